From an optimization exercise on the open Yosys and OpenROAD flow, aimed at a short achievable clock period and few clock cycles; shortcuts taken in it are not production practice. Function was checked by simulation only, so behaviour that the tests miss may differ from the original. Runs are listed by start time; runs that overlapped did not see each other's results, and the first one shown may already differ from the original design. Some runs may be left out. An edit can pass the tests and still lose a function that they never use. Power is estimated from default activity; no workload was simulated.

`design/flow/config.mk`:
```
export PLATFORM = sky130hd
export DESIGN_NAME = mips
export DESIGN_NICKNAME = mips
export VERILOG_FILES = /design/flow/design.v
export SDC_FILE = /design/flow/constraint.sdc
export NUM_CORES = 4
export LEC_CHECK = 0
export CAP_MARGIN = 20
export CORE_MARGIN = 2
export CORE_UTILIZATION = 40
export SLEW_MARGIN = 20
```
`design/flow/constraint.sdc`:
```
create_clock -name core_clock -period 11.0 [get_ports {clock}]
set_input_delay 2.2000 -clock core_clock [delete_from_list [all_inputs] [get_ports {clock}]]
set_output_delay 2.2000 -clock core_clock [all_outputs]
set_load 0.01 [all_outputs]
```
`design/flow/design.v`:
```
module and_3b(output wire res,input wire a, input wire b, input wire c );
    wire ab;  
    and (ab, a, b);  
    and (res, ab, c);  
endmodule
module and_4b(output wire res,input wire a, input wire b, input wire c, input wire d );
    wire ab, cd;  
    and (ab, a, b);  
    and (cd, c, d);  
    and (res, ab, cd);  
endmodule
module and_5b(output wire res,input wire a, input wire b, input wire c, input wire d, input wire e);
	and_4b and1(t1, a,b,c,d);
	and and2(res, t1,e);
endmodule
module and_6b (
    output wire out,
    input wire in1,
    input wire in2,
    input wire in3,
    input wire in4,
    input wire in5,
    input wire in6
);
    wire temp; 
    and_5b and_5b_0 (temp, in1, in2, in3, in4, in5);
    and and_0 (out, temp, in6);
endmodule
module or_3b( output wire res, input wire a, input wire b, input wire c);
    wire ab;  
    or (ab, a, b);  
    or (res, ab, c);  
endmodule
module or_4b( output wire res, input wire a, input wire b, input wire c, input wire d);
    wire ab, cd;  
    or (ab, a, b);  
    or (cd, c, d);  
    or (res, ab, cd);  
endmodule
module or_5b( output wire res, input wire a, input wire b, input wire c, input wire d, input wire e);
    wire ab, cd, abc;  
    or (ab, a, b);  
    or (cd, c, d);  
    or (abc, ab, cd);  
    or (res, abc, e);  
endmodule
module xor_3b( output wire y,input wire a, input wire b, input wire c);
    wire ab;  
    xor (ab, a, b);  
    xor (y, ab, c);  
endmodule
module buf_4b( output  [3:0] y, input  [3:0] a);
    buf buf0 ( y[0],a[0]);
    buf buf1 ( y[1],a[1]);
    buf buf2 ( y[2],a[2]);
    buf buf3 ( y[3],a[3]);
endmodule
module mux_2x1_1b (
    output wire out,
    input wire in1,
    input wire in2,
    input wire sel
);
    wire nsel;
    wire a, b;
    not (nsel, sel);  
    and (a, in1, nsel);  
    and (b, in2, sel);  
    or (out, a, b);  
endmodule
module mux_2x1_5b (
    output wire [4:0] out,
    input wire [4:0] in1,
    input wire [4:0] in2,
    input wire sel
);
    genvar i;
    generate
        for (i = 0; i < 5; i = i + 1) begin : mux_gen
            mux_2x1_1b mux_i (.out(out[i]), .in1(in1[i]), .in2(in2[i]), .sel(sel));
        end
    endgenerate
endmodule
module mux_2x1_32b (
    output wire [31:0] out,
    input wire [31:0] in1,
    input wire [31:0] in2,
    input wire sel
);
    genvar i;
    generate
        for (i = 0; i < 32; i = i + 1) begin : mux_gen
            mux_2x1_1b mux_i (.out(out[i]), .in1(in1[i]), .in2(in2[i]), .sel(sel));
        end
    endgenerate
endmodule
module mux8x1_1b(
    input [2:0] sel,
    output wire res,
    input in0, in1, in2, in3, in4, in5, in6, in7
);
    wire and_out0, and_out1, and_out2, and_out3, and_out4, and_out5, and_out6, and_out7;
    wire or_out0, or_out1, or_out2, or_out3;
	 wire sel0,sel1,sel2,sel3,sel4,sel5,sel6,sel7;
    and_3b and1(sel0,!sel[2],!sel[1],!sel[0] );
	 and_3b and2(sel1,!sel[2],!sel[1],sel[0] );
	 and_3b and3(sel2,!sel[2],sel[1],!sel[0] );
	 and_3b and4(sel3,!sel[2],sel[1],sel[0] );
	 and_3b and5(sel4,sel[2],!sel[1],!sel[0] );
	 and_3b and6(sel5,sel[2],!sel[1],sel[0] );
	 and_3b and7(sel6,sel[2],sel[1],!sel[0] );
	 and_3b and8(sel7,sel[2],sel[1],sel[0] );
    and(and_out0, sel0, in0);
    and(and_out1, sel1, in1);
    and(and_out2, sel2, in2);
    and(and_out3, sel3, in3);
    and(and_out4, sel4, in4);
    and(and_out5, sel5, in5);
    and(and_out6, sel6, in6);
    and(and_out7, sel7, in7);
    or(or_out0, and_out0, and_out1);
    or(or_out1, and_out2, and_out3);
    or(or_out2, and_out4, and_out5);
    or(or_out3, and_out6, and_out7);
    or_4b or1(res, or_out0, or_out1, or_out2, or_out3);
endmodule
module mux8x1_32b(
    input [2:0] sel,
    output [31:0] res,
    input [31:0] in0, in1, in2, in3, in4, in5, in6, in7
);
    mux8x1_1b u0 (.sel(sel), .res(res[0]), .in0(in0[0]), .in1(in1[0]), .in2(in2[0]), .in3(in3[0]), .in4(in4[0]), .in5(in5[0]), .in6(in6[0]), .in7(in7[0]));
    mux8x1_1b u1 (.sel(sel), .res(res[1]), .in0(in0[1]), .in1(in1[1]), .in2(in2[1]), .in3(in3[1]), .in4(in4[1]), .in5(in5[1]), .in6(in6[1]), .in7(in7[1]));
    mux8x1_1b u2 (.sel(sel), .res(res[2]), .in0(in0[2]), .in1(in1[2]), .in2(in2[2]), .in3(in3[2]), .in4(in4[2]), .in5(in5[2]), .in6(in6[2]), .in7(in7[2]));
    mux8x1_1b u3 (.sel(sel), .res(res[3]), .in0(in0[3]), .in1(in1[3]), .in2(in2[3]), .in3(in3[3]), .in4(in4[3]), .in5(in5[3]), .in6(in6[3]), .in7(in7[3]));
    mux8x1_1b u4 (.sel(sel), .res(res[4]), .in0(in0[4]), .in1(in1[4]), .in2(in2[4]), .in3(in3[4]), .in4(in4[4]), .in5(in5[4]), .in6(in6[4]), .in7(in7[4]));
    mux8x1_1b u5 (.sel(sel), .res(res[5]), .in0(in0[5]), .in1(in1[5]), .in2(in2[5]), .in3(in3[5]), .in4(in4[5]), .in5(in5[5]), .in6(in6[5]), .in7(in7[5]));
    mux8x1_1b u6 (.sel(sel), .res(res[6]), .in0(in0[6]), .in1(in1[6]), .in2(in2[6]), .in3(in3[6]), .in4(in4[6]), .in5(in5[6]), .in6(in6[6]), .in7(in7[6]));
    mux8x1_1b u7 (.sel(sel), .res(res[7]), .in0(in0[7]), .in1(in1[7]), .in2(in2[7]), .in3(in3[7]), .in4(in4[7]), .in5(in5[7]), .in6(in6[7]), .in7(in7[7]));
    mux8x1_1b u8 (.sel(sel), .res(res[8]), .in0(in0[8]), .in1(in1[8]), .in2(in2[8]), .in3(in3[8]), .in4(in4[8]), .in5(in5[8]), .in6(in6[8]), .in7(in7[8]));
    mux8x1_1b u9 (.sel(sel), .res(res[9]), .in0(in0[9]), .in1(in1[9]), .in2(in2[9]), .in3(in3[9]), .in4(in4[9]), .in5(in5[9]), .in6(in6[9]), .in7(in7[9]));
    mux8x1_1b u10 (.sel(sel), .res(res[10]), .in0(in0[10]), .in1(in1[10]), .in2(in2[10]), .in3(in3[10]), .in4(in4[10]), .in5(in5[10]), .in6(in6[10]), .in7(in7[10]));
    mux8x1_1b u11 (.sel(sel), .res(res[11]), .in0(in0[11]), .in1(in1[11]), .in2(in2[11]), .in3(in3[11]), .in4(in4[11]), .in5(in5[11]), .in6(in6[11]), .in7(in7[11]));
    mux8x1_1b u12 (.sel(sel), .res(res[12]), .in0(in0[12]), .in1(in1[12]), .in2(in2[12]), .in3(in3[12]), .in4(in4[12]), .in5(in5[12]), .in6(in6[12]), .in7(in7[12]));
    mux8x1_1b u13 (.sel(sel), .res(res[13]), .in0(in0[13]), .in1(in1[13]), .in2(in2[13]), .in3(in3[13]), .in4(in4[13]), .in5(in5[13]), .in6(in6[13]), .in7(in7[13]));
    mux8x1_1b u14 (.sel(sel), .res(res[14]), .in0(in0[14]), .in1(in1[14]), .in2(in2[14]), .in3(in3[14]), .in4(in4[14]), .in5(in5[14]), .in6(in6[14]), .in7(in7[14]));
    mux8x1_1b u15 (.sel(sel), .res(res[15]), .in0(in0[15]), .in1(in1[15]), .in2(in2[15]), .in3(in3[15]), .in4(in4[15]), .in5(in5[15]), .in6(in6[15]), .in7(in7[15]));
    mux8x1_1b u16 (.sel(sel), .res(res[16]), .in0(in0[16]), .in1(in1[16]), .in2(in2[16]), .in3(in3[16]), .in4(in4[16]), .in5(in5[16]), .in6(in6[16]), .in7(in7[16]));
    mux8x1_1b u17 (.sel(sel), .res(res[17]), .in0(in0[17]), .in1(in1[17]), .in2(in2[17]), .in3(in3[17]), .in4(in4[17]), .in5(in5[17]), .in6(in6[17]), .in7(in7[17]));
    mux8x1_1b u18 (.sel(sel), .res(res[18]), .in0(in0[18]), .in1(in1[18]), .in2(in2[18]), .in3(in3[18]), .in4(in4[18]), .in5(in5[18]), .in6(in6[18]), .in7(in7[18]));
    mux8x1_1b u19 (.sel(sel), .res(res[19]), .in0(in0[19]), .in1(in1[19]), .in2(in2[19]), .in3(in3[19]), .in4(in4[19]), .in5(in5[19]), .in6(in6[19]), .in7(in7[19]));
    mux8x1_1b u20 (.sel(sel), .res(res[20]), .in0(in0[20]), .in1(in1[20]), .in2(in2[20]), .in3(in3[20]), .in4(in4[20]), .in5(in5[20]), .in6(in6[20]), .in7(in7[20]));
    mux8x1_1b u21 (.sel(sel), .res(res[21]), .in0(in0[21]), .in1(in1[21]), .in2(in2[21]), .in3(in3[21]), .in4(in4[21]), .in5(in5[21]), .in6(in6[21]), .in7(in7[21]));
    mux8x1_1b u22 (.sel(sel), .res(res[22]), .in0(in0[22]), .in1(in1[22]), .in2(in2[22]), .in3(in3[22]), .in4(in4[22]), .in5(in5[22]), .in6(in6[22]), .in7(in7[22]));
    mux8x1_1b u23 (.sel(sel), .res(res[23]), .in0(in0[23]), .in1(in1[23]), .in2(in2[23]), .in3(in3[23]), .in4(in4[23]), .in5(in5[23]), .in6(in6[23]), .in7(in7[23]));
    mux8x1_1b u24 (.sel(sel), .res(res[24]), .in0(in0[24]), .in1(in1[24]), .in2(in2[24]), .in3(in3[24]), .in4(in4[24]), .in5(in5[24]), .in6(in6[24]), .in7(in7[24]));
    mux8x1_1b u25 (.sel(sel), .res(res[25]), .in0(in0[25]), .in1(in1[25]), .in2(in2[25]), .in3(in3[25]), .in4(in4[25]), .in5(in5[25]), .in6(in6[25]), .in7(in7[25]));
    mux8x1_1b u26 (.sel(sel), .res(res[26]), .in0(in0[26]), .in1(in1[26]), .in2(in2[26]), .in3(in3[26]), .in4(in4[26]), .in5(in5[26]), .in6(in6[26]), .in7(in7[26]));
    mux8x1_1b u27 (.sel(sel), .res(res[27]), .in0(in0[27]), .in1(in1[27]), .in2(in2[27]), .in3(in3[27]), .in4(in4[27]), .in5(in5[27]), .in6(in6[27]), .in7(in7[27]));
    mux8x1_1b u28 (.sel(sel), .res(res[28]), .in0(in0[28]), .in1(in1[28]), .in2(in2[28]), .in3(in3[28]), .in4(in4[28]), .in5(in5[28]), .in6(in6[28]), .in7(in7[28]));
    mux8x1_1b u29 (.sel(sel), .res(res[29]), .in0(in0[29]), .in1(in1[29]), .in2(in2[29]), .in3(in3[29]), .in4(in4[29]), .in5(in5[29]), .in6(in6[29]), .in7(in7[29]));
    mux8x1_1b u30 (.sel(sel), .res(res[30]), .in0(in0[30]), .in1(in1[30]), .in2(in2[30]), .in3(in3[30]), .in4(in4[30]), .in5(in5[30]), .in6(in6[30]), .in7(in7[30]));
    mux8x1_1b u31 (.sel(sel), .res(res[31]), .in0(in0[31]), .in1(in1[31]), .in2(in2[31]), .in3(in3[31]), .in4(in4[31]), .in5(in5[31]), .in6(in6[31]), .in7(in7[31]));
endmodule
module and_32b(
    output [31:0] res,
    input [31:0] a,
    input [31:0] b
);
    and u0 (res[0], a[0], b[0]);
    and u1 (res[1], a[1], b[1]);
    and u2 (res[2], a[2], b[2]);
    and u3 (res[3], a[3], b[3]);
    and u4 (res[4], a[4], b[4]);
    and u5 (res[5], a[5], b[5]);
    and u6 (res[6], a[6], b[6]);
    and u7 (res[7], a[7], b[7]);
    and u8 (res[8], a[8], b[8]);
    and u9 (res[9], a[9], b[9]);
    and u10 (res[10], a[10], b[10]);
    and u11 (res[11], a[11], b[11]);
    and u12 (res[12], a[12], b[12]);
    and u13 (res[13], a[13], b[13]);
    and u14 (res[14], a[14], b[14]);
    and u15 (res[15], a[15], b[15]);
    and u16 (res[16], a[16], b[16]);
    and u17 (res[17], a[17], b[17]);
    and u18 (res[18], a[18], b[18]);
    and u19 (res[19], a[19], b[19]);
    and u20 (res[20], a[20], b[20]);
    and u21 (res[21], a[21], b[21]);
    and u22 (res[22], a[22], b[22]);
    and u23 (res[23], a[23], b[23]);
    and u24 (res[24], a[24], b[24]);
    and u25 (res[25], a[25], b[25]);
    and u26 (res[26], a[26], b[26]);
    and u27 (res[27], a[27], b[27]);
    and u28 (res[28], a[28], b[28]);
    and u29 (res[29], a[29], b[29]);
    and u30 (res[30], a[30], b[30]);
    and u31 (res[31], a[31], b[31]);
endmodule
module or_32b(
    output [31:0] res,
    input [31:0] a,
    input [31:0] b
);
    or u0 (res[0], a[0], b[0]);
    or u1 (res[1], a[1], b[1]);
    or u2 (res[2], a[2], b[2]);
    or u3 (res[3], a[3], b[3]);
    or u4 (res[4], a[4], b[4]);
    or u5 (res[5], a[5], b[5]);
    or u6 (res[6], a[6], b[6]);
    or u7 (res[7], a[7], b[7]);
    or u8 (res[8], a[8], b[8]);
    or u9 (res[9], a[9], b[9]);
    or u10 (res[10], a[10], b[10]);
    or u11 (res[11], a[11], b[11]);
    or u12 (res[12], a[12], b[12]);
    or u13 (res[13], a[13], b[13]);
    or u14 (res[14], a[14], b[14]);
    or u15 (res[15], a[15], b[15]);
    or u16 (res[16], a[16], b[16]);
    or u17 (res[17], a[17], b[17]);
    or u18 (res[18], a[18], b[18]);
    or u19 (res[19], a[19], b[19]);
    or u20 (res[20], a[20], b[20]);
    or u21 (res[21], a[21], b[21]);
    or u22 (res[22], a[22], b[22]);
    or u23 (res[23], a[23], b[23]);
    or u24 (res[24], a[24], b[24]);
    or u25 (res[25], a[25], b[25]);
    or u26 (res[26], a[26], b[26]);
    or u27 (res[27], a[27], b[27]);
    or u28 (res[28], a[28], b[28]);
    or u29 (res[29], a[29], b[29]);
    or u30 (res[30], a[30], b[30]);
    or u31 (res[31], a[31], b[31]);
endmodule
module xor_32b(
    output [31:0] res,
    input [31:0] a,
    input [31:0] b
);
    xor u0 (res[0], a[0], b[0]);
    xor u1 (res[1], a[1], b[1]);
    xor u2 (res[2], a[2], b[2]);
    xor u3 (res[3], a[3], b[3]);
    xor u4 (res[4], a[4], b[4]);
    xor u5 (res[5], a[5], b[5]);
    xor u6 (res[6], a[6], b[6]);
    xor u7 (res[7], a[7], b[7]);
    xor u8 (res[8], a[8], b[8]);
    xor u9 (res[9], a[9], b[9]);
    xor u10 (res[10], a[10], b[10]);
    xor u11 (res[11], a[11], b[11]);
    xor u12 (res[12], a[12], b[12]);
    xor u13 (res[13], a[13], b[13]);
    xor u14 (res[14], a[14], b[14]);
    xor u15 (res[15], a[15], b[15]);
    xor u16 (res[16], a[16], b[16]);
    xor u17 (res[17], a[17], b[17]);
    xor u18 (res[18], a[18], b[18]);
    xor u19 (res[19], a[19], b[19]);
    xor u20 (res[20], a[20], b[20]);
    xor u21 (res[21], a[21], b[21]);
    xor u22 (res[22], a[22], b[22]);
    xor u23 (res[23], a[23], b[23]);
    xor u24 (res[24], a[24], b[24]);
    xor u25 (res[25], a[25], b[25]);
    xor u26 (res[26], a[26], b[26]);
    xor u27 (res[27], a[27], b[27]);
    xor u28 (res[28], a[28], b[28]);
    xor u29 (res[29], a[29], b[29]);
    xor u30 (res[30], a[30], b[30]);
    xor u31 (res[31], a[31], b[31]);
endmodule
module nor_32b(
    output [31:0] res,
    input [31:0] a,
    input [31:0] b
);
    nor u0 (res[0], a[0], b[0]);
    nor u1 (res[1], a[1], b[1]);
    nor u2 (res[2], a[2], b[2]);
    nor u3 (res[3], a[3], b[3]);
    nor u4 (res[4], a[4], b[4]);
    nor u5 (res[5], a[5], b[5]);
    nor u6 (res[6], a[6], b[6]);
    nor u7 (res[7], a[7], b[7]);
    nor u8 (res[8], a[8], b[8]);
    nor u9 (res[9], a[9], b[9]);
    nor u10 (res[10], a[10], b[10]);
    nor u11 (res[11], a[11], b[11]);
    nor u12 (res[12], a[12], b[12]);
    nor u13 (res[13], a[13], b[13]);
    nor u14 (res[14], a[14], b[14]);
    nor u15 (res[15], a[15], b[15]);
    nor u16 (res[16], a[16], b[16]);
    nor u17 (res[17], a[17], b[17]);
    nor u18 (res[18], a[18], b[18]);
    nor u19 (res[19], a[19], b[19]);
    nor u20 (res[20], a[20], b[20]);
    nor u21 (res[21], a[21], b[21]);
    nor u22 (res[22], a[22], b[22]);
    nor u23 (res[23], a[23], b[23]);
    nor u24 (res[24], a[24], b[24]);
    nor u25 (res[25], a[25], b[25]);
    nor u26 (res[26], a[26], b[26]);
    nor u27 (res[27], a[27], b[27]);
    nor u28 (res[28], a[28], b[28]);
    nor u29 (res[29], a[29], b[29]);
    nor u30 (res[30], a[30], b[30]);
    nor u31 (res[31], a[31], b[31]);
endmodule
module cla_4b(input [3:0] a, b, input c_in, output [3:0] S  
, output G,P );
	wire g[3:0];
	wire p[3:0];
	and and1(g[0],a[0], b[0]);
	and and2(g[1],a[1], b[1]);
	and and3(g[2],a[2], b[2]);
	and and4(g[3],a[3], b[3]);
	or or1 (p[0],a[0], b[0]);
	or or2 (p[1],a[1], b[1]);
	or or3 (p[2],a[2], b[2]);
	or or4 (p[3],a[3], b[3]);
	wire c1;
	and and5(t1,p[0], c_in);
	or or5 (c1, g[0], t1);
	wire c2;
	and and6(t2, p[1],g[0]);
	and_3b and7(t3, p[1],p[0],c_in);
	or_3b or6(c2, g[1], t2, t3);
	wire c3;
	and and8(t4, p[2],g[1]);
	and_3b and9(t5, p[2],p[1],g[0]);
	and_4b and10(t6, p[2],p[1],p[0],c_in);
	or_4b or7(c3, g[2], t4, t5, t6);
	wire c4;
	and and11(t7, p[3],g[2]);
	and_3b and12(t8, p[3],p[2],g[1]);
	and_4b and13(t9, p[3],p[2],p[1],g[0]);
	and_5b and14(t10, p[3],p[2],p[1],p[0],c_in);
	or_5b or8(c4, g[3], t7, t8,t9,t10);
	xor_3b xor1(S[0], a[0],b[0],c_in);
	xor_3b xor2(S[1], a[1],b[1],c1);
	xor_3b xor3(S[2], a[2],b[2],c2);
	xor_3b xor4(S[3], a[3],b[3],c3);
	and_4b and15(P,p[3],p[2],p[1],p[0]);
	and and16(t11,p[3],g[2]);
	and_3b and17(t12, p[3],p[2],g[1]);
	and_4b and18(t13, p[3],p[2],p[1],g[0]);
	or_4b or9(G,g[3],t11,t12,t13);
endmodule
module cla_16b(input [15:0] a, b, input c_in, output [15:0] S, output c_out);
		wire [31:0] g;
		wire [31:0] p;
		wire c4,c8,c12;
		cla_4b cla_1 (a[3:0],b[3:0], c_in, S[3:0],g[0],p[0]); 
		and and1(t1, p[0],c_in);
		or or1 (c4, g[0], t1);
		cla_4b cla_2 (a[7:4],b[7:4], c4, S[7:4],g[1],p[1]); 
		and and6(t2, p[1],g[0]);
		and_3b and7(t3, p[1],p[0],c_in);
		or_3b or6(c8, g[1], t2, t3);
		cla_4b cla_3 (a[11:8],b[11:8], c8, S[11:8],g[2],p[2]);
		and and8(t4, p[2],g[1]);
		and_3b and9(t5, p[2],p[1],g[0]);
		and_4b and10(t6, p[2],p[1],p[0],c_in);
		or_4b or7(c12, g[2], t4, t5, t6);
		cla_4b cla_4 (a[15:12],b[15:12], c12, S[15:12],g[3],p[3]);
		and and11(t7, p[3],g[2]);
		and_3b and12(t8, p[3],p[2],g[1]);
		and_4b and13(t9, p[3],p[2],p[1],g[0]);
		and_5b and14(t10, p[3],p[2],p[1],p[0],c_in);
		or_5b or8(c_out, g[3], t7, t8,t9,t10);
endmodule
module cla_32b(input [31:0] a, b, input c_in, output [31:0] S, output c_out);
		wire wc;
		cla_16b cla1(a[15:0], b[15:0], c_in, S[15:0], wc);
		cla_16b cla2(a[31:16], b[31:16], wc, S[31:16], c_out);
endmodule 
module adder(input [31:0] a, b, input c_in, output [31:0] S, output c_out);
	cla_32b cla1(a,b,c_in,S,c_out);
endmodule
module flip_bit(
    input wire in_bit,
    output wire out_bit
);
    not(out_bit, in_bit);
endmodule
module flip_32b(
    input [31:0] in_number,
    output [31:0] out_number
);
    flip_bit u0 (.in_bit(in_number[0]), .out_bit(out_number[0]));
    flip_bit u1 (.in_bit(in_number[1]), .out_bit(out_number[1]));
    flip_bit u2 (.in_bit(in_number[2]), .out_bit(out_number[2]));
    flip_bit u3 (.in_bit(in_number[3]), .out_bit(out_number[3]));
    flip_bit u4 (.in_bit(in_number[4]), .out_bit(out_number[4]));
    flip_bit u5 (.in_bit(in_number[5]), .out_bit(out_number[5]));
    flip_bit u6 (.in_bit(in_number[6]), .out_bit(out_number[6]));
    flip_bit u7 (.in_bit(in_number[7]), .out_bit(out_number[7]));
    flip_bit u8 (.in_bit(in_number[8]), .out_bit(out_number[8]));
    flip_bit u9 (.in_bit(in_number[9]), .out_bit(out_number[9]));
    flip_bit u10 (.in_bit(in_number[10]), .out_bit(out_number[10]));
    flip_bit u11 (.in_bit(in_number[11]), .out_bit(out_number[11]));
    flip_bit u12 (.in_bit(in_number[12]), .out_bit(out_number[12]));
    flip_bit u13 (.in_bit(in_number[13]), .out_bit(out_number[13]));
    flip_bit u14 (.in_bit(in_number[14]), .out_bit(out_number[14]));
    flip_bit u15 (.in_bit(in_number[15]), .out_bit(out_number[15]));
    flip_bit u16 (.in_bit(in_number[16]), .out_bit(out_number[16]));
    flip_bit u17 (.in_bit(in_number[17]), .out_bit(out_number[17]));
    flip_bit u18 (.in_bit(in_number[18]), .out_bit(out_number[18]));
    flip_bit u19 (.in_bit(in_number[19]), .out_bit(out_number[19]));
    flip_bit u20 (.in_bit(in_number[20]), .out_bit(out_number[20]));
    flip_bit u21 (.in_bit(in_number[21]), .out_bit(out_number[21]));
    flip_bit u22 (.in_bit(in_number[22]), .out_bit(out_number[22]));
    flip_bit u23 (.in_bit(in_number[23]), .out_bit(out_number[23]));
    flip_bit u24 (.in_bit(in_number[24]), .out_bit(out_number[24]));
    flip_bit u25 (.in_bit(in_number[25]), .out_bit(out_number[25]));
    flip_bit u26 (.in_bit(in_number[26]), .out_bit(out_number[26]));
    flip_bit u27 (.in_bit(in_number[27]), .out_bit(out_number[27]));
    flip_bit u28 (.in_bit(in_number[28]), .out_bit(out_number[28]));
    flip_bit u29 (.in_bit(in_number[29]), .out_bit(out_number[29]));
    flip_bit u30 (.in_bit(in_number[30]), .out_bit(out_number[30]));
    flip_bit u31 (.in_bit(in_number[31]), .out_bit(out_number[31]));
endmodule
module sub_32b(input [31:0] a, b, output [31:0] res, output borrow);
    wire [31:0] b_complement;
    flip_32b flp(.in_number(b), .out_number(b_complement));
    cla_32b adder(a, b_complement, 1'b1, res, borrow);
endmodule
module lt_32b(input [31:0] a, b, output[31:0] res);
    wire borrow;
		wire[31:0] result;
    sub_32b sub(a, b, result, borrow);
	wire zero = 1'b0;	
not not0 (res[0 ],borrow);
and andt1 (res[1 ],zero);
and andt2 (res[2 ],zero);
and andt3 (res[3 ],zero);
and andt4 (res[4 ],zero);
and andt5 (res[5 ],zero);
and andt6 (res[6 ],zero);
and andt7 (res[7 ],zero);
and andt8 (res[8 ],zero);
and andt9 (res[9 ],zero);
and andt10(res[10],zero);
and andt11(res[11],zero);
and andt12(res[12],zero);
and andt13(res[13],zero);
and andt14(res[14],zero);
and andt15(res[15],zero);
and andt16(res[16],zero);
and andt17(res[17],zero);
and andt18(res[18],zero);
and andt19(res[19],zero);
and andt20(res[20],zero);
and andt21(res[21],zero);
and andt22(res[22],zero);
and andt23(res[23],zero);
and andt24(res[24],zero);
and andt25(res[25],zero);
and andt26(res[26],zero);
and andt27(res[27],zero);
and andt28(res[28],zero);
and andt29(res[29],zero);
and andt30(res[30],zero);
and andt31(res[31],zero);
endmodule
module zero_bit (
    input [31:0] data,
    output wire all_zero
);
    wire [31:0] not_data_in;
    not not_gate_0 (not_data_in[0], data[0]);
    not not_gate_1 (not_data_in[1], data[1]);
    not not_gate_2 (not_data_in[2], data[2]);
    not not_gate_3 (not_data_in[3], data[3]);
    not not_gate_4 (not_data_in[4], data[4]);
    not not_gate_5 (not_data_in[5], data[5]);
    not not_gate_6 (not_data_in[6], data[6]);
    not not_gate_7 (not_data_in[7], data[7]);
    not not_gate_8 (not_data_in[8], data[8]);
    not not_gate_9 (not_data_in[9], data[9]);
    not not_gate_10 (not_data_in[10], data[10]);
    not not_gate_11 (not_data_in[11], data[11]);
    not not_gate_12 (not_data_in[12], data[12]);
    not not_gate_13 (not_data_in[13], data[13]);
    not not_gate_14 (not_data_in[14], data[14]);
    not not_gate_15 (not_data_in[15], data[15]);
    not not_gate_16 (not_data_in[16], data[16]);
    not not_gate_17 (not_data_in[17], data[17]);
    not not_gate_18 (not_data_in[18], data[18]);
    not not_gate_19 (not_data_in[19], data[19]);
    not not_gate_20 (not_data_in[20], data[20]);
    not not_gate_21 (not_data_in[21], data[21]);
    not not_gate_22 (not_data_in[22], data[22]);
    not not_gate_23 (not_data_in[23], data[23]);
    not not_gate_24 (not_data_in[24], data[24]);
    not not_gate_25 (not_data_in[25], data[25]);
    not not_gate_26 (not_data_in[26], data[26]);
    not not_gate_27 (not_data_in[27], data[27]);
    not not_gate_28 (not_data_in[28], data[28]);
    not not_gate_29 (not_data_in[29], data[29]);
    not not_gate_30 (not_data_in[30], data[30]);
    not not_gate_31 (not_data_in[31], data[31]);
    wire [30:0] inter_wire;
    and and_gate_0 (inter_wire[0],   not_data_in[0], not_data_in[1]);
    and and_gate_1 (inter_wire[1],   inter_wire[0],    not_data_in[2]);
    and and_gate_2 (inter_wire[2],   inter_wire[1],    not_data_in[3]);
    and and_gate_3 (inter_wire[3],   inter_wire[2],    not_data_in[4]);
    and and_gate_4 (inter_wire[4],   inter_wire[3],    not_data_in[5]);
    and and_gate_5 (inter_wire[5],   inter_wire[4],    not_data_in[6]);
    and and_gate_6 (inter_wire[6],   inter_wire[5],    not_data_in[7]);
    and and_gate_7 (inter_wire[7],   inter_wire[6],    not_data_in[8]);
    and and_gate_8 (inter_wire[8],   inter_wire[7],    not_data_in[9]);
    and and_gate_9 (inter_wire[9],   inter_wire[8],    not_data_in[10]);
    and and_gate_10 (inter_wire[10], inter_wire[9],    not_data_in[11]);
    and and_gate_11 (inter_wire[11], inter_wire[10],   not_data_in[12]);
    and and_gate_12 (inter_wire[12], inter_wire[11],   not_data_in[13]);
    and and_gate_13 (inter_wire[13], inter_wire[12],   not_data_in[14]);
    and and_gate_14 (inter_wire[14], inter_wire[13],   not_data_in[15]);
    and and_gate_15 (inter_wire[15], inter_wire[14],   not_data_in[16]);
    and and_gate_16 (inter_wire[16], inter_wire[15],   not_data_in[17]);
    and and_gate_17 (inter_wire[17], inter_wire[16],   not_data_in[18]);
    and and_gate_18 (inter_wire[18], inter_wire[17],   not_data_in[19]);
    and and_gate_19 (inter_wire[19], inter_wire[18],   not_data_in[20]);
    and and_gate_20 (inter_wire[20], inter_wire[19],   not_data_in[21]);
    and and_gate_21 (inter_wire[21], inter_wire[20],   not_data_in[22]);
    and and_gate_22 (inter_wire[22], inter_wire[21],   not_data_in[23]);
    and and_gate_23 (inter_wire[23], inter_wire[22],   not_data_in[24]);
    and and_gate_24 (inter_wire[24], inter_wire[23],   not_data_in[25]);
    and and_gate_25 (inter_wire[25], inter_wire[24],   not_data_in[26]);
    and and_gate_26 (inter_wire[26], inter_wire[25],   not_data_in[27]);
    and and_gate_27 (inter_wire[27], inter_wire[26],   not_data_in[28]);
    and and_gate_28 (inter_wire[28], inter_wire[27],   not_data_in[29]);
    and and_gate_29 (inter_wire[29], inter_wire[28],   not_data_in[30]);
    and and_gate_30 (inter_wire[30], inter_wire[29],   not_data_in[31]);
    and and_gate_31 (all_zero, inter_wire[30], inter_wire[29]);
endmodule
module alu(
    output [31:0] res,
    output zero,
    input [31:0] a,
    input [31:0] b,
    input [2:0] sel
);
	wire borrow;
	wire c_in = 1'b0;
	wire x;
	wire [31:0] res_and,res_or,res_xor,res_nor,res_add,res_lt,res_sub,res_mod;
	and_32b u1(res_and,a,b);						 
	or_32b u2(res_or,a,b);							 
	xor_32b u4(res_xor,a,b);						 
	nor_32b u3(res_nor,a,b);						 
	adder u5(a, b, c_in, res_add, x);			 
	lt_32b lt1(a, b,res_lt);						 
	sub_32b sub1(a, b, res_sub, borrow);		 
	mux8x1_32b mux(sel, res, res_and,res_or,res_xor,res_nor,res_lt,res_add,res_sub, res_sub);
	zero_bit zero1(res, zero);
endmodule 
 module alu_control(
output  [2:0] C,
input [5:0] F,
input [2:0] P);
    wire rtype;
    wire not_rtype;
    wire N0, N1, N2;
    wire H0, H1, H2;
    wire R0, R1;
	 wire Mq;
    and_3b and1(rtype, P[0], P[1], P[2]);
    not not1(not_rtype, rtype);
    xor xor1(R0, F[1], F[0]);
    not not2(M1, F[2]);
    and_3b and_3b_1(R1, M1,F[1], F[0]);
    and and3(N0, P[0], not_rtype);
    and and4(N1, P[1], not_rtype);
    and and5(N2, P[2], not_rtype);
    and and6(H0, R0, rtype);
    and and7(H1, R1, rtype);
    and and8(H2, F[1], rtype);
    or or1(C[0], H0, N0);
    or or2(C[1], H1, N1);
    or or3(C[2], H2, N2);
endmodule
module control_unit (
output regDst, 
output branch, 
output memRead,
output memWrite,
output [2:0] ALUop,
output ALUsrc,
output regWrite,
output jump,
output byteOperations,
output move,  
input [5:0] opcode);
    not not_0 (not_p0, opcode[0]);
    not not_1 (not_p1, opcode[1]);
    not not_2 (not_p2, opcode[2]);
    not not_3 (not_p3, opcode[3]);
    not not_4 (not_p4, opcode[4]);
    not not_5 (not_p5, opcode[5]);
    and_6b and_6b_0 (move, opcode[5], not_p4, not_p3, not_p2, not_p1, not_p0);
    and_3b and_3b_0 (branch, opcode[5], opcode[1], opcode[0]);  
    and_6b and_6b_1 ( regDst, not_p5, not_p4, not_p3, not_p2, not_p1, not_p0);
    and_6b and_6b_5 ( temp4, not_p5, opcode[4], not_p3, not_p2, not_p1, opcode[0]);
    and_6b and_6b_3 ( temp2, not_p5, opcode[4], not_p3, not_p2, not_p1, not_p0);
    or or_0 ( memWrite, temp4, temp2);
    and_6b and_6b_4 ( temp3, not_p5, not_p4, opcode[3], not_p2, not_p1, opcode[0]);
    and_6b and_6b_2 ( temp1, not_p5, not_p4, opcode[3], not_p2, not_p1, not_p0);
    or or_1 (  memRead, temp3, temp1);
    and_3b and_3b_1 ( temp5, opcode[5], opcode[4], opcode[3]);
    not not_6 ( not_regDst, regDst);
    not not_7(temp6, temp5);
    and_3b and_3b_7 ( temp11, opcode[5], opcode[1], opcode[0]);
    not not_9 ( not_temp11, temp11);
    and_3b and_3b_6 ( ALUsrc, temp6, not_regDst, not_temp11);
    and_3b and_3b_3 ( jump, opcode[5], opcode[4], opcode[3]);
    or or_2 ( byteOperations, temp3, temp4 );
    or_3b or_3b_0 (temp10, memWrite, jump , branch );
    not not_8 ( regWrite, temp10);
	     xor xor_0 ( xor_1_0, opcode[0], opcode[1]); 
    or or_3 ( or_3_4, opcode[3], opcode[4]);
    or or_4 ( temp7 , or_3_4, xor_1_0);
    or or_5(ALUop[0], temp7, regDst);
    and_3b and_3b_5 ( temp8, not_p2, opcode[1], opcode[0]);
    or or_6 ( temp9, opcode[5], temp8);
    or or_7 ( ALUop[1], temp9, regDst);
    nand nand_0 ( ALUop[2] , opcode[2], not_p1);
endmodule
module sign_extend (
    output wire [31:0] sign_ext_imm,
    input wire [15:0] imm
); 
    wire zero = 1'b0;
    buf_4b buf_4b0 ( sign_ext_imm[3:0],imm[3:0]);
    buf_4b buf_4b1 ( sign_ext_imm[7:4],imm[7:4]);
    buf_4b buf_4b2 ( sign_ext_imm[11:8],imm[11:8]);
    buf_4b buf_4b3 ( sign_ext_imm[15:12],imm[15:12]);
    buf buf_0 ( sign_ext_imm[16],imm[15]);
    buf buf_1 ( sign_ext_imm[17],imm[15]);
    buf buf_2 ( sign_ext_imm[18],imm[15]);
    buf buf_3 ( sign_ext_imm[19],imm[15]);
    buf buf_4 ( sign_ext_imm[20],imm[15]);
    buf buf_5 ( sign_ext_imm[21],imm[15]);
    buf buf_6 ( sign_ext_imm[22],imm[15]);
    buf buf_7 ( sign_ext_imm[23],imm[15]);
    buf buf_8 ( sign_ext_imm[24],imm[15]);
    buf buf_9 ( sign_ext_imm[25],imm[15]);
    buf buf_10 ( sign_ext_imm[26],imm[15]);
    buf buf_11 ( sign_ext_imm[27],imm[15]);
    buf buf_12 ( sign_ext_imm[28],imm[15]);
    buf buf_13 ( sign_ext_imm[29],imm[15]);
    buf buf_14 ( sign_ext_imm[30],imm[15]);
    buf buf_15 ( sign_ext_imm[31],imm[15]);
endmodule
module shift_left_2 (
output [31:0] shifted_address,
input [31:0] address);
wire [1:0] zero = 2'b00;
buf_4b buf_4b0 ( shifted_address[5:2],address[3:0]);
buf_4b buf_4b1 ( shifted_address[9:6],address[7:4]);
buf_4b buf_4b2 ( shifted_address[13:10],address[11:8]);
buf_4b buf_4b3 ( shifted_address[17:14],address[15:12]);
buf_4b buf_4b4 ( shifted_address[21:18],address[19:16]);
buf_4b buf_4b5 ( shifted_address[25:22],address[23:20]);
buf_4b buf_4b6 ( shifted_address[29:26],address[27:24]);
buf buf_0 ( shifted_address[30],address[28]);
buf buf_1 ( shifted_address[31],address[29]);
buf buf_2 ( shifted_address[0],zero[0]);
buf buf_3 ( shifted_address[1],zero[1]);
endmodule
module register_block (
    input clock,
    output [31:0] read_data1,
    output [31:0] read_data2,
    input [31:0] write_data,
    input [4:0] read_reg1,
    input [4:0] read_reg2,
    input[4:0] write_reg,
    input regWrite
);
    reg [31:0] registers [31:0];
    always @ (posedge clock) begin
        if (regWrite) begin
            registers[write_reg] <= write_data;
        end
    end
    assign read_data1 = registers[read_reg1];
    assign read_data2 = registers[read_reg2];
endmodule
module mips (
    input clock,
    input reset,
    output [31:0] imem_addr,
    input  [31:0] imem_data,
    output [7:0]  dmem_addr,
    output [31:0] dmem_wdata,
    output        dmem_we,
    output        dmem_byte,
    input  [31:0] dmem_rdata
);
    wire [31:0]  instruction, read_data1, read_data2, sign_ext_imm, shifted_address, alu_result, mem_data;
    wire regDst, branch, memRead, memWrite, ALUsrc, regWrite, jump, byteOperations, move;
    wire [2:0] ALUop;
    wire [4:0] write_reg;
    wire zero;
    wire [31:0] alu_in, write_data;
    wire [2:0] alu_sel;
    wire [31:0] add_con = 32'h00000004;
    wire [31:0] temp1, temp2;
    wire temp3;
    reg [31:0] pc;
    wire [31:0] pc_in;
    wire [31:0] write_move_or_not;
    wire [31:0] jumpadress;
    wire [31:0] pc_in_1;
    always @(posedge clock) begin
        if (reset)
            pc <= 32'd0;
        else
            pc <= pc_in;
    end
    assign imem_addr = pc;
    assign instruction = imem_data;
    control_unit control_unit (
        .regDst(regDst),
        .branch(branch),
        .memRead(memRead),
        .memWrite(memWrite),
        .ALUop(ALUop),
        .ALUsrc(ALUsrc),
        .regWrite(regWrite),
        .jump(jump),
        .byteOperations(byteOperations),
        .move(move),
        .opcode(instruction[31:26])
    );
    mux_2x1_5b mux_2x1_5b (
        .out(write_reg),
        .in1(instruction[20:16]),
        .in2(instruction[15:11]),
        .sel(regDst)
    );
    mux_2x1_32b mux_2x1_32b_1 (
        .out(write_move_or_not),
        .in1(write_data),
        .in2(read_data1),
        .sel(move)
    );
    register_block register_block (
        .clock(clock),
        .read_data1(read_data1),
        .read_data2(read_data2),
        .write_data(write_move_or_not),
        .read_reg1(instruction[25:21]),
        .read_reg2(instruction[20:16]),
        .write_reg(write_reg),
        .regWrite(regWrite & ~reset)
    );
    sign_extend sign_extend (
        .sign_ext_imm(sign_ext_imm),
        .imm(instruction[15:0])
    );
    shift_left_2 shift_left_2 (
        .shifted_address(shifted_address),
        .address(sign_ext_imm)
    );
    mux_2x1_32b mux_2x1_32b_4 (
        .out(alu_in),
        .in1(read_data2),
        .in2(sign_ext_imm),
        .sel(ALUsrc)
    );
    alu_control alu_control (
        .C(alu_sel),
        .F(instruction[5:0]),
        .P(ALUop)
    );
    alu alu (
        .res(alu_result),
        .zero(zero),
        .a(read_data1),
        .b(alu_in),
        .sel(alu_sel)
    );
    assign dmem_addr  = alu_result[7:0];
    assign dmem_wdata = read_data2;
    assign dmem_we    = memWrite & ~reset;
    assign dmem_byte  = byteOperations;
    assign mem_data   = byteOperations ? {24'b0, dmem_rdata[7:0]} : dmem_rdata;
    mux_2x1_32b mux_2x1_32b_2 (
        .out(write_data),
        .in1(alu_result),
        .in2(mem_data),
        .sel(memRead)
    );
    wire c_out;
    adder adder_1 (
        .S(temp1),
        .a(pc),
        .b(add_con),
        .c_in(1'b0),
        .c_out(c_out)
    );
    wire c_out2;
    adder adder_2 (
        .S(temp2),
        .a(temp1),
        .b(shifted_address),
        .c_in(1'b0),
        .c_out(c_out2)
    );
    and and1 (temp3, branch, zero);
    mux_2x1_32b mux_2x1_32b_3 (
       .out(pc_in_1),
       .in1(temp1),
       .in2(temp2),
       .sel(temp3)
    );
    assign jumpadress = {6'b000000, instruction[25:0]};
    mux_2x1_32b mux_2x1_32b_5 (
       .out(pc_in),
       .in1(pc_in_1),
       .in2(jumpadress),
       .sel(jump)
    );
endmodule
```
`design/flow/run.sh`:
```
#!/bin/bash
# synth_recipe.tcl (not shown) runs the flow's synth.tcl, then flattens the netlist and writes it again
# the make line also repeats each setting of config.mk as NAME=value (left out here)
make -C /OpenROAD-flow-scripts/flow DESIGN_CONFIG=/design/flow/config.mk WORK_HOME=/design/flow/orfs CLKGATE_MAP_FILE= SYNTH_SCRIPT=/design/flow/synth_recipe.tcl finish
```
==> impl_metrics.ini, run 1 <==
[logic_synthesis]
synth_top_area_share_pct = 53.36
syn_nets = 3747
synthArstFlopShare_pct = 0
seq_area_frac_synth_pct = 54.47
synth.largest_area_cell = edfxtp_1
netlist_instances = 3460
yosys_warnings = 49
synthTopCellsByArea = edfxtp_1 (53%), mux4_2 (25%), ha_1 (4.3%), a21oi_1 (1.2%), nor2_1 (1.1%)
avgSynthCellArea_sq_um = 16.66
ys_types = 88
synth_ff_type = edfxtp_1
synth_area_sq_um = 57630
ys_ff_latch = 1056
synth_edf_count = 1024

[clocking]
cts_sinks = 1056
hold_buffers = 0
clock_path_buffers = 3
cts_made_buffers = 110
cts_tree = yes
clockRootBuffer = clkbuf_16
clk_latency_ps = 770
cts_resized = 0
h-tree-depth = 3
clk_pin_slew_ps = 50
post_cts_buffers = 0

[grt]
grt_pass1_vias = 34810
antenna_found_initial = 5
grt.total_usage_pct = 25.40
grt_overflow = 0
grt_first_pass_wirelength_um = 263600
grt_max_degree = 78

[final_layout]
antenna_cells = 0
fillers = 12350
fin_nets = 3858
syn2layout_area_growth_pct = 13.36
drive_above_1_share_pct = 30.29

[floorplan]
initial_core_util_pct = 40.22
die_w_um = 383.6
die_y_um = 383.6
rows = 139
core_area_sq_um = 143300
die-area_sq_um = 147100
ioPinCount = 140

[setup_path]
cp.required_ps = 8800
cp_common_cell = mux4_2
cp.arrival_ps = 7950
end_kind = output port
path_max_fanout = 48
start_kind = primary input
worst-r2r-cell-count = 25
critPathLaunch = imem_data[16]
r2r_end = pc[23]
slowest_delay_ps = 590
worstSetupPathType = primary input to output port
slowest_stage = buf_4
r2r_setup_slack_ps = 3390
cp_cell_sequence = buf_8 > buf_4 > mux4_2 > mux4_2 > mux2_2 > o21ai_0 > inv_1 > ha_1 > or4_1 > a31oi_1 > o211ai_1 > a211oi_1 > and2_1 > o41ai_1 > clkdlybuf4s50_1
r2r-start = register_block.registers[16][4]

[route]
drt_first_pass_iters = 5
drt_iter0_drc = 4594
vias_per_cell = 6.409
post_drt_wl_per_cell_um = 33.77
postRouteAntennaNets = 0
wl_um = 187700
drc = 0
vias = 35620

[sta]
hold_viol_final = 0
fin_crit_ps = 10150
post-route-period-util_pct = 92.23
tightest_slew_ps = 1170
setup_viol = 0
drv_slew = 0
rsz0062_at_grt = no
skew_ps = 51.06
fmax_ghz = 0.09857
fin_hold_ws_ps = 459.5
slew_headroom_pct = 21.79
tns_ps = 0

[placed_design]
gp_congestion = 0.9528
io_buffers = 139
dp_hpwl_um = 115700

[power_and_ir_drop]
p_comb_share_pct = 19.7
p_switching_w = 0.002971
pwr-share-clk_pct = 34.5
ir_drop_mv = 0.1344
powerDensity_nw_per_um2 = 162.9
p_leak_nw = 21.33
p_seq_share_pct = 45.8
p_int_w = 0.007670
swShare_pct = 27.92

[hold_path]
hold_class = flip-flop to flip-flop
min_delay_path_depth = 2

[status]
run_status = no timing/DRC/antenna violations

[flow_run]
maxCapViolations = 0
-- final cells by class --
| type | instances | area, sq um | area share, % |
|---|---|---|---|
| clock inverters | 61 | 608.1 | 0.9307 |
| repair buffers | 293 | 2795 | 4.278 |
| flip-flops and latches | 1056 | 31390 | 48.05 |
| multi-input cells | 1942 | 24660 | 37.75 |
| inverters | 168 | 630.6 | 0.9652 |
| well taps | 1903 | 2381 | 3.644 |
| clock buffers | 135 | 2868 | 4.389 |
-- power by group through the flow --
stage               Combinational, W  Clock (W)  Sequential [W]
floorplan                    0.00127          0         0.00497
global placement             0.00205          0         0.00496
detailed placement           0.00207          0         0.00496
CTS                          0.00207    0.00373         0.00488
global route                 0.00224    0.00387         0.00488
finish                       0.00209    0.00367         0.00488
-- worst max-delay path: cells and delay by family --
family | cells | cell delay [ps]
and+or+nand+nor | 2 | 670
adders and majority gates | 1 | 240
AOI/OAI and AO/OA | 5 | 1600
muxes | 3 | 1450
buffers and inverters | 4 | 1690
-- routing by layer --
layer,part of all wire (%),track usage [%],wire length (um),vias to the layer above
met4,4.8,11.38,9025,2
met3,9.6,4.271,18000,344
met5,0.0075,0,14,-
li1,-,-,-,14320
met1,40,35.97,74960,18910
met2,46,38.66,85720,2052
-- Yosys cell counts (16+ instances only) --
master	instances
ha_1	198
mux2_2	57
edfxtp_1	1024
nand3_1	57
nand2b_1	21
dfxtp_1	32
o211ai_1	16
fa_1	23
nor2_1	175
clkbuf_1	131
inv_1	167
nand2_1	111
buf_4	74
nor3_1	29
mux2i_1	36
a21oi_1	138
buf_1	70
o21ai_0	54
xnor2_1	54
mux4_2	640
a211oi_1	20
-- state kept, by name, indices dropped and copies added (netlist names), named ones only --
name / flops
register_block.registers: 1024
pc: 30
-- cells by family after synthesis --
logic type                 after synthesis  synth area share [%]
xor gates and xnor gates                66                 1.003
muxes                                  733                 26.75
buffers and inverters                  462                 3.604
and+or+nand+nor                        497                 4.088
adders and majority gates              221                 5.098
DFF                                   1056                 54.47
AOI/OAI and AO/OA                      425                 4.991
-- cell usage in the layout (no fill, tap or decap), types with 33 or more instances in the layout --
cell             instances
xnor2_1                 54
clkbuf_16              111
edfxtp_1              1024
nand2_1                110
a21oi_1                115
buf_4                  138
nand3_1                 57
ha_1                   198
mux4_2                 640
nor2_1                 141
inv_1                  167
mux2i_1                 36
o21ai_0                 51
mux2_2                  57
nor2_4                  33
clkdlybuf4s50_1        129
-- worst max path at each step --
stage	depth (start not counted)	slack [ps]	end
floorplan	29	1640	pc[19]
global placement	15	900	dmem_addr[0]
detailed placement	24	830	pc[23]
CTS	15	840	dmem_addr[0]
global route	15	560	dmem_addr[0]
finish	15	850	dmem_addr[0]
-- metrics by stage --
stage	util [%]	instance area, sq um	total power [W]	cells	setup slack (ps)
6_report	45.59	65330	0.01064	5558	855.0
5_1_grt	45.59	65330	0.01099	5558	565.0
4_1_cts	45.57	65310	0.01068	5558	840.2
3_5_place_dp	43.15	61830	0.007031	5362	830.0
3_3_place_gp	43.11	61780	0.007008	5362	903.7
2_1_floorplan	-	57630	0.006238	3460	1641
Testbench counts, summed over its fixed seeds: cycles 36,750.
==> inputs of run 2 (changes only) <==
==> design/flow/design.v (replaced) <==
module mips (
    input clock,
    input reset,
    output [31:0] imem_addr,
    input  [31:0] imem_data,
    output [7:0]  dmem_addr,
    output [31:0] dmem_wdata,
    output        dmem_we,
    output        dmem_byte,
    input  [31:0] dmem_rdata
);
    reg [31:0] pc;
    reg        d_valid;
    reg [31:0] d_ir;
    reg [31:0] d_pc4;
    reg        e_valid_wr;    
    reg        e_load;
    reg        e_store;
    reg        e_byte;
    reg        e_branch;      
    reg [4:0]  e_rd;
    reg [2:0]  e_sel;         
    reg [31:0] e_a;
    reg [31:0] e_b;
    reg [31:0] e_sd;          
    reg        e_fwd_a, e_fwd_b, e_fwd_sd;
    reg [31:0] e_target;
    reg        m_wr;
    reg        m_load;
    reg        m_store;
    reg        m_byte;
    reg [4:0]  m_rd;
    reg [31:0] m_res;
    reg [31:0] m_sd;
    reg        w_wr;
    reg [4:0]  w_rd;
    reg [31:0] w_data;
    reg [31:0] registers [0:31];
    assign imem_addr = pc;
    wire [31:0] pc_plus4 = pc + 32'd4;
    wire        f_jump = &imem_data[31:29];
    wire [31:0] f_jtarget = {6'b000000, imem_data[25:0]};
    wire [5:0] op = d_ir[31:26];
    wire [4:0] rs = d_ir[25:21];
    wire [4:0] rt = d_ir[20:16];
    wire [4:0] rd = d_ir[15:11];
    wire [31:0] simm = {{16{d_ir[15]}}, d_ir[15:0]};
    wire dc_rtype  = (op == 6'b000000);
    wire dc_jump   = op[5] & op[4] & op[3];
    wire dc_branch = op[5] & op[1] & op[0] & ~dc_jump;
    wire dc_move   = (op == 6'b100000);
    wire dc_store  = (op[5:1] == 5'b01000);
    wire dc_load   = (op[5:1] == 5'b00100);
    wire dc_byte   = (op == 6'b001001) | (op == 6'b010001);
    wire dc_regwr  = ~(dc_store | dc_jump | (op[5] & op[1] & op[0]));
    wire dc_useimm = ~dc_rtype & ~(op[5] & op[1] & op[0]);
    wire [2:0] P;
    assign P[0] = op[3] | op[4] | (op[0] ^ op[1]) | dc_rtype;
    assign P[1] = op[5] | (~op[2] & op[1] & op[0]) | dc_rtype;
    assign P[2] = ~op[2] | op[1];
    wire       fn_sel = &P;
    wire [2:0] C = fn_sel ? {d_ir[1], ~d_ir[2] & d_ir[1] & d_ir[0], d_ir[1] ^ d_ir[0]} : P;
    wire d_static_taken = d_valid & dc_branch & (rs == rt) & C[2] & ~(~C[1] & C[0]);
    wire [31:0] d_target = d_pc4 + {simm[29:0], 2'b00};
    wire [4:0] dst = dc_rtype ? rd : rt;
    wire uses_rs = ~d_static_taken;
    wire uses_rt = dc_rtype | dc_branch | dc_store;
    wire        e_wr_now = e_valid_wr;
    wire a_hit_e = e_wr_now & (e_rd == rs);
    wire a_hit_m = m_wr & (m_rd == rs);
    wire a_hit_w = w_wr & (w_rd == rs);
    wire b_hit_e = e_wr_now & (e_rd == rt);
    wire b_hit_m = m_wr & (m_rd == rt);
    wire b_hit_w = w_wr & (w_rd == rt);
    wire [31:0] rf_a = registers[rs];
    wire [31:0] rf_b = registers[rt];
    wire [31:0] va = a_hit_m ? m_res : a_hit_w ? w_data : rf_a;
    wire [31:0] vb = b_hit_m ? m_res : b_hit_w ? w_data : rf_b;
    wire a_wait = a_hit_e ? e_load : (a_hit_m & m_load);
    wire b_wait = b_hit_e ? e_load : (b_hit_m & m_load);
    wire stall = d_valid & ((uses_rs & a_wait) | (uses_rt & b_wait));
    wire [31:0] a  = e_fwd_a  ? m_res : e_a;
    wire [31:0] b  = e_fwd_b  ? m_res : e_b;
    wire [31:0] sd = e_fwd_sd ? m_res : e_sd;
    wire [31:0] sum  = a + b;
    wire [31:0] diff = a - b;
    wire        ltu  = a < b;
    reg  [31:0] alu;
    always @(*) begin
        case (e_sel)
            3'b000: alu = a & b;
            3'b001: alu = a | b;
            3'b010: alu = a ^ b;
            3'b011: alu = ~(a | b);
            3'b100: alu = {31'd0, ltu};
            3'b101: alu = sum;
            default: alu = diff;
        endcase
    end
    wire z_and = ~|(a & sd);
    wire z_or  = ~|(a | sd);
    wire z_add = ~|((a ^ sd) ^ {(a[30:0] | sd[30:0]), 1'b0});
    wire z_sub = (a == sd);
    wire z_lt  = ~(a < sd);
    reg  cond;
    always @(*) begin
        case (e_sel)
            3'b000: cond = z_and;
            3'b001: cond = z_or;
            3'b100: cond = z_lt;
            3'b101: cond = z_add;
            default: cond = z_sub;
        endcase
    end
    wire e_redirect = e_branch & cond;
    assign dmem_addr  = m_res[7:0];
    assign dmem_wdata = m_sd;
    assign dmem_we    = m_store;
    assign dmem_byte  = m_byte;
    wire [31:0] mem_data = m_byte ? {24'b0, dmem_rdata[7:0]} : dmem_rdata;
    wire d_go = d_valid & ~stall & ~e_redirect;
    always @(posedge clock) begin
        if (reset)
            pc <= 32'd0;
        else if (e_redirect)
            pc <= e_target;
        else if (d_static_taken)
            pc <= d_target;
        else if (stall)
            pc <= pc;
        else if (f_jump)
            pc <= f_jtarget;
        else
            pc <= pc_plus4;
        if (reset)
            d_valid <= 1'b0;
        else if (e_redirect | d_static_taken)
            d_valid <= 1'b0;
        else if (~stall)
            d_valid <= ~f_jump;
        if (~stall) begin
            d_ir  <= imem_data;
            d_pc4 <= pc_plus4;
        end
        if (reset) begin
            e_valid_wr <= 1'b0;
            e_load     <= 1'b0;
            e_store    <= 1'b0;
            e_branch   <= 1'b0;
        end else begin
            e_valid_wr <= d_go & dc_regwr;
            e_load     <= d_go & dc_load;
            e_store    <= d_go & dc_store;
            e_branch   <= d_go & dc_branch & ~d_static_taken;
        end
        e_byte   <= dc_byte;
        e_rd     <= dst;
        e_sel    <= dc_move ? 3'b001 : C;
        e_a      <= va;
        e_b      <= dc_move ? 32'd0 : dc_useimm ? simm : vb;
        e_sd     <= vb;
        e_fwd_a  <= a_hit_e;
        e_fwd_b  <= b_hit_e & ~dc_useimm;
        e_fwd_sd <= b_hit_e;
        e_target <= d_target;
        if (reset) begin
            m_wr    <= 1'b0;
            m_load  <= 1'b0;
            m_store <= 1'b0;
        end else begin
            m_wr    <= e_valid_wr;
            m_load  <= e_load;
            m_store <= e_store;
        end
        m_byte <= e_byte;
        m_rd   <= e_rd;
        m_res  <= alu;
        m_sd   <= sd;
        if (reset)
            w_wr <= 1'b0;
        else
            w_wr <= m_wr;
        w_rd   <= m_rd;
        w_data <= m_load ? mem_data : m_res;
        if (w_wr)
            registers[w_rd] <= w_data;
    end
endmodule
==> impl_metrics.ini, run 2 <==
[status]
run_status = no timing/DRC/antenna violations

[hold_path]
min-delay-start = e_byte
hold_class = flip-flop to flip-flop
min_delay_path_depth = 0

[logic_synthesis]
syn_nets = 4899
synth_common_cells = edfxtp_1 (1088), mux4_2 (640), dfxtp_1 (298)
yosys_warnings = 1
synth_area_sq_um = 69510
synthArstFlopShare_pct = 0
ys_types = 90
synth_ff_type = edfxtp_1
avgSynthCellArea_sq_um = 15.09
synth.largest_area_cell = edfxtp_1
synth_edf_count = 1088
synth_top_area_share_pct = 47.01
ys_ff_latch = 1386
synthTopCellsByArea = edfxtp_1 (47%), mux4_2 (21%), dfxtp_1 (8.6%), ha_1 (4.0%), mux2i_1 (2.8%)
netlist_instances = 4606
seq_area_frac_synth_pct = 55.59
yosysMostFrequentCell = edfxtp_1

[route]
vias_per_cell = 6.096
drc = 0
drt_iter0_drc = 5555
vias = 43360
drt_first_pass_iters = 6
postRouteAntennaNets = 0
wl_um = 214000
post_drt_wl_per_cell_um = 30.09

[setup_path]
worstSetupPathType = flip-flop to flip-flop
worst-r2r-cell-count = 15
path_max_fanout = 32
start_kind = flip-flop
cp.arrival_ps = 6260
r2r-start = e_fwd_a
end_kind = flip-flop
cp.required_ps = 11640
critPathLaunch = e_fwd_a

[floorplan]
die-area_sq_um = 177100
die_w_um = 420.9
die_y_um = 420.9
core_area_sq_um = 172100
initial_core_util_pct = 40.38
ioPinCount = 140
rows = 152

[sta]
fmax_ghz = 0.1780
drv_slew = 0
fin_crit_ps = 5618
tns_ps = 0
skew_ps = 38.37
rsz0062_at_grt = no
setup_viol = 0
hold_viol_final = 0
tightest_slew_ps = 1076
post-route-period-util_pct = 51.08
slew_headroom_pct = 28.17

[grt]
grt_pass1_vias = 43250
grt_first_pass_wirelength_um = 308100
grt_overflow = 0
grt.total_usage_pct = 24.10
antenna_found_initial = 2
grt_max_degree = 106

[power_and_ir_drop]
powerDensity_nw_per_um2 = 174.9
total_power_w = 0.01372
p_leak_nw = 26.70
ir_drop_mv = 0.1796

[placed_design]
dp_hpwl_um = 128800
placed_area_sq_um = 73560
dp_cells = 6834
gp_congestion = 0.9049
io_buffers = 139

[clocking]
clockRootBuffer = clkbuf_16
cts_made_buffers = 148
clock_path_buffers = 3
cts_sinks = 1386
cts_resized = 0
clk_latency_ps = 790
h-tree-depth = 4
hold_buffers = 0
clk_pin_slew_ps = 60
cts_tree = yes
post_cts_buffers = 0

[flow_run]
maxCapViolations = 0

[final_layout]
fillers = 14960
fin_nets = 4969
final_area_sq_um = 78450
layout_common_cells = edfxtp_1 (1088), mux4_2 (640), dfxtp_1 (259)
drive_above_1_share_pct = 22.83
regMostFlops = registers
final_common_cell = edfxtp_1
final_cells = 7112
multiInputGateArea_sq_um = 29130
largest_register_ffs = 1024
syn2layout_area_growth_pct = 12.86
area.sequential_sq_um = 38710
==> run 2: changes by cell type after synthesis, moves of 62 or more <==
cell	previous run	this run
edfxtp_1	1024	1088
o21ai_0	54	185
a21oi_1	138	244
nor2_1	175	280
nand2_1	111	219
dfxtp_1	32	298
mux2i_1	36	194
buf_4	74	12
==> run 2: kinds of logic (layout without fill, tap and decap cells) <==
group | after synthesis | after routing | synth area share [%]
muxes | 864 | 864 | 24.02
AOI/OAI and AO/OA | 760 | 760 | 7.058
DFF | 1386 | 1386 | 55.59
and+or+nand+nor | 738 | 738 | 4.781
xor gates and xnor gates | 123 | 123 | 1.550
adders and majority gates | 227 | 227 | 4.119
other | 0 | 1 | 0
buffers and inverters | 508 | 703 | 2.886
==> run 2: power by group <==
group | total (W) | internal [W] | leakage (nW) | switching (W)
clock | 0.00499 | 0.00281 | 2.36 | 0.00217
combinational | 0.00193 | 0.000792 | 11.9 | 0.00113
sequential | 0.00681 | 0.00623 | 12.5 | 0.000578
total | 0.0137 | 0.00983 | 26.7 | 0.00388
==> run 2: final cells by class <==
| cell class | instances | share of cell area, % |
|---|---|---|
| sequential | 1386 | 49.35 |
| multi-input combinational | 2712 | 37.13 |
| clock buffer | 192 | 5.155 |
| tap | 2310 | 3.684 |
| timing repair buffer | 232 | 2.747 |
| clock inverter | 83 | 0.9921 |
| inverter | 196 | 0.9378 |
| antenna | 1 | 0.003190 |
==> run 2: per-stage QoR <==
stage          hold slack (ps)  utilization [%]  setup WS (ps)
3_5_place_dp             314.3            42.74           5622
3_3_place_gp             312.0            42.74           5729
6_report                 324.7            45.58           5382
2_1_floorplan            309.6                -           6909
4_1_cts                  327.5            45.54           5594
5_1_grt                  340.2            45.58           5277
==> run 2: final timing paths <==
check             slack (ps)        end
setup / recovery        5380  m_res[30]
hold / removal           320     m_byte
setup reg to reg        5380  m_res[30]
hold reg to reg          320     m_byte
==> run 2: per-layer routing <==
layer,vias to the layer above,global-route usage [%],share of wire (%)
li1,18400,-,-
met1,22580,33.16,41
met2,1996,38.55,48
met3,378,3.676,7.6
met4,2,9.544,4.0
met5,-,0,0.0047
==> run 2: critical path, cell delays in order (launching register included) <==
cell and delay (ps):
dfxtp_2 310, buf_4 520, mux2i_1 510, inv_1 140
ha_1 280, fa_1 490, a21oi_1 230, nor4_1 80
nor3_1 570, a211oi_1 290, o21ai_0 580, nand2_1 230
a21boi_0 590, o21ai_0 230, mux2_2 260, o311ai_0 130
Testbench counts for the RTL of run 2, summed over its fixed seeds: cycles 40,346.
==> inputs of run 3 (changes only) <==
==> design/flow/flow/run.sh (new file) <==
#!/bin/bash
export SETUP_SLACK_MARGIN=7.6
bash standard.sh > standard.log 2>&1
==> design/flow/standard.sh (new file) <==
#!/bin/bash
# synth_recipe.tcl (not shown) runs the flow's synth.tcl, then flattens the netlist and writes it again
# the make line also repeats each setting of config.mk as NAME=value (left out here)
make -C /OpenROAD-flow-scripts/flow DESIGN_CONFIG=/design/flow/config.mk WORK_HOME=/design/flow/orfs CLKGATE_MAP_FILE= SYNTH_SCRIPT=/design/flow/synth_recipe.tcl "${@:-finish}"
--- a/design/flow/config.mk
+++ b/design/flow/config.mk
@@ -6,4 +6,5 @@
 export NUM_CORES = 4
 export LEC_CHECK = 0
+export ABC_CLOCK_PERIOD_IN_PS = 3000
 export CAP_MARGIN = 20
 export CORE_MARGIN = 2
removed: design/flow/run.sh
==> impl_metrics.ini, run 3 <==
[logic_synthesis]
syn_nets = 4899
synthMuxAreaShare_pct = 24.02
synth_common_cells = edfxtp_1 (1088), mux4_2 (640), dfxtp_1 (298)
synth_edf_count = 1088
ys_ff_latch = 1386
synth_adder_area_share_pct = 4.119
synth_top_family_by_area = multiplexers
synthTopCellsByArea = edfxtp_1 (47%), mux4_2 (21%), dfxtp_1 (8.6%), ha_1 (4.0%), mux2i_1 (2.8%)
yosysMostFrequentCell = edfxtp_1
yosys.area_share.simple_pct = 4.781
synth_ff_type = edfxtp_1
synth_area_sq_um = 69510
seq_area_frac_synth_pct = 55.59
yosys_warnings = 1
netlist_instances = 4606
synth_xor_area_share_pct = 1.550
avgSynthCellArea_sq_um = 15.09
synth.largest_area_cell = edfxtp_1
ys_types = 90
synth_top_area_share_pct = 47.01
synthArstFlopShare_pct = 0
synth-compound-area-share_pct = 7.058

[route]
vias_per_cell = 6.135
postRouteAntennaNets = 0
vias = 44930
post_drt_wl_per_cell_um = 31.06
drt_first_pass_iters = 5
drt_iter0_drc = 5731
wl_um = 227500
drc = 0

[floorplan]
ioPinCount = 140
die_w_um = 420.9
initial_core_util_pct = 40.38
core_area_sq_um = 172100
die_y_um = 420.9
die-area_sq_um = 177100
rows = 152

[sta]
slew_headroom_pct = 25.83
fin_crit_ps = 3711
setup_viol = 0
post-route-period-util_pct = 33.73
hold_viol_final = 0
tns_ps = 0
fmax_ghz = 0.2695
rsz0062_at_grt = yes
tightest_slew_ps = 1111
skew_ps = 43.54
drv_slew = 0

[grt]
grt.total_usage_pct = 25.30
grtUsageMet1_pct = 34.22
met2_usage_pct = 40.25
use_met3_pct = 4.437
grt_pass1_vias = 44040
grt_first_pass_wirelength_um = 320100
grt_max_degree = 83
antenna_found_initial = 7
grt.busiest_layer = met2
grt_overflow = 0

[final_layout]
syn2layout_area_growth_pct = 20.89
layout_common_cells = edfxtp_1 (1088), mux4_2 (640), nor2_1 (241)
antenna_cells = 0
final_area_sq_um = 84020
final_common_cell = edfxtp_1
fillers = 14370
largest_register_ffs = 1024
fin_nets = 5183
drive_above_1_share_pct = 34.94
regMostFlops = registers

[clocking]
h-tree-depth = 4
cts_tree = yes
clock_path_buffers = 3
cts_sinks = 1386
clk_pin_slew_ps = 60
clockRootBuffer = clkbuf_16
clk_latency_ps = 830
hold_buffers = 0
cts_made_buffers = 153

[setup_path]
cp.required_ps = 11720
start_kind = flip-flop
end_kind = flip-flop
worstSetupPathType = flip-flop to flip-flop
cp.arrival_ps = 4430
path_max_fanout = 8

[flow_run]
maxCapViolations = 0

[power_and_ir_drop]
ir_drop_mv = 0.1638
p_leak_nw = 28.83
powerDensity_nw_per_um2 = 173.3

[placed_design]
dp_hpwl_um = 131200
gp_congestion = 0.9288
placed_area_sq_um = 73590
io_buffers = 139

[hold_path]
hold_class = flip-flop to flip-flop

[status]
run_status = no timing/DRC/antenna violations
run 3: metrics by stage:
| step | instances | setup slack [ps] | hold slack, ps | utilization, % | power, W |
|---|---|---|---|---|---|
| finish | 7324 | 7289 | 335.0 | 48.82 | 0.01456 |
| global route | 7324 | 7194 | 338.4 | 48.82 | 0.01501 |
| CTS | 7249 | 7299 | 338.2 | 47.79 | 0.01439 |
| detailed placement | 6832 | 5942 | 314.4 | 42.76 | 0.008825 |
| global placement | 6832 | 5997 | 313.4 | 42.75 | 0.008808 |
| floorplan | 4606 | 7590 | 309.6 | - | 0.007895 |
run 3: worst max-delay path, cell delays in order (launching register included):
cell      delay (ps)
dfxtp_4          440
buf_12           170
buf_16           180
mux2i_4          310
ha_4             190
inv_1             50
a21oi_2          140
o31ai_2           90
a221o_1          360
a311oi_2         350
a31oi_4          190
buf_4            190
buf_12           140
buf_16           140
or4_1            520
a21oi_1          140
run 3: kinds of logic after synthesis:
kind of cell / count (synthesis)
flops: 1386
mux: 864
compound gates: 760
simple gates: 738
buf+inv: 508
fa+ha+maj: 227
xor+xnor: 123
run 3: what timing repair did:
item                                    4_1_cts  5_1_grt
cloned                                       18        4
buffers inserted                            120       70
pin swaps                                    68       91
endpoints found under the setup margin      304      167
resized for setup                           823      223
run 3: per-layer routing:
| metal | wire length, um | vias up |
|---|---|---|
| met5 | 0 | - |
| met3 | 19150 | 437 |
| met4 | 10370 | 0 |
| li1 | - | 18860 |
| met2 | 107600 | 2247 |
| met1 | 90390 | 23380 |
run 3: where the power goes:
group,leakage [nW],internal [W],switching (W)
logic,13.8,0.00105,0.00135
registers,12.5,0.00624,0.000623
clock network,2.51,0.00310,0.00219
run 3: worst paths after layout:
| kind | from | to | slack, ps | cells after the start |
|---|---|---|---|---|
| setup reg to reg | e_fwd_sd | pc[10] | 7290 | 15 |
| hold reg to reg | e_byte | m_byte | 330 | 0 |
| setup / recovery | e_fwd_sd | pc[10] | 7290 | 15 |
| hold / removal | e_byte | m_byte | 330 | 0 |
run 3: layout make-up:
cell class / instances / area, sq um / share of cell area [%]
Tap cell: 2310 / 2890 / 3.440
Clock buffer: 200 / 4189 / 4.985
Sequential cell: 1386 / 38940 / 46.34
Clock inverter: 79 / 968.4 / 1.153
Inverter: 196 / 770.7 / 0.9173
Multi-Input combinational cell: 2713 / 31420 / 37.40
Timing Repair Buffer: 440 / 4845 / 5.766
==> inputs of run 4 (changes only) <==
==> design/flow/design.v (replaced) <==
module mips (
    input clock,
    input reset,
    output [31:0] imem_addr,
    input  [31:0] imem_data,
    output [7:0]  dmem_addr,
    output [31:0] dmem_wdata,
    output        dmem_we,
    output        dmem_byte,
    input  [31:0] dmem_rdata
);
    reg [31:0] pc;
    reg        e_wr;          
    reg        e_load;
    reg        e_store;
    reg        e_branch;
    reg        e_byte;
    reg [4:0]  e_rd;
    reg        e_and, e_or, e_xor, e_nor, e_lt, e_add, e_sub;
    reg [31:0] e_a;           
    reg [31:0] e_t;           
    reg [31:0] e_imm;         
    reg [31:0] e_pc4;
    reg        e_am, e_aw, e_ar;
    reg        e_tm, e_tw, e_tr;
    reg        e_bm, e_bw, e_br, e_bi;
    reg        m_wr;
    reg        m_load;
    reg        m_store;
    reg        m_byte;
    reg [4:0]  m_rd;
    reg [31:0] m_res;
    reg [31:0] m_sd;
    reg [31:0] w_data;        
    reg [31:0] registers [0:31];
    assign imem_addr = pc;
    wire [31:0] ins = imem_data;
    wire [31:0] pc_plus4 = pc + 32'd4;
    wire [5:0] op = ins[31:26];
    wire [4:0] rs = ins[25:21];
    wire [4:0] rt = ins[20:16];
    wire [4:0] rd = ins[15:11];
    wire dc_rtype  = (op == 6'b000000);
    wire dc_jump   = op[5] & op[4] & op[3];
    wire dc_brlike = op[5] & op[1] & op[0];
    wire dc_branch = dc_brlike & ~dc_jump;
    wire dc_move   = (op == 6'b100000);
    wire dc_store  = (op[5:1] == 5'b01000);
    wire dc_load   = (op[5:1] == 5'b00100);
    wire dc_byte   = (op == 6'b001001) | (op == 6'b010001);
    wire dc_regwr  = ~(dc_store | dc_jump | dc_brlike);
    wire dc_useimm = ~dc_rtype & ~dc_brlike;
    wire [2:0] P;
    assign P[0] = op[3] | op[4] | (op[0] ^ op[1]) | dc_rtype;
    assign P[1] = op[5] | (~op[2] & op[1] & op[0]) | dc_rtype;
    assign P[2] = ~op[2] | op[1];
    wire       fn_sel = &P;
    wire [2:0] C = fn_sel ? {ins[1], ~ins[2] & ins[1] & ins[0], ins[1] ^ ins[0]} : P;
    wire [4:0] dst = dc_rtype ? rd : rt;
    wire uses_rs = ~dc_jump;
    wire uses_rt = dc_rtype | dc_branch | dc_store;
    wire a_hit_m = e_wr & (e_rd == rs);      
    wire a_hit_w = m_wr & (m_rd == rs);      
    wire t_hit_m = e_wr & (e_rd == rt);
    wire t_hit_w = m_wr & (m_rd == rt);
    wire stall = (uses_rs & e_load & (e_rd == rs)) | (uses_rt & e_load & (e_rd == rt));
    wire [31:0] a = ({32{e_am}} & m_res) | ({32{e_aw}} & w_data) | ({32{e_ar}} & e_a);
    wire [31:0] t = ({32{e_tm}} & m_res) | ({32{e_tw}} & w_data) | ({32{e_tr}} & e_t);
    wire [31:0] b = ({32{e_bm}} & m_res) | ({32{e_bw}} & w_data) | ({32{e_br}} & e_t) |
                    ({32{e_bi}} & e_imm);
    wire [31:0] sum = a + b;
    wire [32:0] dif = {1'b0, a} + {1'b0, ~b} + 33'd1;    
    wire        ltu = ~dif[32];
    wire [31:0] alu = ({32{e_and}} & (a & b)) |
                      ({32{e_or}}  & (a | b)) |
                      ({32{e_xor}} & (a ^ b)) |
                      ({32{e_nor}} & ~(a | b)) |
                      ({32{e_add}} & sum) |
                      ({32{e_sub}} & dif[31:0]) |
                      {31'd0, e_lt & ltu};
    wire z_and = ~|(a & b);
    wire z_or  = ~|(a | b);
    wire z_add = ~|((a ^ b) ^ {(a[30:0] | b[30:0]), 1'b0});
    wire z_sub = ~|(a ^ b);
    wire z_lt  = dif[32];
    wire cond  = (e_and & z_and) | (e_or & z_or) | (e_add & z_add) |
                 (e_sub & z_sub) | (e_lt & z_lt);
    wire e_redirect = e_branch & cond;
    wire [31:0] e_target = e_pc4 + {e_imm[29:0], 2'b00};
    assign dmem_addr  = m_res[7:0];
    assign dmem_wdata = m_sd;
    assign dmem_we    = m_store;
    assign dmem_byte  = m_byte;
    wire [31:0] mem_data = m_byte ? {24'b0, dmem_rdata[7:0]} : dmem_rdata;
    wire [31:0] wb_data  = m_load ? mem_data : m_res;
    wire go = ~stall & ~e_redirect;
    always @(posedge clock) begin
        if (reset)
            pc <= 32'd0;
        else if (e_redirect)
            pc <= e_target;
        else if (stall)
            pc <= pc;
        else if (dc_jump)
            pc <= {6'b000000, ins[25:0]};
        else
            pc <= pc_plus4;
        if (reset) begin
            e_wr     <= 1'b0;
            e_load   <= 1'b0;
            e_store  <= 1'b0;
            e_branch <= 1'b0;
        end else begin
            e_wr     <= go & dc_regwr;
            e_load   <= go & dc_load;
            e_store  <= go & dc_store;
            e_branch <= go & dc_branch;
        end
        e_byte <= dc_byte;
        e_rd   <= dst;
        e_and  <= ~dc_move & (C == 3'b000);
        e_or   <=  dc_move | (C == 3'b001);
        e_xor  <= ~dc_move & (C == 3'b010);
        e_nor  <= ~dc_move & (C == 3'b011);
        e_lt   <= ~dc_move & (C == 3'b100);
        e_add  <= ~dc_move & (C == 3'b101);
        e_sub  <= ~dc_move & C[2] & C[1];
        e_a    <= registers[rs];
        e_t    <= registers[rt];
        e_imm  <= {{16{ins[15]}}, ins[15:0]};
        e_pc4  <= pc_plus4;
        e_am   <= a_hit_m;
        e_aw   <= ~a_hit_m & a_hit_w;
        e_ar   <= ~a_hit_m & ~a_hit_w;
        e_tm   <= t_hit_m;
        e_tw   <= ~t_hit_m & t_hit_w;
        e_tr   <= ~t_hit_m & ~t_hit_w;
        e_bm   <= ~dc_useimm & t_hit_m;
        e_bw   <= ~dc_useimm & ~t_hit_m & t_hit_w;
        e_br   <= ~dc_useimm & ~t_hit_m & ~t_hit_w;
        e_bi   <= dc_useimm & ~dc_move;
        if (reset) begin
            m_wr    <= 1'b0;
            m_load  <= 1'b0;
            m_store <= 1'b0;
        end else begin
            m_wr    <= e_wr;
            m_load  <= e_load;
            m_store <= e_store;
        end
        m_byte <= e_byte;
        m_rd   <= e_rd;
        m_res  <= alu;
        m_sd   <= t;
        w_data <= wb_data;
        if (m_wr)
            registers[m_rd] <= wb_data;
    end
endmodule
==> impl_metrics.ini, run 4 <==
[floorplan]
die_w_um = 401.8
die-area_sq_um = 161400
core_area_sq_um = 156800
ioPinCount = 140
initial_core_util_pct = 40.38
die_y_um = 401.8
rows = 145

[power_and_ir_drop]
p_comb_share_pct = 19.3
p_switching_w = 0.003660
powerDensity_nw_per_um2 = 170.2
p_int_w = 0.009459
p_leak_nw = 26.46
p_seq_share_pct = 46.3
ir_drop_mv = 0.1736
pwr-share-clk_pct = 34.4
swShare_pct = 27.90

[clocking]
cts_made_buffers = 137
h-tree-depth = 4
cts_tree = yes
cts_sinks = 1300
clock_path_buffers = 3
clockRootBuffer = clkbuf_16
hold_buffers = 0
clk_latency_ps = 790
clk_pin_slew_ps = 60

[setup_path]
slowest_stage = o41a_4
worstSetupPathType = flip-flop to flip-flop
path_max_fanout = 8
cp.required_ps = 11660
cp_cell_sequence = buf_12 > a222oi_1 > inv_1 > ha_4 > buf_2 > or3_1 > o41a_4 > o221ai_4 > a31oi_4 > o31ai_4 > buf_4 > buf_6 > o21a_1 > o21ai_2
cp.arrival_ps = 4570
slowest_delay_ps = 490
start_kind = flip-flop
end_kind = flip-flop

[logic_synthesis]
synth_common_cells = edfxtp_1 (1024), mux4_2 (640), dfxtp_1 (276)
ys_ff_latch = 1300
yosys_warnings = 1
ys_types = 79
synth_edf_count = 1024
synthTopCellsByArea = edfxtp_1 (49%), mux4_2 (23%), dfxtp_1 (8.7%), ha_1 (2.4%), mux2_2 (1.4%)
seq_area_frac_synth_pct = 57.31
yosysMostFrequentCell = edfxtp_1
synthArstFlopShare_pct = 0
synth.largest_area_cell = edfxtp_1
syn_nets = 4135
synth_area_sq_um = 63290
synth_top_area_share_pct = 48.58
synth_ff_type = edfxtp_1
netlist_instances = 3947
avgSynthCellArea_sq_um = 16.04

[placed_design]
dp_hpwl_um = 118000
dp_slack_ps = 5143
io_buffers = 139
gp_congestion = 0.9385

[grt]
antenna_found_initial = 2
grt_first_pass_wirelength_um = 308000
grt_max_degree = 65
grt_overflow = 0
grt.total_usage_pct = 26.77
grt_pass1_vias = 41000

[final_layout]
fin_nets = 4500
antenna_cells = 0
largest_register_ffs = 1024
drive_above_1_share_pct = 38.37
layout_common_cells = edfxtp_1 (1024), mux4_2 (640), buf_4 (240)
final_common_cell = edfxtp_1
regMostFlops = registers
syn2layout_area_growth_pct = 21.76

[sta]
slew_headroom_pct = 28.34
fmax_ghz = 0.2558
fin_ws_ps = 7090
hold_viol_final = 0
rsz0062_at_grt = yes
post-route-period-util_pct = 35.54
tightest_slew_ps = 1075
fin_crit_ps = 3910
fin_hold_ws_ps = 324.8
tns_ps = 0
skew_ps = 36.51
setup_viol = 0
drv_slew = 0

[route]
wl_um = 222700
post_drt_wl_per_cell_um = 34.36
drt_first_pass_iters = 8
vias = 41860
drt_iter0_drc = 6154
postRouteAntennaNets = 0
drc = 0
vias_per_cell = 6.459

[status]
run_status = no timing/DRC/antenna violations

[hold_path]
hold_class = flip-flop to flip-flop

[flow_run]
maxCapViolations = 0
==> run 4: cell types whose count changed after synthesis, sizes merged, moves of 64 or more <==
cell / before / now
a21oi: 246 / 133
o21ai: 189 / 117
nor2: 281 / 161
ha: 224 / 119
edfxtp: 1088 / 1024
mux2i: 194 / 18
==> run 4: worst paths after layout <==
path                             start  slack (ps)         to  depth (start not counted)
worst max register to register    e_am        7090  m_res[27]                         14
worst min register to register  e_byte         320     m_byte                          0
worst max-delay path              e_am        7090  m_res[27]                         14
worst min-delay path            e_byte         320     m_byte                          0
==> run 4: power groups by stage <==
stage	combinational, W	sequential, W	clock [W]
floorplan	0.00137	0.00611	0
finish	0.00254	0.00607	0.00451
global placement	0.00205	0.00616	0
CTS	0.00236	0.00606	0.00455
detailed placement	0.00207	0.00616	0
global route	0.00269	0.00608	0.00475
==> run 4: through the flow <==
step	std cells	utilization, %	cell area, sq um	power (W)
final	6481	49.17	77070	0.01312
after global routing	6481	49.17	77070	0.01352
after CTS	6419	48.30	75710	0.01297
after detailed placement	5956	43.03	67440	0.008232
after global placement	5956	43.01	67420	0.008213
after floorplan	3947	-	64450	0.007472
==> run 4: worst max-delay path, delay by kind of cell, from the launching register on <==
family | cells | cell delay, ps
fa+ha+maj | 1 | 280
simple gates | 1 | 460
flops | 1 | 410
buf+inv | 5 | 780
compound gates | 7 | 1820
==> run 4: area by class of cell <==
cell class	instances	area, sq um
well taps	2058	2575
flip-flops and latches	1300	36450
fillers	12980	79680
inverters	168	653.1
repair buffers	504	6152
clock buffers	191	3815
repair inverters	2	17.52
multi-input cells	2199	26910
clock inverters	59	494.2
==> run 4: layer usage <==
metal  vias to the layer above  GRT usage [%]  routed length [um]
met5                         -              0                   0
met4                         0          11.73               11220
met3                       478          5.294               21680
met2                      2569          43.66              106800
met1                     21920          34.85               82970
li1                      16890              -                   -
==> run 4: repair_timing <==
item	CTS	global route
buffers inserted	168	36
endpoints found under the setup margin	215	169
hold endpoints to repair	0	0
gates resized for setup	760	108
pin swaps	77	66
cloned	45	26
==> run 4: kinds of logic after synthesis <==
family          Yosys count  synth area share, %
buf+inv                 453                2.770
mux                     737                24.46
flops                  1300                57.31
xor+xnor                135                1.868
fa+ha+maj               122                2.447
simple gates            604                4.481
compound gates          596                6.658
Testbench counts for the RTL of run 4, summed over its fixed seeds: cycles 39,013.
==> inputs of run 5 (changes only) <==
--- a/design/flow/design.v
+++ b/design/flow/design.v
@@ -58,6 +58,10 @@
     wire [2:0] C = fn_sel ? {ins[1], ~ins[2] & ins[1] & ins[0], ins[1] ^ ins[0]} : P;
     wire [4:0] dst = dc_rtype ? rd : rt;
-    wire uses_rs = ~dc_jump;
-    wire uses_rt = dc_rtype | dc_branch | dc_store;
+    wire f_static = dc_branch & (rs == rt) & (~fn_sel | (ins[1] & ins[0]));
+    wire [32:0] f_tsum;
+    ks_add32 ftgt_u (.x({2'b00, pc[31:2]}), .y({{16{ins[15]}}, ins[15:0]}), .cin(1'b1), .s(f_tsum));
+    wire [31:0] f_target = {f_tsum[29:0], pc[1:0]};
+    wire uses_rs = ~dc_jump & ~f_static;
+    wire uses_rt = (dc_rtype | dc_branch | dc_store) & ~f_static;
     wire a_hit_m = e_wr & (e_rd == rs);      
     wire a_hit_w = m_wr & (m_rd == rs);      
@@ -69,6 +73,9 @@
     wire [31:0] b = ({32{e_bm}} & m_res) | ({32{e_bw}} & w_data) | ({32{e_br}} & e_t) |
                     ({32{e_bi}} & e_imm);
-    wire [31:0] sum = a + b;
-    wire [32:0] dif = {1'b0, a} + {1'b0, ~b} + 33'd1;    
+    wire [32:0] sum_c;
+    wire [32:0] dif;                                      
+    ks_add32 add_u (.x(a), .y(b),  .cin(1'b0), .s(sum_c));
+    ks_add32 sub_u (.x(a), .y(~b), .cin(1'b1), .s(dif));
+    wire [31:0] sum = sum_c[31:0];
     wire        ltu = ~dif[32];
     wire [31:0] alu = ({32{e_and}} & (a & b)) |
@@ -87,5 +94,7 @@
                  (e_sub & z_sub) | (e_lt & z_lt);
     wire e_redirect = e_branch & cond;
-    wire [31:0] e_target = e_pc4 + {e_imm[29:0], 2'b00};
+    wire [32:0] e_tsum;
+    ks_add32 etgt_u (.x({2'b00, e_pc4[31:2]}), .y(e_imm), .cin(1'b0), .s(e_tsum));
+    wire [31:0] e_target = {e_tsum[29:0], e_pc4[1:0]};
     assign dmem_addr  = m_res[7:0];
     assign dmem_wdata = m_sd;
@@ -95,15 +104,12 @@
     wire [31:0] wb_data  = m_load ? mem_data : m_res;
     wire go = ~stall & ~e_redirect;
+    wire sel_inc = ~stall & ~f_static & ~dc_jump;
+    wire [31:0] pc_f = ({32{stall}}    & pc) |
+                       ({32{f_static}} & f_target) |
+                       ({32{dc_jump}}  & {6'b000000, ins[25:0]}) |
+                       ({32{sel_inc}}  & pc_plus4);
+    wire [31:0] pc_next = reset ? 32'd0 : e_redirect ? e_target : pc_f;
     always @(posedge clock) begin
-        if (reset)
-            pc <= 32'd0;
-        else if (e_redirect)
-            pc <= e_target;
-        else if (stall)
-            pc <= pc;
-        else if (dc_jump)
-            pc <= {6'b000000, ins[25:0]};
-        else
-            pc <= pc_plus4;
+        pc <= pc_next;
         if (reset) begin
             e_wr     <= 1'b0;
@@ -115,5 +121,5 @@
             e_load   <= go & dc_load;
             e_store  <= go & dc_store;
-            e_branch <= go & dc_branch;
+            e_branch <= go & dc_branch & ~f_static;
         end
         e_byte <= dc_byte;
@@ -158,2 +164,29 @@
     end
 endmodule
+module ks_add32 (
+    input  [31:0] x,
+    input  [31:0] y,
+    input         cin,
+    output [32:0] s
+);
+    wire [31:0] p0 = x ^ y;
+    wire [191:0] g;
+    wire [191:0] p;
+    assign g[31:0] = (x & y) | {31'd0, p0[0] & cin};
+    assign p[31:0] = p0;
+    genvar l, i;
+    generate
+        for (l = 0; l < 5; l = l + 1) begin : lvl
+            for (i = 0; i < 32; i = i + 1) begin : col
+                if (i >= (1 << l)) begin : op
+                    assign g[32*(l+1) + i] = g[32*l + i] | (p[32*l + i] & g[32*l + i - (1 << l)]);
+                    assign p[32*(l+1) + i] = p[32*l + i] & p[32*l + i - (1 << l)];
+                end else begin : pass
+                    assign g[32*(l+1) + i] = g[32*l + i];
+                    assign p[32*(l+1) + i] = p[32*l + i];
+                end
+            end
+        end
+    endgenerate
+    assign s = {g[191], p0 ^ {g[190:160], cin}};
+endmodule
==> impl_metrics.ini, run 5 <==
[status]
run_status = no timing/DRC/antenna violations

[grt]
grt_max_degree = 58
grt_first_pass_wirelength_um = 332700
grt_overflow = 0
grt.total_usage_pct = 27.93
antenna_found_initial = 4
grt_pass1_vias = 44350

[logic_synthesis]
synth_edf_count = 1024
netlist_instances = 4259
synthTopCellsByArea = edfxtp_1 (47%), mux4_2 (22%), dfxtp_1 (8.4%), ha_1 (2.9%), mux2_2 (1.3%)
synth_top_area_share_pct = 47.02
syn_nets = 4479
synth.largest_area_cell = edfxtp_1
synth_common_cells = edfxtp_1 (1024), mux4_2 (640), dfxtp_1 (276)
synth_ff_type = edfxtp_1
seq_area_frac_synth_pct = 55.47
synthArstFlopShare_pct = 0
avgSynthCellArea_sq_um = 15.36
ys_types = 91
ys_ff_latch = 1300
yosysMostFrequentCell = edfxtp_1
yosys_warnings = 1
synth_area_sq_um = 65400

[sta]
fmax_ghz = 0.2571
hold_viol_final = 0
setup_viol = 0
fin_hold_ws_ps = 328.2
slew_headroom_pct = 25.37
rsz0062_at_grt = yes
fin_ws_ps = 7110
skew_ps = 36.16
tightest_slew_ps = 1119
drv_slew = 0
fin_crit_ps = 3890
post-route-period-util_pct = 35.36
tns_ps = 0

[setup_path]
crit_family = compound AO/OA/AOI/OAI gates
path_max_fanout = 8
end_kind = flip-flop
slowest_delay_ps = 470
cp_cell_sequence = buf_12 > a222oi_1 > buf_4 > inv_4 > ha_4 > o21bai_4 > a22oi_2 > o41a_1 > o22ai_4 > o21ai_4 > buf_6 > o21ai_4 > buf_4 > buf_6 > a21oi_4 > xnor2_2 > o221ai_2
slowest_stage = o41a_1
cp.required_ps = 11650
cp.buffers_inverters = 6
worstSetupPathType = flip-flop to flip-flop
cp.arrival_ps = 4540
start_kind = flip-flop

[clocking]
cts_tree = yes
clk_pin_slew_ps = 60
cts_made_buffers = 139
cts_sinks = 1300
clock_path_buffers = 3
h-tree-depth = 4
clk_latency_ps = 800
hold_buffers = 0
clockRootBuffer = clkbuf_16

[final_layout]
layout_common_cells = edfxtp_1 (1024), mux4_2 (640), buf_4 (273)
drive_above_1_share_pct = 39.30
final_cells = 6974
syn2layout_area_growth_pct = 24.71
largest_register_ffs = 1024
regMostFlops = registers
fillers = 13450
fin_nets = 4900
final_common_cell = edfxtp_1

[power_and_ir_drop]
pwr-share-clk_pct = 34.9
p_leak_nw = 28.17
p_seq_share_pct = 44.5
p_int_w = 0.009754
ir_drop_mv = 0.1358
p_switching_w = 0.003971
p_comb_share_pct = 20.6
powerDensity_nw_per_um2 = 168.3
swShare_pct = 28.93

[route]
drc = 0
vias = 45200
drt_iter0_drc = 6671
vias_per_cell = 6.480
postRouteAntennaNets = 0
wl_um = 239000
post_drt_wl_per_cell_um = 34.27
drt_first_pass_iters = 9

[floorplan]
die-area_sq_um = 166800
initial_core_util_pct = 40.23
rows = 148
ioPinCount = 140
die_y_um = 408.4
die_w_um = 408.4
core_area_sq_um = 162600

[placed_design]
gp_congestion = 0.9988
dp_cells = 6381
dp_hpwl_um = 129100
dp_slack_ps = 5051
io_buffers = 139

[hold_path]
hold_class = flip-flop to flip-flop

[flow_run]
maxCapViolations = 0
## run 5: layer usage
metal	share of wire [%]	GRT usage, %	vias up
met4	5.4	13.17	4
met1	37	36.52	23530
met3	10	5.421	598
li1	-	-	18230
met2	48	44.95	2832
met5	0.0096	0	-
## run 5: logic make-up (layout without fill, tap and decap cells)
logic type,after synthesis,in the layout,synth area share [%]
simple gates,725,728,5.290
compound gates,710,710,7.683
mux,725,725,23.49
other cells,0,2,0
buf+inv,477,1012,2.831
fa+ha+maj,154,154,2.992
xor+xnor,168,168,2.250
flops,1300,1300,55.47
## run 5: stage by stage
stage	area [sq um]	util, %	power, W
after floorplan	67000	-	0.007611
after global placement	69890	42.98	0.008405
after detailed placement	69920	43.00	0.008440
after CTS	80310	49.40	0.01357
after global routing	81560	50.16	0.01413
final	81560	50.17	0.01373
## run 5: area by class of cell
class                      instances  area (sq um)  area share, %
antenna                            2         5.005       0.006136
inverter                         177         701.9         0.8606
clock buffer                     184          3800          4.659
multi-input combinational       2485         29750          36.48
tap                             2175          2721          3.337
sequential                      1300         36450          44.69
clock inverter                    74         857.1          1.051
timing repair buffer             577          7272          8.916
## run 5: timing repair
item,4_1_cts,5_1_grt
buffers inserted,220,38
setup endpoints to repair,212,189
pin swaps,173,88
cloned,61,14
resized for setup,1022,137
hold endpoints to repair,0,0
## run 5: power groups by stage
stage	logic [W]	registers, W	clock network (W)
final	0.00282	0.00611	0.00479
after global routing	0.00297	0.00612	0.00503
after detailed placement	0.00223	0.00621	0
after CTS	0.00263	0.00609	0.00484
after floorplan	0.00148	0.00613	0
after global placement	0.00220	0.00620	0
## run 5: path summary, 6_finish.rpt
check | startpoint | cells after the start | slack [ps] | to
min reg2reg | e_byte | 0 | 330 | m_byte
max reg2reg | e_am | 17 | 7110 | m_res[23]
max | e_am | 17 | 7110 | m_res[23]
min | e_byte | 0 | 330 | m_byte
Testbench counts for the RTL of run 5, summed over its fixed seeds: cycles 38,047.
==> inputs of run 6 (changes only) <==
--- a/design/flow/config.mk
+++ b/design/flow/config.mk
@@ -9,4 +9,5 @@
 export CAP_MARGIN = 20
 export CORE_MARGIN = 2
-export CORE_UTILIZATION = 40
+export CORE_UTILIZATION = 55
+export PLACE_DENSITY = 0.7
 export SLEW_MARGIN = 20
==> impl_metrics.ini, run 6 <==
[logic_synthesis]
seq_area_frac_synth_pct = 55.47
synth_area_sq_um = 65400
netlist_instances = 4259
ys_ff_latch = 1300
synth_common_cells = edfxtp_1 (1024), mux4_2 (640), dfxtp_1 (276)
yosys_warnings = 1
synth_ff_type = edfxtp_1
synth.largest_area_cell = edfxtp_1
synthArstFlopShare_pct = 0
synth_edf_count = 1024
yosysMostFrequentCell = edfxtp_1
synthTopCellsByArea = edfxtp_1 (47%), mux4_2 (22%), dfxtp_1 (8.4%), ha_1 (2.9%), mux2_2 (1.3%)
syn_nets = 4479
ys_types = 91
avgSynthCellArea_sq_um = 15.36
synth_top_area_share_pct = 47.02

[setup_path]
worstSetupPathType = primary input to flip-flop
path_max_fanout = 7
cp_cell_sequence = buf_16 > buf_4 > xnor2_2 > o2111a_1 > o21a_4 > buf_12 > buf_12 > and2_4 > a311oi_2 > a21oi_1 > a21oi_1 > a21oi_1 > o21a_1
cp.required_ps = 11690
cp.arrival_ps = 4600
cp_common_cell = a21oi_1
end_kind = flip-flop
slowest_delay_ps = 490
slowest_stage = xnor2_2
start_kind = primary input

[route]
vias_per_cell = 7.465
postRouteAntennaNets = 0
post_drt_wl_per_cell_um = 38.15
drc = 0
vias = 47250
wl_um = 241400
drt_first_pass_iters = 13
drt_iter0_drc = 8565

[power_and_ir_drop]
p_comb_share_pct = 20.6
powerDensity_nw_per_um2 = 169.2
p_seq_share_pct = 44.5
p_leak_nw = 28.36
total_power_w = 0.01371
ir_drop_mv = 0.1457
pwr-share-clk_pct = 34.9
p_switching_w = 0.003913
p_int_w = 0.009801
swShare_pct = 28.53

[clocking]
cts_made_buffers = 136
cts_sinks = 1300
cts_tree = yes
hold_buffers = 0
clock_path_buffers = 3
clk_pin_slew_ps = 60
h-tree-depth = 4
clk_latency_ps = 780
clockRootBuffer = clkbuf_16

[sta]
hold_viol_final = 0
drv_slew = 0
tns_ps = 0
fmax_ghz = 0.2559
post-route-period-util_pct = 35.52
rsz0062_at_grt = yes
fin_crit_ps = 3907
setup_viol = 0
slew_headroom_pct = 29.44
tightest_slew_ps = 1057
skew_ps = 35.93

[final_layout]
drive_above_1_share_pct = 39.53
largest_register_ffs = 1024
regMostFlops = registers
layout_common_cells = edfxtp_1 (1024), mux4_2 (640), buf_4 (252)
fin_nets = 4898
final_common_cell = edfxtp_1
syn2layout_area_growth_pct = 23.91
fillers = 7398

[floorplan]
die-area_sq_um = 121700
die_y_um = 348.8
initial_core_util_pct = 55.46
rows = 126
ioPinCount = 140
die_w_um = 348.8
core_area_sq_um = 117900

[placed_design]
gp_congestion = 1.017
dp_hpwl_um = 123400
io_buffers = 139

[status]
run_status = no timing/DRC/antenna violations

[hold_path]
hold_class = flip-flop to flip-flop

[grt]
grt_max_degree = 65
grt.total_usage_pct = 38.88
grt_first_pass_wirelength_um = 334000
grt_overflow = 0
grt_pass1_vias = 45870
antenna_found_initial = 10

[flow_run]
maxCapViolations = 0
-- run 6: cell counts after synthesis --
No cell type changed its count.
-- run 6: critical path: cells and delay by family --
kind / cells / cell delay, ps
simple gates: 1 / 140
compound gates: 7 / 1140
xor+xnor: 1 / 490
buf+inv: 4 / 580
-- run 6: logic make-up (layout without fill, tap and decap cells) --
group                    after synthesis  after routing  share of synthesized area, %
buffers and inverters                477           1004                         2.831
other                                  0              4                             0
XOR/XNOR                             168            168                         2.250
multiplexers                         725            725                         23.49
AND/OR/NAND/NOR                      725            728                         5.290
flip-flops                          1300           1300                         55.47
AO/OA/AOI/OAI                        710            710                         7.683
adder cells (fa/ha/maj)              154            154                         2.992
-- run 6: timing repair --
item,in CTS,in global routing
setup endpoints to repair,213,183
gates resized for setup,985,180
endpoints found under the hold margin,0,0
cloned,78,11
pin swaps,123,121
buffers inserted,192,64
-- run 6: area by class of cell --
| cell class | count | area [sq um] | share of cell area (%) |
|---|---|---|---|
| diodes | 4 | 10.01 | 0.01235 |
| clock buffers | 185 | 3894 | 4.805 |
| clock inverters | 64 | 706.9 | 0.8723 |
| inverters | 177 | 694.4 | 0.8569 |
| multi-input cells | 2485 | 29760 | 36.72 |
| flip-flops and latches | 1300 | 36450 | 44.98 |
| well taps | 1536 | 1922 | 2.371 |
| repair buffers | 578 | 7602 | 9.381 |
-- run 6: path summary, 6_finish.rpt --
kind            startpoint     end  slack (ps)  depth (start not counted)
max reg2reg           e_aw  pc[30]        7090                         15
min                 e_byte  m_byte         330                          0
min reg2reg         e_byte  m_byte         330                          0
max          imem_data[16]  pc[12]        7090                         13
-- run 6: metal layers --
| metal | part of all wire [%] | global-route usage [%] |
|---|---|---|
| met5 | 0.067 | 0 |
| met4 | 7.0 | 22.67 |
| met3 | 14 | 10.70 |
| met2 | 45 | 58.81 |
| met1 | 34 | 50.81 |
-- run 6: power groups by stage --
stage               registers (W)  logic [W]  clock network (W)
floorplan                 0.00613    0.00148                  0
global placement          0.00619    0.00215                  0
detailed placement        0.00619    0.00219                  0
CTS                       0.00608    0.00258            0.00476
global route              0.00611    0.00295            0.00498
finish                    0.00610    0.00283            0.00478
-- run 6: metrics by stage --
step                instances  area, sq um  util (%)  worst slack [ps]  hold slack, ps
finish                   6329        81040     68.72              7093           325.1
global route             6326        81030     68.72              7009           333.9
CTS                      6250        79430     67.36              7114           322.1
detailed placement       5731        69040     58.55              5057           321.2
global placement         5731        69010     58.52              5074           312.9
floorplan                4259        67000         -              6676           309.6
==> inputs of run 7 (changes only) <==
==> design/flow/design.v (replaced) <==
module mips (
    input clock,
    input reset,
    output [31:0] imem_addr,
    input  [31:0] imem_data,
    output [7:0]  dmem_addr,
    output [31:0] dmem_wdata,
    output        dmem_we,
    output        dmem_byte,
    input  [31:0] dmem_rdata
);
    reg [31:0] pc;
    reg        e_wr;          
    reg        e_load;
    reg        e_store;
    reg        e_branch;
    reg        e_byte;
    reg [4:0]  e_rd;
    reg        e_and, e_or, e_xor, e_nor;
    reg        e_klog, e_ksum, e_kdif, e_klt;
    reg [31:0] e_a;           
    reg [31:0] e_t;           
    reg [31:0] e_imm;         
    reg [31:0] e_pc4;
    reg [31:0] e_pc;
    reg        e_replay;      
    reg        e_a_sum, e_a_dif, e_a_log, e_a_lt, e_a_w, e_a_r;
    reg        e_t_sum, e_t_dif, e_t_log, e_t_lt, e_t_w, e_t_r;
    reg        e_b_sum, e_b_dif, e_b_log, e_b_lt, e_b_w, e_b_r, e_b_i;
    reg        m_wr;
    reg        m_load;
    reg        m_store;
    reg        m_byte;
    reg [4:0]  m_rd;
    reg        m_klog, m_ksum, m_kdif, m_klt;
    reg [31:0] m_sum;
    reg [31:1] m_dif;         
    reg [31:0] m_log;
    reg        m_lt;
    reg [31:0] m_sd;
    reg [31:0] w_data;        
    reg [31:0] registers [0:31];
    assign imem_addr = pc;
    wire [31:0] ins = imem_data;
    wire [31:0] pc_plus4 = pc + 32'd4;
    wire [5:0] op = ins[31:26];
    wire [4:0] rs = ins[25:21];
    wire [4:0] rt = ins[20:16];
    wire [4:0] rd = ins[15:11];
    wire dc_rtype  = (op == 6'b000000);
    wire dc_jump   = op[5] & op[4] & op[3];
    wire dc_brlike = op[5] & op[1] & op[0];
    wire dc_branch = dc_brlike & ~dc_jump;
    wire dc_move   = (op == 6'b100000);
    wire dc_store  = (op[5:1] == 5'b01000);
    wire dc_load   = (op[5:1] == 5'b00100);
    wire dc_byte   = (op == 6'b001001) | (op == 6'b010001);
    wire dc_regwr  = ~(dc_store | dc_jump | dc_brlike);
    wire dc_useimm = ~dc_rtype & ~dc_brlike;
    wire [2:0] P;
    assign P[0] = op[3] | op[4] | (op[0] ^ op[1]) | dc_rtype;
    assign P[1] = op[5] | (~op[2] & op[1] & op[0]) | dc_rtype;
    assign P[2] = ~op[2] | op[1];
    wire       fn_sel = &P;
    wire [2:0] C = fn_sel ? {ins[1], ~ins[2] & ins[1] & ins[0], ins[1] ^ ins[0]} : P;
    wire [4:0] dst = dc_rtype ? rd : rt;
    wire f_static = dc_branch & (rs == rt) & (~fn_sel | (ins[1] & ins[0]));
    wire [32:0] f_tsum;
    ks_add32 ftgt_u (.x({2'b00, pc[31:2]}), .y({{16{ins[15]}}, ins[15:0]}), .cin(1'b1), .s(f_tsum));
    wire [31:0] f_target = {f_tsum[29:0], pc[1:0]};
    wire uses_rs = ~dc_jump & ~f_static;
    wire uses_rt = (dc_rtype | dc_branch | dc_store) & ~f_static;
    reg [31:0] rf_a, rf_t;
    integer k;
    always @(*) begin
        rf_a = 32'd0;
        rf_t = 32'd0;
        for (k = 0; k < 32; k = k + 1) begin
            rf_a = rf_a | ({32{rs == k}} & registers[k]);
            rf_t = rf_t | ({32{rt == k}} & registers[k]);
        end
    end
    wire a_hit_m = e_wr & (e_rd == rs);                
    wire a_hit_w = m_wr & (m_rd == rs) & ~a_hit_m;     
    wire t_hit_m = e_wr & (e_rd == rt);
    wire t_hit_w = m_wr & (m_rd == rt) & ~t_hit_m;
    wire hazard = (uses_rs & e_load & (e_rd == rs)) | (uses_rt & e_load & (e_rd == rt));
    wire [31:0] a = ({32{e_a_sum}} & m_sum) | ({32{e_a_dif}} & {m_dif, m_sum[0]}) |
                    ({32{e_a_log}} & m_log) | {31'd0, e_a_lt & m_lt} |
                    ({32{e_a_w}} & w_data)  | ({32{e_a_r}} & e_a);
    wire [31:0] t = ({32{e_t_sum}} & m_sum) | ({32{e_t_dif}} & {m_dif, m_sum[0]}) |
                    ({32{e_t_log}} & m_log) | {31'd0, e_t_lt & m_lt} |
                    ({32{e_t_w}} & w_data)  | ({32{e_t_r}} & e_t);
    wire [31:0] b = ({32{e_b_sum}} & m_sum) | ({32{e_b_dif}} & {m_dif, m_sum[0]}) |
                    ({32{e_b_log}} & m_log) | {31'd0, e_b_lt & m_lt} |
                    ({32{e_b_w}} & w_data)  | ({32{e_b_r}} & e_t) |
                    ({32{e_b_i}} & e_imm);
    wire [32:0] sum_c;
    wire [32:0] dif;                                      
    ks_add32 add_u (.x(a), .y(b),  .cin(1'b0), .s(sum_c));
    ks_add32 sub_u (.x(a), .y(~b), .cin(1'b1), .s(dif));
    wire [31:0] logic_res = ({32{e_and}} & (a & b)) |
                            ({32{e_or}}  & (a | b)) |
                            ({32{e_xor}} & (a ^ b)) |
                            ({32{e_nor}} & ~(a | b));
    wire z_and = ~|(a & b);
    wire z_or  = ~|(a | b);
    wire z_add = ~|((a ^ b) ^ {(a[30:0] | b[30:0]), 1'b0});
    wire z_sub = ~|(a ^ b);
    wire z_lt  = dif[32];
    wire cond  = (e_and & z_and) | (e_or & z_or) | (e_ksum & z_add) |
                 (e_kdif & z_sub) | (e_klt & z_lt);
    wire e_redirect = e_branch & cond;
    wire [32:0] e_tsum;
    ks_add32 etgt_u (.x({2'b00, e_pc4[31:2]}), .y(e_imm), .cin(1'b0), .s(e_tsum));
    wire [31:0] e_target = {e_tsum[29:0], e_pc4[1:0]};
    wire [31:0] m_res = ({32{m_ksum}} & m_sum) | ({32{m_kdif}} & {m_dif, m_sum[0]}) |
                        ({32{m_klog}} & m_log) | {31'd0, m_klt & m_lt};
    assign dmem_addr  = m_sum[7:0];         
    assign dmem_wdata = m_sd;
    assign dmem_we    = m_store;
    assign dmem_byte  = m_byte;
    wire [31:0] mem_data = m_byte ? {24'b0, dmem_rdata[7:0]} : dmem_rdata;
    wire [31:0] wb_data  = m_load ? mem_data : m_res;
    wire pc_fixed = reset | e_redirect | e_replay;
    wire [31:0] pc_other = reset ? 32'd0 : e_redirect ? e_target : e_replay ? e_pc : pc_plus4;
    wire sel_static = f_static & ~pc_fixed;
    wire sel_jump   = dc_jump & ~pc_fixed;
    wire [31:0] pc_next = sel_static ? f_target :
                          sel_jump   ? {6'b000000, ins[25:0]} : pc_other;
    wire go = ~e_redirect & ~e_replay;
    wire ok = go & ~hazard;
    wire f_and = ~dc_move & (C == 3'b000);
    wire f_or  =  dc_move | (C == 3'b001);
    wire f_xor = ~dc_move & (C == 3'b010);
    wire f_nor = ~dc_move & (C == 3'b011);
    wire f_lt  = ~dc_move & (C == 3'b100);
    wire f_sum = ~dc_move & (C == 3'b101);
    wire f_dif = ~dc_move & C[2] & C[1];
    always @(posedge clock) begin
        pc <= pc_next;
        if (reset) begin
            e_wr     <= 1'b0;
            e_load   <= 1'b0;
            e_store  <= 1'b0;
            e_branch <= 1'b0;
        end else begin
            e_wr     <= ok & dc_regwr;
            e_load   <= ok & dc_load;
            e_store  <= ok & dc_store;
            e_branch <= ok & dc_branch & ~f_static;
        end
        if (reset)
            e_replay <= 1'b0;
        else
            e_replay <= go & hazard;
        e_byte <= dc_byte;
        e_rd   <= dst;
        e_and  <= f_and;
        e_or   <= f_or;
        e_xor  <= f_xor;
        e_nor  <= f_nor;
        e_klog <= f_and | f_or | f_xor | f_nor;
        e_ksum <= f_sum;
        e_kdif <= f_dif;
        e_klt  <= f_lt;
        e_a    <= rf_a;
        e_t    <= rf_t;
        e_imm  <= {{16{ins[15]}}, ins[15:0]};
        e_pc4  <= pc_plus4;
        e_pc   <= pc;
        e_a_sum <= a_hit_m & e_ksum;
        e_a_dif <= a_hit_m & e_kdif;
        e_a_log <= a_hit_m & e_klog;
        e_a_lt  <= a_hit_m & e_klt;
        e_a_w   <= a_hit_w;
        e_a_r   <= ~a_hit_m & ~a_hit_w;
        e_t_sum <= t_hit_m & e_ksum;
        e_t_dif <= t_hit_m & e_kdif;
        e_t_log <= t_hit_m & e_klog;
        e_t_lt  <= t_hit_m & e_klt;
        e_t_w   <= t_hit_w;
        e_t_r   <= ~t_hit_m & ~t_hit_w;
        e_b_sum <= ~dc_useimm & t_hit_m & e_ksum;
        e_b_dif <= ~dc_useimm & t_hit_m & e_kdif;
        e_b_log <= ~dc_useimm & t_hit_m & e_klog;
        e_b_lt  <= ~dc_useimm & t_hit_m & e_klt;
        e_b_w   <= ~dc_useimm & t_hit_w;
        e_b_r   <= ~dc_useimm & ~t_hit_m & ~t_hit_w;
        e_b_i   <= dc_useimm & ~dc_move;
        if (reset) begin
            m_wr     <= 1'b0;
            m_load   <= 1'b0;
            m_store  <= 1'b0;
        end else begin
            m_wr     <= e_wr;
            m_load   <= e_load;
            m_store  <= e_store;
        end
        m_byte   <= e_byte;
        m_rd     <= e_rd;
        m_klog   <= e_klog;
        m_ksum   <= e_ksum;
        m_kdif   <= e_kdif;
        m_klt    <= e_klt;
        m_sum    <= sum_c[31:0];
        m_dif    <= dif[31:1];
        m_log    <= logic_res;
        m_lt     <= ~dif[32];
        m_sd     <= t;
        w_data <= wb_data;
        if (m_wr)
            registers[m_rd] <= wb_data;
    end
endmodule
module ks_add32 (
    input  [31:0] x,
    input  [31:0] y,
    input         cin,
    output [32:0] s
);
    wire [31:0] p0 = x ^ y;
    wire [191:0] g;
    wire [191:0] p;
    assign g[31:0] = (x & y) | {31'd0, p0[0] & cin};
    assign p[31:0] = p0;
    genvar l, i;
    generate
        for (l = 0; l < 5; l = l + 1) begin : lvl
            for (i = 0; i < 32; i = i + 1) begin : col
                if (i >= (1 << l)) begin : op
                    assign g[32*(l+1) + i] = g[32*l + i] | (p[32*l + i] & g[32*l + i - (1 << l)]);
                    assign p[32*(l+1) + i] = p[32*l + i] & p[32*l + i - (1 << l)];
                end else begin : pass
                    assign g[32*(l+1) + i] = g[32*l + i];
                    assign p[32*(l+1) + i] = p[32*l + i];
                end
            end
        end
    endgenerate
    assign s = {g[191], p0 ^ {g[190:160], cin}};
endmodule
==> design/flow/flow/run.sh (replaced) <==
#!/bin/bash
# The standard layout with two changes:
#  - synthesis maps the logic with a delay-driven ABC script
#    (flow/abc_speed.script in place of ORFS's scripts/abc_speed.script)
#    and leaves adders to ABC instead of mapping them to full-adder cells
#    first (ADDER_MAP_FILE empty); everything else, registers included, is
#    the standard synthesis;
#  - the resizer is asked to keep 7.6 ns of extra setup slack, so that it
#    works on paths well below the 11 ns clock period.
set -euo pipefail
rm -rf scripts_mod
cp -r "$FLOW_HOME/scripts" scripts_mod
cp flow/abc_speed.script scripts_mod/abc_speed.script
export SCRIPTS_DIR="$PWD/scripts_mod"
export ADDER_MAP_FILE=
export SETUP_SLACK_MARGIN=7.6
bash standard.sh > standard.log 2>&1
==> design/flow/flow/abc_speed.script (new file) <==
strash
dch -f
map -D 800
buffer
upsize -D 800
dnsize -D 800
stime -p
==> design/flow/config.mk (replaced) <==
export PLATFORM = sky130hd
export DESIGN_NAME = mips
export DESIGN_NICKNAME = mips
export VERILOG_FILES = /design/flow/design.v
export SDC_FILE = /design/flow/constraint.sdc
export NUM_CORES = 4
export LEC_CHECK = 0
export ABC_CLOCK_PERIOD_IN_PS = 800
export CAP_MARGIN = 20
export CORE_MARGIN = 2
export CORE_UTILIZATION = 40
export SLEW_MARGIN = 20
==> impl_metrics.ini, run 7 <==
[grt]
grt_max_degree = 39
grt_overflow = 0
grt.total_usage_pct = 39.74
grt_pass1_vias = 60390
antenna_found_initial = 23
grt_first_pass_wirelength_um = 469700

[logic_synthesis]
yosysMostFrequentCell = nand2_1
synth_ff_type = edfxtp_1
synth_adder_area_share_pct = 0
synthArstFlopShare_pct = 0
yosys.area_share.simple_pct = 16.59
netlist_instances = 6492
synth_area_sq_um = 65900
avgSynthCellArea_sq_um = 10.15
yosys_warnings = 1
ys_ff_latch = 1409
synth_top_area_share_pct = 46.75
synth_xor_area_share_pct = 1.714
synth_top_family_by_area = compound AO/OA/AOI/OAI gates
synth-compound-area-share_pct = 18.50
synthMuxAreaShare_pct = 0
syn_nets = 6558
ys_types = 81
synth.largest_area_cell = edfxtp_1
synth_common_cells = nand2_1 (1056), edfxtp_1 (1026), a22oi_1 (796)
synthTopCellsByArea = edfxtp_1 (47%), dfxtp_1 (12%), a22oi_1 (9.1%), nand2_1 (6.0%), nor2_1 (3.8%)
synth_edf_count = 1026
seq_area_frac_synth_pct = 58.39

[sta]
fmax_ghz = 0.2754
fin_ws_ps = 7369
fin_crit_ps = 3631
hold_viol_final = 0
rsz0062_at_grt = yes
tns_ps = 0
post-route-period-util_pct = 33.01
setup_viol = 0
tightest_slew_ps = 1213
slew_headroom_pct = 18.96
drv_slew = 0
skew_ps = 88.71

[route]
drt_iter0_drc = 13840
post_drt_wl_per_cell_um = 37.72
wl_um = 361400
vias_per_cell = 6.967
drc = 0
postRouteAntennaNets = 0
vias = 66750
drt_first_pass_iters = 12

[final_layout]
largest_register_ffs = 1024
layout_common_cells = edfxtp_1 (1026), nand2_1 (950), a22oi_1 (669)
final_cells = 9580
syn2layout_area_growth_pct = 34.06
final_common_cell = edfxtp_1
fillers = 13690
final_area_sq_um = 88350
regMostFlops = registers
drive_above_1_share_pct = 29.03
fin_nets = 7326

[clocking]
h-tree-depth = 4
cts_sinks = 1409
clockRootBuffer = clkbuf_16
cts_made_buffers = 154
clock_path_buffers = 3
clk_pin_slew_ps = 60
clk_latency_ps = 870
hold_buffers = 0
cts_tree = yes

[placed_design]
placed_area_sq_um = 71550
dp_hpwl_um = 194500
io_buffers = 139
dp_slack_ps = 4922
dp_cells = 8638
gp_congestion = 1.013

[setup_path]
end_kind = flip-flop
cp.required_ps = 11690
r2r-start = e_a_sum
critPathLaunch = imem_data[16]
worstSetupPathType = primary input to flip-flop
cp.arrival_ps = 4320
path_max_fanout = 7
start_kind = primary input

[floorplan]
initial_core_util_pct = 40.39
core_area_sq_um = 163100
die-area_sq_um = 168000
ioPinCount = 140
die_w_um = 409.9
die_y_um = 409.9
rows = 148

[status]
run_status = no timing/DRC/antenna violations

[power_and_ir_drop]
p_leak_nw = 32.44
total_power_w = 0.01492
p_comb_share_pct = 18.7
pwr-share-clk_pct = 36.1
p_switching_w = 0.004669
p_seq_share_pct = 45.1
swShare_pct = 31.30
ir_drop_mv = 0.1892
p_int_w = 0.01025
powerDensity_nw_per_um2 = 168.9

[hold_path]
hold_class = flip-flop to flip-flop
min-delay-start = e_byte

[flow_run]
maxCapViolations = 0
run 7: cell types whose count changed in the layout (fill, tap and decap cells not counted), sizes merged, moves of 236 or more:
cell,before,now
a22oi,40,812
inv,180,416
mux4,640,0
nand2,227,1102
nor2,193,670
buf,517,858
run 7: layout make-up:
| class | instances | area [sq um] | area share, % |
|---|---|---|---|
| clock buffer | 204 | 4163 | 4.712 |
| multi-input combinational | 4320 | 29210 | 33.06 |
| inverter | 436 | 1853 | 2.097 |
| timing repair inverter | 1 | 16.27 | 0.01841 |
| sequential | 1409 | 38710 | 43.82 |
| timing repair buffer | 938 | 10590 | 11.98 |
| clock inverter | 82 | 1054 | 1.192 |
| tap | 2175 | 2721 | 3.080 |
| antenna | 15 | 37.54 | 0.04249 |
run 7: final timing paths:
path | endpoint | slack, ps | cells after the start
max | e_t[19] | 7370 | 16
min | m_byte | 310 | 0
max reg2reg | pc[1] | 7380 | 19
min reg2reg | m_byte | 310 | 0
run 7: cell families after synthesis:
| kind of cell | Yosys count |
|---|---|
| AND/OR/NAND/NOR | 2470 |
| buffers and inverters | 768 |
| flip-flops | 1409 |
| XOR/XNOR | 129 |
| AO/OA/AOI/OAI | 1716 |
run 7: timing repair:
action                     in CTS  in global routing
pin swaps                     159                254
gates cloned                   45                 27
setup buffers                 371                198
resized for setup            1279                479
setup endpoints to repair     239                202
run 7: through the flow:
stage / hold slack [ps] / utilization [%]
2_1_floorplan: 309.6 / -
3_3_place_gp: 314.8 / 43.85
3_5_place_dp: 314.3 / 43.86
4_1_cts: 316.0 / 51.53
5_1_grt: 319.0 / 54.13
6_report: 311.6 / 54.15
run 7: power groups by stage:
stage                     clock (W)  sequential, W  combinational, W
after floorplan                   0        0.00665           0.00119
after global placement            0        0.00681           0.00207
after detailed placement          0        0.00681           0.00208
after CTS                   0.00538        0.00669           0.00245
after global routing        0.00560        0.00674           0.00287
final                       0.00539        0.00673           0.00280
run 7: per-layer routing:
| layer | GRT usage [%] | wire [um] |
|---|---|---|
| met1 | 47.86 | 122200 |
| met2 | 55.79 | 142500 |
| met3 | 17.66 | 60520 |
| met4 | 29.11 | 35530 |
| met5 | 1.523 | 647 |
run 7: worst max-delay path: stages:
cell and delay, ps:
buf_12 130, clkinv_8 50, nor2_4 50, nand2_4 70, nor2_4 50, buf_12 150, buf_12 140, buf_6 110
a22oi_2 150, nand3_1 140, a221oi_2 220, o221ai_2 210, a221oi_2 220, nand4_1 120, a221oi_2 180, nand3_1 110
Testbench counts for the RTL of run 7, summed over its fixed seeds: cycles 38,196.
==> inputs of run 8 (changes only) <==
--- a/design/flow/design.v
+++ b/design/flow/design.v
@@ -17,6 +17,7 @@
     reg        e_byte;
     reg [4:0]  e_rd;
-    reg        e_and, e_or, e_xor, e_nor;
-    reg        e_klog, e_ksum, e_kdif, e_klt;
+    reg [5:0]  e_op;          
+    reg [2:0]  e_fn;
+    reg        e_move;
     reg [31:0] e_a;           
     reg [31:0] e_t;           
@@ -58,12 +59,6 @@
     wire dc_regwr  = ~(dc_store | dc_jump | dc_brlike);
     wire dc_useimm = ~dc_rtype & ~dc_brlike;
-    wire [2:0] P;
-    assign P[0] = op[3] | op[4] | (op[0] ^ op[1]) | dc_rtype;
-    assign P[1] = op[5] | (~op[2] & op[1] & op[0]) | dc_rtype;
-    assign P[2] = ~op[2] | op[1];
-    wire       fn_sel = &P;
-    wire [2:0] C = fn_sel ? {ins[1], ~ins[2] & ins[1] & ins[0], ins[1] ^ ins[0]} : P;
     wire [4:0] dst = dc_rtype ? rd : rt;
-    wire f_static = dc_branch & (rs == rt) & (~fn_sel | (ins[1] & ins[0]));
+    wire f_static = dc_branch & (rs == rt) & (~(op[3] | op[4]) | (ins[1] & ins[0]));
     wire [32:0] f_tsum;
     ks_add32 ftgt_u (.x({2'b00, pc[31:2]}), .y({{16{ins[15]}}, ins[15:0]}), .cin(1'b1), .s(f_tsum));
@@ -86,4 +81,19 @@
     wire t_hit_w = m_wr & (m_rd == rt) & ~t_hit_m;
     wire hazard = (uses_rs & e_load & (e_rd == rs)) | (uses_rt & e_load & (e_rd == rt));
+    wire e_rtype = (e_op == 6'b000000);
+    wire [2:0] P;
+    assign P[0] = e_op[3] | e_op[4] | (e_op[0] ^ e_op[1]) | e_rtype;
+    assign P[1] = e_op[5] | (~e_op[2] & e_op[1] & e_op[0]) | e_rtype;
+    assign P[2] = ~e_op[2] | e_op[1];
+    wire       fn_sel = &P;
+    wire [2:0] C = fn_sel ? {e_fn[1], ~e_fn[2] & e_fn[1] & e_fn[0], e_fn[1] ^ e_fn[0]} : P;
+    wire e_and  = ~e_move & (C == 3'b000);
+    wire e_or   =  e_move | (C == 3'b001);
+    wire e_xor  = ~e_move & (C == 3'b010);
+    wire e_nor  = ~e_move & (C == 3'b011);
+    wire e_klt  = ~e_move & (C == 3'b100);
+    wire e_ksum = ~e_move & (C == 3'b101);
+    wire e_kdif = ~e_move & C[2] & C[1];
+    wire e_klog = e_and | e_or | e_xor | e_nor;
     wire [31:0] a = ({32{e_a_sum}} & m_sum) | ({32{e_a_dif}} & {m_dif, m_sum[0]}) |
                     ({32{e_a_log}} & m_log) | {31'd0, e_a_lt & m_lt} |
@@ -131,11 +141,4 @@
     wire go = ~e_redirect & ~e_replay;
     wire ok = go & ~hazard;
-    wire f_and = ~dc_move & (C == 3'b000);
-    wire f_or  =  dc_move | (C == 3'b001);
-    wire f_xor = ~dc_move & (C == 3'b010);
-    wire f_nor = ~dc_move & (C == 3'b011);
-    wire f_lt  = ~dc_move & (C == 3'b100);
-    wire f_sum = ~dc_move & (C == 3'b101);
-    wire f_dif = ~dc_move & C[2] & C[1];
     always @(posedge clock) begin
         pc <= pc_next;
@@ -157,12 +160,7 @@
         e_byte <= dc_byte;
         e_rd   <= dst;
-        e_and  <= f_and;
-        e_or   <= f_or;
-        e_xor  <= f_xor;
-        e_nor  <= f_nor;
-        e_klog <= f_and | f_or | f_xor | f_nor;
-        e_ksum <= f_sum;
-        e_kdif <= f_dif;
-        e_klt  <= f_lt;
+        e_op   <= op;
+        e_fn   <= ins[2:0];
+        e_move <= dc_move;
         e_a    <= rf_a;
         e_t    <= rf_t;
==> impl_metrics.ini, run 8 <==
[status]
run_status = no timing/DRC/antenna violations

[logic_synthesis]
ys_types = 83
synth_ff_type = edfxtp_1
yosysMostFrequentCell = edfxtp_1
avgSynthCellArea_sq_um = 10.21
ys_ff_latch = 1408
yosys_warnings = 1
synth.largest_area_cell = edfxtp_1
synth_top_area_share_pct = 46.56
syn_nets = 6550
synth_common_cells = edfxtp_1 (1026), nand2_1 (994), a22oi_1 (770)
synthTopCellsByArea = edfxtp_1 (47%), dfxtp_1 (12%), a22oi_1 (8.7%), nand2_1 (5.6%), nor2_1 (4.1%)
seq_area_frac_synth_pct = 58.11
netlist_instances = 6484
synthArstFlopShare_pct = 0
synth_area_sq_um = 66180
synth_edf_count = 1026

[setup_path]
cp.required_ps = 11730
worst-r2r-cell-count = 18
start_kind = flip-flop
path_max_fanout = 15
end_kind = flip-flop
cp.arrival_ps = 4340
worstSetupPathType = flip-flop to flip-flop

[sta]
drv_slew = 0
fmax_ghz = 0.2772
slew_headroom_pct = 24.78
rsz0062_at_grt = yes
tightest_slew_ps = 1124
hold_viol_final = 0
post-route-period-util_pct = 32.79
tns_ps = 0
skew_ps = 46.33
fin_crit_ps = 3607
setup_viol = 0

[clocking]
clockRootBuffer = clkbuf_16
cts_tree = yes
h-tree-depth = 4
hold_buffers = 0
clock_path_buffers = 3
clk_latency_ps = 830
cts_made_buffers = 152
cts_sinks = 1408
clk_pin_slew_ps = 60

[power_and_ir_drop]
p_int_w = 0.01015
p_leak_nw = 30.83
p_switching_w = 0.004623
p_seq_share_pct = 45.5
swShare_pct = 31.29
pwr-share-clk_pct = 36.3
ir_drop_mv = 0.1515
powerDensity_nw_per_um2 = 172.6
p_comb_share_pct = 18.2

[final_layout]
area.sequential_sq_um = 38670
final_common_cell = edfxtp_1
syn2layout_area_growth_pct = 29.36
layout_common_cells = edfxtp_1 (1026), nand2_1 (898), a22oi_1 (674)
regMostFlops = registers
final_cells = 9379
drive_above_1_share_pct = 25.57
fin_nets = 7111
multiInputGateArea_sq_um = 28870
utilization_pct = 52.01
largest_register_ffs = 1024
fillers = 14110

[grt]
grt_first_pass_wirelength_um = 466500
grt_overflow = 0
antenna_found_initial = 30
grt_pass1_vias = 59440
grt.total_usage_pct = 39.51
grt_max_degree = 50

[floorplan]
die-area_sq_um = 168700
ioPinCount = 140
initial_core_util_pct = 40.20
core_area_sq_um = 164600
rows = 149
die_w_um = 410.8
die_y_um = 410.8

[route]
vias = 65930
wl_um = 359800
post_drt_wl_per_cell_um = 38.36
drt_first_pass_iters = 11
postRouteAntennaNets = 0
vias_per_cell = 7.030
drc = 0
drt_iter0_drc = 13520

[hold_path]
min_delay_path_depth = 0
hold_class = flip-flop to flip-flop

[placed_design]
dp_cells = 8642
io_buffers = 139
gp_congestion = 1.030
dp_hpwl_um = 191100

[flow_run]
maxCapViolations = 0
-- run 8: changes by cell type in the layout (fill, tap and decap cells not counted), sizes merged, moves of 14 or more --
cell | before | now
buf | 858 | 645
a221oi | 109 | 140
nand2 | 1102 | 1015
o2111ai | 25 | 41
a22o | 44 | 65
o221ai | 17 | 39
nor2 | 670 | 738
nand4 | 270 | 284
a21oi | 228 | 196
nand3 | 266 | 233
a22oi | 812 | 781
-- run 8: path summary, 6_finish.rpt --
check	startpoint	endpoint	slack [ps]
setup / recovery	e_imm[15]	pc[5]	7390
hold / removal	e_byte	m_byte	330
hold reg to reg	e_byte	m_byte	330
setup reg to reg	e_imm[15]	pc[5]	7390
-- run 8: routing by layer --
metal,GRT usage (%),vias to the layer above,share of wire (%)
met5,0.9045,-,0.077
met4,27.73,24,9.4
met3,16.52,1991,17
met2,56.25,6908,40
met1,48.13,31520,33
li1,-,25490,-
-- run 8: metrics by stage --
stage | hold WS (ps) | power (W) | setup slack (ps) | area, sq um
2_1_floorplan | 309.6 | 0.007811 | 7015 | 68730
4_1_cts | 325.4 | 0.01436 | 7402 | 82020
3_3_place_gp | 314.6 | 0.008880 | 5182 | 71880
6_report | 325.4 | 0.01478 | 7393 | 85610
5_1_grt | 331.2 | 0.01502 | 7398 | 85560
3_5_place_dp | 313.5 | 0.008891 | 5106 | 71900
-- run 8: power by group through the flow --
stage               combinational (W)  clock, W  sequential, W
floorplan                     0.00120         0        0.00662
global placement              0.00209         0        0.00679
detailed placement            0.00210         0        0.00680
CTS                           0.00236   0.00532        0.00668
global route                  0.00274   0.00554        0.00673
finish                        0.00269   0.00536        0.00673
-- run 8: logic make-up (layout without fill, tap and decap cells) --
logic type,count (synthesis),in the layout,synth area share [%]
simple gates,2437,2442,16.28
xor+xnor,141,141,1.866
flops,1408,1408,58.11
buf+inv,764,1443,4.785
other cells,0,21,0
compound gates,1734,1735,18.96
-- run 8: layout make-up --
cell class	instances	area share [%]
Multi-Input combinational cell	4318	33.73
Clock inverter	75	1.033
Timing Repair inverter	3	0.06284
Clock buffer	203	4.935
Sequential cell	1408	45.17
Inverter	433	2.145
Antenna cell	21	0.06138
Tap cell	2189	3.199
Timing Repair Buffer	729	9.666
-- run 8: repair_timing --
item,4_1_cts,5_1_grt
gates cloned,31,27
pin swaps,110,176
gates resized for setup,1128,378
setup buffers,225,155
setup endpoints to repair,224,186
-- run 8: worst max-delay path, stage by stage (launching register included) --
cell and delay [ps]:
dfxtp_2 350, buf_12 170, nand2_4 240, nand3_1 140
nor2_2 170, nand2_2 180, inv_1 230, nand4_1 190
nor2_4 290, nand4_1 150, o211a_1 260, nand2_4 120
o21bai_4 100, buf_12 150, nand4_1 80, buf_6 190
clkbuf_16 180, o2111ai_1 130, a31oi_1 170
Testbench counts for the RTL of run 8, summed over its fixed seeds: cycles 38,196.
==> inputs of run 9 (changes only) <==
--- a/design/flow/config.mk
+++ b/design/flow/config.mk
@@ -10,3 +10,5 @@
 export CORE_MARGIN = 2
 export CORE_UTILIZATION = 40
+export CTS_CLUSTER_DIAMETER = 90
+export CTS_CLUSTER_SIZE = 22
 export SLEW_MARGIN = 20
==> impl_metrics.ini, run 9 <==
[setup_path]
r2r-start = e_a_sum
slowest_stage = dfxtp_4
crit_family = simple AND/OR/NAND/NOR gates
cp.arrival_ps = 4250
r2r_setup_slack_ps = 7430
crit_path_end = pc[5]
slowest_delay_ps = 420
worstSetupPathType = flip-flop to flip-flop
worst-r2r-cell-count = 18
cp.depth = 18
cp_cell_sequence = buf_12 > a22oi_2 > nand4_1 > buf_4 > nand2_2 > nand2_8 > a2bb2oi_2 > nand4_1 > nor3_2 > nand4_1 > nand2_2 > o21bai_4 > buf_12 > nand4_1 > buf_6 > clkbuf_16 > o2111ai_1 > a31oi_1
cp_common_cell = nand4_1
critPathLaunch = e_a_sum
cp.required_ps = 11680
cp.buffers_inverters = 5
end_kind = flip-flop
start_kind = flip-flop
r2r_end = pc[5]
path_max_fanout = 7

[final_layout]
area.sequential_sq_um = 38670
fin_nets = 7041
layout_common_cells = edfxtp_1 (1026), nand2_1 (901), a22oi_1 (664)
drive_above_1_share_pct = 24.50
fillers = 14250
multiInputGateArea_sq_um = 28850
final_common_cell = edfxtp_1
final_area_sq_um = 83330
syn2layout_area_growth_pct = 25.91
regMostFlops = registers
largest_register_ffs = 1024

[grt]
grt.total_usage_pct = 39.52
grt_overflow = 0
antenna_found_initial = 44
grt_max_degree = 50
grt_first_pass_wirelength_um = 465400
grt_pass1_vias = 58570

[placed_design]
io_buffers = 139
placed_area_sq_um = 71900
gp_congestion = 1.030
dp_hpwl_um = 191100

[route]
dr_wl_met3_um = 62640
postRouteAntennaNets = 0
post_drt_wl_per_cell_um = 39.11
drt_first_pass_iters = 10
drc = 0
vias_per_cell = 7.102
wl_met1_um = 119600
vias = 65790
drt_iter0_drc = 13350
wl_met2_um = 145000
maxUsedRoutingLayer = met5
wl_um = 362400

[sta]
fin_hold_ws_ps = 330.2
slew_headroom_pct = 22.00
setup_viol = 0
fin_crit_ps = 3566
post-route-period-util_pct = 32.41
drv_slew = 0
hold_viol_final = 0
tns_ps = 0
fmax_ghz = 0.2805
rsz0062_at_grt = yes
skew_ps = 40.79
tightest_slew_ps = 1166

[logic_synthesis]
synthArstFlopShare_pct = 0
yosysMostFrequentCell = edfxtp_1
netlist_instances = 6484
synth_ff_type = edfxtp_1
ys_ff_latch = 1408
synthTopCellsByArea = edfxtp_1 (47%), dfxtp_1 (12%), a22oi_1 (8.7%), nand2_1 (5.6%), nor2_1 (4.1%)
syn_nets = 6550
avgSynthCellArea_sq_um = 10.21
synth.largest_area_cell = edfxtp_1
synth_common_cells = edfxtp_1 (1026), nand2_1 (994), a22oi_1 (770)
synth_top_area_share_pct = 46.56
yosys_warnings = 1
seq_area_frac_synth_pct = 58.11
synth_edf_count = 1026
ys_types = 83
synth_area_sq_um = 66180

[floorplan]
initial_core_util_pct = 40.20
die-area_sq_um = 168700
core_area_sq_um = 164600
ioPinCount = 140
rows = 149
die_y_um = 410.8
die_w_um = 410.8

[clocking]
hold_buffers = 0
clk_latency_ps = 790
h-tree-depth = 3
cts_sinks = 1408
cts_tree = yes
cts_made_buffers = 80
clock_path_buffers = 3
clk_pin_slew_ps = 100
clockRootBuffer = clkbuf_16

[hold_path]
hold_class = flip-flop to flip-flop

[power_and_ir_drop]
total_power_w = 0.01281
ir_drop_mv = 0.1298
p_leak_nw = 29.67
powerDensity_nw_per_um2 = 153.8

[status]
run_status = no timing/DRC/antenna violations

[flow_run]
maxCapViolations = 0
[run 9: kinds of logic after synthesis]
kind of cell | count (synthesis) | share of synthesized area (%)
flip-flops | 1408 | 58.11
XOR/XNOR | 141 | 1.866
AO/OA/AOI/OAI | 1734 | 18.96
AND/OR/NAND/NOR | 2437 | 16.28
buffers and inverters | 764 | 4.785
[run 9: metrics by stage]
step,worst slack (ps),std cells,util [%]
2_1_floorplan,7015,6484,-
3_3_place_gp,5182,8642,43.67
3_5_place_dp,5106,8642,43.68
4_1_cts,7455,9039,48.32
5_1_grt,7404,9231,50.57
6_report,7434,9264,50.62
[run 9: timing repair]
action	in CTS	in global routing
gates cloned	31	30
gates resized for setup	1159	400
endpoints found under the setup margin	225	195
endpoints found under the hold margin	0	0
buffers inserted	219	160
pin swaps	113	207
[run 9: final cells by class]
class                   instances  share of cell area [%]
diodes                         35                  0.1051
clock buffers                 126                   2.659
clock inverters                21                  0.4144
inverters                     433                   2.224
multi-input cells            4318                   34.62
flip-flops and latches       1408                   46.41
well taps                    2189                   3.287
repair buffers                731                   10.21
repair inverters                3                 0.06457
[run 9: how the worst min path moves through the flow]
| stage | endpoint | depth (start not counted) | startpoint | slack [ps] |
|---|---|---|---|---|
| after floorplan | m_byte | 0 | e_byte | 310 |
| after global placement | m_byte | 0 | e_byte | 310 |
| after detailed placement | m_byte | 0 | e_byte | 310 |
| after CTS | m_byte | 0 | e_byte | 330 |
| after global routing | m_byte | 0 | e_byte | 340 |
| final | m_byte | 0 | e_byte | 330 |
[run 9: per-layer routing]
| metal | track usage (%) | vias to the layer above |
|---|---|---|
| met5 | 0.9045 | - |
| met4 | 27.59 | 42 |
| met3 | 16.60 | 2004 |
| met2 | 56.37 | 6812 |
| met1 | 48.07 | 31620 |
| li1 | - | 25320 |
[run 9: power by group]
part           switching [W]  total, W  internal (W)  leakage [nW]
clock network        0.00198   0.00346       0.00148          1.22
logic                0.00187   0.00264      0.000775          15.9
registers           0.000406   0.00672       0.00631          12.6
total                0.00425    0.0128       0.00856          29.7

afterwards: timing with drivers on the ports:
The flow's constraints put no driver on any port. The routed layouts listed below were extracted and timed again, unchanged, in two steps.
Step 1, drivers: a clkbuf_16 drives clock and a buf_2 each remaining input, both assumed.
Step 2 also shifts input and output timing later by t, the mid clock arrival at the registers, as if the neighbouring blocks saw the same clock.
Slacks: ideal / step 1 / step 2; pairs: ideal / step 1.
run	shift t [ns]	setup WS [ns]	worst setup path after step 2	worst slew at a driven data input, ns
run 1	0.833	0.855 / 0.804 / 0.724	input to register	0.06
run 2	0.861	5.382 / 5.382 / 5.382	register to register	0.09
run 3	0.885	7.289 / 7.289 / 6.764	input to register	0.05
run 4	0.863	7.090 / 7.090 / 6.411	input to register	0.29
run 5	0.859	7.110 / 7.083 / 6.225	input to register	0.39
run 6	0.831	7.093 / 7.020 / 6.189	input to register	0.30
run 7	0.906	7.369 / 7.177 / 6.271	input to register	0.33
run 8	0.889	7.393 / 7.344 / 6.581	input to register	0.19
run 9	0.853	7.434 / 7.376 / 6.585	input to register	0.18
After both steps every run listed still meets setup and hold. The setup slack of run 7, which loses most, moves by -0.192 ns with the drivers and by -1.098 ns with both steps.
